Background: an optimization exercise with open tools, aiming at small area. Do not read the settings as production practice. Where RTL was checked, it was by simulation tests only, not by an equivalence proof against the original. Order is by start time. A run may have started before the one above it ended, and the first run may already hold edits. Not every run is shown, and edits may drop behaviour that the tests do not exercise. Function not checked in runs 1, 3 and 4: the RTL went through the layout flow alone. No activity file was given, so power comes from the tool's default toggle rates. The flow treats the clock pin as an ideal source, which a real chip does not have.

--- constraint.sdc ---
create_clock -name core_clock -period 4.5 [get_ports {clk}]
set_input_delay 0.9000 -clock core_clock [delete_from_list [all_inputs] [get_ports {clk}]]
set_output_delay 0.9000 -clock core_clock [all_outputs]
set_load 0.01 [all_outputs]
--- run.sh ---
#!/bin/bash
# synth_recipe.tcl (not shown) runs the flow's synth.tcl, then flattens the netlist and writes it again
# the make line also repeats each setting of config.mk as NAME=value (left out here)
make -C /OpenROAD-flow-scripts/flow DESIGN_CONFIG=/design/flow/config.mk WORK_HOME=/design/flow/orfs CLKGATE_MAP_FILE= SYNTH_SCRIPT=/design/flow/synth_recipe.tcl finish
--- config.mk ---
export PLATFORM = sky130hd
export DESIGN_NAME = cardinal_ring
export DESIGN_NICKNAME = cardinal_ring
export VERILOG_FILES = /design/flow/design.v
export SDC_FILE = /design/flow/constraint.sdc
export NUM_CORES = 4
export LEC_CHECK = 0
export CAP_MARGIN = 20
export CORE_MARGIN = 2
export CORE_UTILIZATION = 40
export PLACE_DENSITY = 0.6
export SLEW_MARGIN = 20
--- design.v ---
module buffer_1loc 
(
    input clk, reset,  
    input re, we,  
    input [64 - 1:0] data_in,
    output [64 - 1:0] data_out,
    output full, empty
);
    reg [64 - 1:0] mem;  
    reg flag;
    assign full = flag;
    assign empty = ~flag;
    wire re_ql, we_ql;  
    assign re_ql = (re & flag);
    assign we_ql = (we & !flag);
    always @(posedge clk)
    begin
        if(reset)
        begin
            flag <= 0;  
            mem <= 0;
        end
        else
        begin
            if(re_ql) flag <= 0;
            else if(we_ql)
                begin
                    mem <= data_in;
                    flag <= 1;
                end
        end
    end
    assign data_out = mem;
endmodule
module rotating_prioritizer 
#(
	parameter initial_value = 1  
)
(
	input clk, reset,  
	input polarity,  
	input rq_0, rq_1,  
	output reg gt_0, gt_1  
);
	reg last_gt_v0, last_gt_v1; 
	reg rq_0_f, rq_1_f;
	reg gt_0_f, gt_1_f;
	always @(*)
	begin
		if(rq_0_f == 1) 
		begin
			gt_0_f = 1;
			gt_1_f = 0;
		end
		else
		begin
			gt_0_f = 0;
			gt_1_f = rq_1_f;
		end
	end
	always @(*)
	begin
		if(polarity == 1)
			if(last_gt_v1 == 1) 
			begin
				{rq_0_f, rq_1_f} = {rq_0, rq_1};  
				{gt_0, gt_1} = {gt_0_f, gt_1_f};  
			end
			else 
			begin
				{rq_1_f, rq_0_f} = {rq_0, rq_1};  
				{gt_1, gt_0} = {gt_0_f, gt_1_f};  
			end
		else  
			if(last_gt_v0 == 1) 
			begin
				{rq_0_f, rq_1_f} = {rq_0, rq_1};  
				{gt_0, gt_1} = {gt_0_f, gt_1_f};  
			end
			else 
			begin
				{rq_1_f, rq_0_f} = {rq_0, rq_1};  
				{gt_1, gt_0} = {gt_0_f, gt_1_f};  
			end	
	end	
	always @(posedge clk)
	begin
		if(reset) 
		begin
			last_gt_v0 <= initial_value;
			last_gt_v1 <= initial_value;
		end
		else
		begin
			if(polarity == 1)
				if((rq_0 == 0) || (rq_1 == 0))  
					last_gt_v1 <= initial_value;
				else
				begin
					if(gt_0) last_gt_v1 <= 0;
					if(gt_1) last_gt_v1 <= 1;
				end
			else  
				if((rq_0 == 0) || (rq_1 == 0))  
					last_gt_v0 <= initial_value;
				else
				begin
					if(gt_0) last_gt_v0 <= 0;
					if(gt_1) last_gt_v0 <= 1;
				end
		end
	end
endmodule
module cardinal_router 
#(
    parameter PACKET_SIZE = 64  
)
(
    input clk, reset, polarity,  
    input cwsi,  
    output reg cwri,  
    input [PACKET_SIZE - 1:0] cwdi,  
    input ccwsi,  
    output reg ccwri,  
    input [PACKET_SIZE - 1:0] ccwdi,  
    input pesi,  
    output reg peri,  
    input [PACKET_SIZE - 1:0] pedi,  
    output cwso,  
    input cwro,  
    output [PACKET_SIZE - 1:0] cwdo,  
    output ccwso,  
    input ccwro,  
    output [PACKET_SIZE - 1:0] ccwdo,  
    output peso,  
    input pero,  
    output [PACKET_SIZE - 1:0] pedo  
);
    wire full_cwi_v0, full_cwi_v1, full_ccwi_v0, full_ccwi_v1, full_pei_v0, full_pei_v1;
    wire empty_cwi_v0, empty_cwi_v1, empty_ccwi_v0, empty_ccwi_v1, empty_pei_v0, empty_pei_v1;
    reg re_cwi_v0, re_cwi_v1, re_ccwi_v0, re_ccwi_v1, re_pei_v0, re_pei_v1;
    reg we_cwi_v0, we_cwi_v1, we_ccwi_v0, we_ccwi_v1, we_pei_v0, we_pei_v1;
    wire [PACKET_SIZE - 1:0] do_cwi_v0, do_cwi_v1, do_ccwi_v0, do_ccwi_v1, do_pei_v0, do_pei_v1;
    buffer_1loc buf_cwi_v0
    (
        .clk(clk),
        .reset(reset),
        .full(full_cwi_v0),
        .empty(empty_cwi_v0),
        .re(re_cwi_v0),
        .we(we_cwi_v0),
        .data_in(cwdi),
        .data_out(do_cwi_v0)
    );
    buffer_1loc buf_cwi_v1
    (
        .clk(clk),
        .reset(reset),
        .full(full_cwi_v1),
        .empty(empty_cwi_v1),
        .re(re_cwi_v1),
        .we(we_cwi_v1),
        .data_in(cwdi),
        .data_out(do_cwi_v1)
    );
    buffer_1loc buf_ccwi_v0
    (
        .clk(clk),
        .reset(reset),
        .full(full_ccwi_v0),
        .empty(empty_ccwi_v0),
        .re(re_ccwi_v0),
        .we(we_ccwi_v0),
        .data_in(ccwdi),
        .data_out(do_ccwi_v0)
    );
    buffer_1loc buf_ccwi_v1
    (
        .clk(clk),
        .reset(reset),
        .full(full_ccwi_v1),
        .empty(empty_ccwi_v1),
        .re(re_ccwi_v1),
        .we(we_ccwi_v1),
        .data_in(ccwdi),
        .data_out(do_ccwi_v1)
    );
    buffer_1loc buf_pei_v0
    (
        .clk(clk),
        .reset(reset),
        .full(full_pei_v0),
        .empty(empty_pei_v0),
        .re(re_pei_v0),
        .we(we_pei_v0),
        .data_in(pedi),
        .data_out(do_pei_v0)
    );   
    buffer_1loc buf_pei_v1
    (
        .clk(clk),
        .reset(reset),
        .full(full_pei_v1),
        .empty(empty_pei_v1),
        .re(re_pei_v1),
        .we(we_pei_v1),
        .data_in(pedi),
        .data_out(do_pei_v1)
    ); 
    wire vc_cwi, vc_ccwi, vc_pei;
    assign vc_cwi = cwdi[63];
    assign vc_ccwi = ccwdi[63];
    assign vc_pei = pedi[63];
    wire dir_cwi, dir_ccwi, dir_pei;
    assign dir_cwi = cwdi[62];
    assign dir_ccwi = ccwdi[62];
    assign dir_pei = pedi[62];
    wire [7:0] hop_cwi, hop_ccwi, hop_pei;
    assign hop_cwi = cwdi[55-:8];
    assign hop_ccwi = ccwdi[55-:8];
    assign hop_pei = pedi[55-:8];
    wire [15:0] src_cwi, src_ccwi, src_pei;
    assign src_cwi = cwdi[47-:16];
    assign src_ccwi = ccwdi[47-:16];
    assign src_pei = pedi[47-:16];
    always @(*)
    begin
        if(polarity == 0)
        begin
            we_cwi_v0 = 0;
            we_ccwi_v0 = 0;
            we_pei_v0 = 0;
            if(cwsi && cwri) we_cwi_v1 = 1;
            else we_cwi_v1 = 0;
            if(ccwsi && ccwri) we_ccwi_v1 = 1;
            else we_ccwi_v1 = 0; 
            if(pesi && peri) we_pei_v1 = 1;
            else we_pei_v1 = 0;   
        end
        else
        begin
            we_cwi_v1 = 0;
            we_ccwi_v1 = 0;
            we_pei_v1 = 0;
            if(cwsi && cwri) we_cwi_v0 = 1;
            else we_cwi_v0 = 0;
            if(ccwsi && ccwri) we_ccwi_v0 = 1;
            else we_ccwi_v0 = 0; 
            if(pesi && peri) we_pei_v0 = 1;
            else we_pei_v0 = 0; 
        end 
    end
    always @(*)
    begin
        if(polarity == 0)
        begin
            if(empty_cwi_v1) cwri = 1;
            else cwri = 0;
            if(empty_ccwi_v1) ccwri = 1;
            else ccwri = 0;
            if(empty_pei_v1) peri = 1; 
            else peri = 0;
        end
        else  
        begin
            if(empty_cwi_v0) cwri = 1;
            else cwri = 0;
            if(empty_ccwi_v0) ccwri = 1;
            else ccwri = 0;
            if(empty_pei_v0) peri = 1;
            else peri = 0;
        end
    end
    wire full_cwo_v0, full_cwo_v1, full_ccwo_v0, full_ccwo_v1, full_peo_v0, full_peo_v1;
    wire empty_cwo_v0, empty_cwo_v1, empty_ccwo_v0, empty_ccwo_v1, empty_peo_v0, empty_peo_v1;
    wire re_cwo_v0, re_cwo_v1, re_ccwo_v0, re_ccwo_v1, re_peo_v0, re_peo_v1;
    reg we_cwo_v0, we_cwo_v1, we_ccwo_v0, we_ccwo_v1, we_peo_v0, we_peo_v1;
    reg [PACKET_SIZE - 1:0] di_cwo_v0, di_cwo_v1, di_ccwo_v0, di_ccwo_v1, di_peo_v0, di_peo_v1;
    wire [PACKET_SIZE - 1:0] do_cwo_v0, do_cwo_v1, do_ccwo_v0, do_ccwo_v1, do_peo_v0, do_peo_v1;
    buffer_1loc buf_cwo_v0
    (
        .clk(clk),
        .reset(reset),
        .full(full_cwo_v0),
        .empty(empty_cwo_v0),
        .re(re_cwo_v0),
        .we(we_cwo_v0),
        .data_in(di_cwo_v0),
        .data_out(do_cwo_v0)
    );
    buffer_1loc buf_cwo_v1
    (
        .clk(clk),
        .reset(reset),
        .full(full_cwo_v1),
        .empty(empty_cwo_v1),
        .re(re_cwo_v1),
        .we(we_cwo_v1),
        .data_in(di_cwo_v1),
        .data_out(do_cwo_v1)
    );
    buffer_1loc buf_ccwo_v0
    (
        .clk(clk),
        .reset(reset),
        .full(full_ccwo_v0),
        .empty(empty_ccwo_v0),
        .re(re_ccwo_v0),
        .we(we_ccwo_v0),
        .data_in(di_ccwo_v0),
        .data_out(do_ccwo_v0)
    );
    buffer_1loc buf_ccwo_v1
    (
        .clk(clk),
        .reset(reset),
        .full(full_ccwo_v1),
        .empty(empty_ccwo_v1),
        .re(re_ccwo_v1),
        .we(we_ccwo_v1),
        .data_in(di_ccwo_v1),
        .data_out(do_ccwo_v1)
    );
    buffer_1loc buf_peo_v0
    (
        .clk(clk),
        .reset(reset),
        .full(full_peo_v0),
        .empty(empty_peo_v0),
        .re(re_peo_v0),
        .we(we_peo_v0),
        .data_in(di_peo_v0),
        .data_out(do_peo_v0)
    );   
    buffer_1loc buf_peo_v1
    (
        .clk(clk),
        .reset(reset),
        .full(full_peo_v1),
        .empty(empty_peo_v1),
        .re(re_peo_v1),
        .we(we_peo_v1),
        .data_in(di_peo_v1),
        .data_out(do_peo_v1)
    );  
    reg rq_cwi_cwo, rq_cwi_peo; 
    reg rq_ccwi_ccwo, rq_ccwi_peo;
    reg rq_pei_cwo, rq_pei_ccwo;
    always @(*)
    begin
        rq_cwi_cwo = 0;
        rq_cwi_peo = 0;
        rq_ccwi_ccwo = 0;
        rq_ccwi_peo = 0;
        rq_pei_cwo = 0;
        rq_pei_ccwo = 0;
        if(polarity == 0)  
        begin
            if(full_cwi_v0 && (do_cwi_v0[48] == 1) && empty_cwo_v0) rq_cwi_cwo = 1;
            if(full_cwi_v0 && (do_cwi_v0[48] == 0) && empty_peo_v0) rq_cwi_peo = 1;
            if(full_ccwi_v0 && (do_ccwi_v0[48] == 1) && empty_ccwo_v0) rq_ccwi_ccwo = 1;
            if(full_ccwi_v0 && (do_ccwi_v0[48] == 0) && empty_peo_v0) rq_ccwi_peo = 1;
            if(full_pei_v0 && (do_pei_v0[62] == 0) && empty_cwo_v0) rq_pei_cwo = 1;
            if(full_pei_v0 && (do_pei_v0[62] == 1) && empty_ccwo_v0) rq_pei_ccwo = 1;
        end
        else  
        begin
            if(full_cwi_v1 && (do_cwi_v1[48] == 1) && empty_cwo_v1) rq_cwi_cwo = 1;
            if(full_cwi_v1 && (do_cwi_v1[48] == 0) && empty_peo_v1) rq_cwi_peo = 1;
            if(full_ccwi_v1 && (do_ccwi_v1[48] == 1) && empty_ccwo_v1) rq_ccwi_ccwo = 1;
            if(full_ccwi_v1 && (do_ccwi_v1[48] == 0) && empty_peo_v1) rq_ccwi_peo = 1;
            if(full_pei_v1 && (do_pei_v1[62] == 0) && empty_cwo_v1) rq_pei_cwo = 1;
            if(full_pei_v1 && (do_pei_v1[62] == 1) && empty_ccwo_v1) rq_pei_ccwo = 1;
        end
    end
    wire gt_cwi_cwo, gt_cwi_peo; 
    wire gt_ccwi_ccwo, gt_ccwi_peo;
    wire gt_pei_cwo, gt_pei_ccwo;
    rotating_prioritizer #(
        .initial_value(1)  
    )
    arbitor_cwo
    (
        .clk(clk),
        .reset(reset),
        .polarity(polarity),
        .rq_0(rq_cwi_cwo),
        .rq_1(rq_pei_cwo),
        .gt_0(gt_cwi_cwo),
        .gt_1(gt_pei_cwo)
    );
    rotating_prioritizer #(
        .initial_value(1)  
    )
    arbitor_ccwo
    (
        .clk(clk),
        .reset(reset),
        .polarity(polarity),
        .rq_0(rq_ccwi_ccwo),
        .rq_1(rq_pei_ccwo),
        .gt_0(gt_ccwi_ccwo),
        .gt_1(gt_pei_ccwo)
    );
    rotating_prioritizer #(
        .initial_value(1)  
    )
    arbitor_peo
    (
        .clk(clk),
        .reset(reset),
        .polarity(polarity),
        .rq_0(rq_cwi_peo),
        .rq_1(rq_ccwi_peo),
        .gt_0(gt_cwi_peo),
        .gt_1(gt_ccwi_peo)
    );
    always @(*)
    begin
        re_cwi_v0 = 0;
        re_cwi_v1 = 0;
        re_ccwi_v0 = 0;
        re_ccwi_v1 = 0;
        re_pei_v0 = 0;
        re_pei_v1 = 0;
        we_cwo_v0 = 0;
        we_cwo_v1 = 0;
        we_ccwo_v0 = 0;
        we_ccwo_v1 = 0;
        we_peo_v0 = 0;
        we_peo_v1 = 0;
        di_cwo_v0 = 64'bx;
        di_cwo_v1 = 64'bx;
        di_ccwo_v0 = 64'bx;
        di_ccwo_v1 = 64'bx;
        di_peo_v0 = 64'bx;
        di_peo_v1 = 64'bx;
        if(polarity == 0)  
        begin
            if(gt_cwi_cwo)  
            begin
                re_cwi_v0 = 1;
                we_cwo_v0 = 1;
                di_cwo_v0 = do_cwi_v0; 
                di_cwo_v0[55-:8] = do_cwi_v0[55-:8] >> 1;  
            end
            if(gt_cwi_peo)
            begin
                re_cwi_v0 = 1;
                we_peo_v0 = 1;
                di_peo_v0 = do_cwi_v0;
                di_peo_v0[55-:8] = do_cwi_v0[55-:8] >> 1;
            end
            if(gt_ccwi_ccwo)
            begin
                re_ccwi_v0 = 1;
                we_ccwo_v0 = 1;
                di_ccwo_v0 = do_ccwi_v0;
                di_ccwo_v0[55-:8] = do_ccwi_v0[55-:8] >> 1;
            end
            if(gt_ccwi_peo)
            begin
                re_ccwi_v0 = 1;
                we_peo_v0 = 1;
                di_peo_v0 = do_ccwi_v0;
                di_peo_v0[55-:8] = do_ccwi_v0[55-:8] >> 1;
            end
            if(gt_pei_cwo)
            begin
                re_pei_v0 = 1;
                we_cwo_v0 = 1;
                di_cwo_v0 = do_pei_v0;
                di_cwo_v0[55-:8] = do_pei_v0[55-:8] >> 1;
            end
            if(gt_pei_ccwo)
            begin
                re_pei_v0 = 1;
                we_ccwo_v0 = 1;
                di_ccwo_v0 = do_pei_v0;
                di_ccwo_v0[55-:8] = do_pei_v0[55-:8] >> 1;
            end
        end
        else  
        begin
            if(gt_cwi_cwo) 
            begin
                re_cwi_v1 = 1;
                we_cwo_v1 = 1;
                di_cwo_v1 = do_cwi_v1;
                di_cwo_v1[55-:8] = do_cwi_v1[55-:8] >> 1;
            end
            if(gt_cwi_peo)
            begin
                re_cwi_v1 = 1;
                we_peo_v1 = 1;
                di_peo_v1 = do_cwi_v1;
                di_peo_v1[55-:8] = do_cwi_v1[55-:8] >> 1;
            end
            if(gt_ccwi_ccwo)
            begin
                re_ccwi_v1 = 1;
                we_ccwo_v1 = 1;
                di_ccwo_v1 = do_ccwi_v1;
                di_ccwo_v1[55-:8] = do_ccwi_v1[55-:8] >> 1;
            end
            if(gt_ccwi_peo)
            begin
                re_ccwi_v1 = 1;
                we_peo_v1 = 1;
                di_peo_v1 = do_ccwi_v1;
                di_peo_v1[55-:8] = do_ccwi_v1[55-:8] >> 1;
            end
            if(gt_pei_cwo)
            begin
                re_pei_v1 = 1;
                we_cwo_v1 = 1;
                di_cwo_v1 = do_pei_v1;
                di_cwo_v1[55-:8] = do_pei_v1[55-:8] >> 1;
            end
            if(gt_pei_ccwo)
            begin
                re_pei_v1 = 1;
                we_ccwo_v1 = 1;
                di_ccwo_v1 = do_pei_v1;
                di_ccwo_v1[55-:8] = do_pei_v1[55-:8] >> 1;
            end
        end
    end
    assign cwdo = (polarity == 0) ? do_cwo_v1 : do_cwo_v0;
    assign ccwdo = (polarity == 0) ? do_ccwo_v1 : do_ccwo_v0;  
    assign pedo = (polarity == 0) ? do_peo_v1 : do_peo_v0;  
    assign cwso = (polarity == 0) ? (full_cwo_v1 & cwro) : (full_cwo_v0 & cwro);
    assign ccwso = (polarity == 0) ? (full_ccwo_v1 & ccwro) : (full_ccwo_v0 & ccwro);  
    assign peso = (polarity == 0) ? (full_peo_v1 & pero) : (full_peo_v0 & pero); 
    assign re_cwo_v0 = (polarity == 1) ? (cwso & cwro) : 0;
    assign re_cwo_v1 = (polarity == 0) ? (cwso & cwro) : 0;
    assign re_ccwo_v0 = (polarity == 1) ? (ccwso & ccwro) : 0;  
    assign re_ccwo_v1 = (polarity == 0) ? (ccwso & ccwro) : 0;  
    assign re_peo_v0 = (polarity == 1) ? (peso & pero) : 0;
    assign re_peo_v1 = (polarity == 0) ? (peso & pero) : 0;   
endmodule 
module cardinal_ring 
#(
    parameter PAC_SIZE = 64
)
(
    input clk, reset,  
    input node0_pesi, node0_pero,
    output node0_peri, node0_peso,
    input [PAC_SIZE - 1:0] node0_pedi,
    output [PAC_SIZE - 1:0] node0_pedo,
    input node1_pesi, node1_pero,
    output node1_peri, node1_peso,
    input [PAC_SIZE - 1:0] node1_pedi,
    output [PAC_SIZE - 1:0] node1_pedo, 
    input node2_pesi, node2_pero,
    output node2_peri, node2_peso,
    input [PAC_SIZE - 1:0] node2_pedi,
    output [PAC_SIZE - 1:0] node2_pedo,
    input node3_pesi, node3_pero,
    output node3_peri, node3_peso,
    input [PAC_SIZE - 1:0] node3_pedi,
    output [PAC_SIZE - 1:0] node3_pedo,
    output node0_polarity, node1_polarity, node2_polarity, node3_polarity
);
    reg polarity;
    always @(posedge clk)
    begin
        if(reset) polarity <= 1;  
        else polarity <= ~ polarity;
    end
    assign node0_polarity = polarity;
    assign node1_polarity = polarity;
    assign node2_polarity = polarity;
    assign node3_polarity = polarity;
    wire cwr_0, cwr_1, cwr_2, cwr_3;
    wire cws_0, cws_1, cws_2, cws_3;
    wire [PAC_SIZE - 1:0] cwd_0, cwd_1, cwd_2, cwd_3;
    wire ccwr_0, ccwr_1, ccwr_2, ccwr_3;
    wire ccws_0, ccws_1, ccws_2, ccws_3;
    wire [PAC_SIZE - 1:0] ccwd_0, ccwd_1, ccwd_2, ccwd_3;
    cardinal_router #(
        .PACKET_SIZE(PAC_SIZE)
    )
    router_0
    (
        .clk(clk), .reset(reset), .polarity(node0_polarity),
        .cwsi(cws_3), .cwri(cwr_3), .cwdi(cwd_3),
        .ccwsi(ccws_1), .ccwri(ccwr_1), .ccwdi(ccwd_1),
        .pesi(node0_pesi), .peri(node0_peri), .pedi(node0_pedi),
        .cwso(cws_0), .cwro(cwr_0), .cwdo(cwd_0),
        .ccwso(ccws_0), .ccwro(ccwr_0), .ccwdo(ccwd_0),
        .peso(node0_peso), .pero(node0_pero), .pedo(node0_pedo)
    );
    cardinal_router #(
        .PACKET_SIZE(PAC_SIZE)
    )
    router_1
    (
        .clk(clk), .reset(reset), .polarity(node1_polarity),
        .cwsi(cws_0), .cwri(cwr_0), .cwdi(cwd_0),
        .ccwsi(ccws_2), .ccwri(ccwr_2), .ccwdi(ccwd_2),
        .pesi(node1_pesi), .peri(node1_peri), .pedi(node1_pedi),
        .cwso(cws_1), .cwro(cwr_1), .cwdo(cwd_1),
        .ccwso(ccws_1), .ccwro(ccwr_1), .ccwdo(ccwd_1),
        .peso(node1_peso), .pero(node1_pero), .pedo(node1_pedo)
    );
    cardinal_router #(
        .PACKET_SIZE(PAC_SIZE)
    )
    router_2
    (
        .clk(clk), .reset(reset), .polarity(node2_polarity),
        .cwsi(cws_1), .cwri(cwr_1), .cwdi(cwd_1),
        .ccwsi(ccws_3), .ccwri(ccwr_3), .ccwdi(ccwd_3),
        .pesi(node2_pesi), .peri(node2_peri), .pedi(node2_pedi),
        .cwso(cws_2), .cwro(cwr_2), .cwdo(cwd_2),
        .ccwso(ccws_2), .ccwro(ccwr_2), .ccwdo(ccwd_2),
        .peso(node2_peso), .pero(node2_pero), .pedo(node2_pedo)
    );
    cardinal_router #(
        .PACKET_SIZE(PAC_SIZE)
    )
    router_3
    (
        .clk(clk), .reset(reset), .polarity(node3_polarity),
        .cwsi(cws_2), .cwri(cwr_2), .cwdi(cwd_2),
        .ccwsi(ccws_0), .ccwri(ccwr_0), .ccwdi(ccwd_0),
        .pesi(node3_pesi), .peri(node3_peri), .pedi(node3_pedi),
        .cwso(cws_3), .cwro(cwr_3), .cwdo(cwd_3),
        .ccwso(ccws_3), .ccwro(ccwr_3), .ccwdo(ccwd_3),
        .peso(node3_peso), .pero(node3_pero), .pedo(node3_pedo)
    );
endmodule
==> results.txt, run 1 <==
Status: finished clean
Tmin final: 4430 ps
Post-route DRC violation count: 0
Period Utilization, post-route: 0.985
Post-DP HPWL: 370 mm
Final Worst Setup Slack: 68.7 ps
Most common cell after layout, fill and taps aside: nand2_1
Via/cell ratio: 5.80
H-tree depth: 5
Internal: 45.6 mW
Via count: 107600
Vias in the first global route: 94351
Worst slack, placed: 858 ps
Worst path arrival time: 3530 ps
Die Span X: 559 um
Port bufs: 521
Per-cell routed wire length: 28.4 um
Clock latency at the later pin of the worst-skew pair: 890 ps
Max-slew violations: 0
Max-cap violations: 0
Total negative setup slack: 0 ps
Gr usage total: 0.323
Final instance area: 144000 um^2
Switch share: 0.241
Hold Path Stages: 2
Reg power frac: 0.472
Post-CTS Setup Inserts: 0
Hold Startpoint: reset
Post-Syn Area per Cell: 8.70 um^2
Design Power: 60.1 mW
Slew headroom: 0.265
Post-synthesis sequential area ratio: 0.502
GP Congestion: 0.974
Most frequent cells in the layout: nand2_1, dfxtp_1, a21oi_1
CTS tree: built
Asr flop ratio synth: 0
Initial antenna violation count: 75
Post-Place Cell Area: 133000 um^2
Final setup viols: 0
Fmax: 226 MHz
Antenna-violating nets left: 0
Synth Cell Area: 123000 um^2
Worst min path class: primary input to register
Clock power frac: 0.466
Row cnt: 203
I/O pins: 534
Number of synthesis warnings: 4
Pwr dens: 417 nW/um^2
EDFF count, synth: 0
Final Skew: 35.7 ps
Gate power share: 0.062
GR Overflow Total: 0
Reg2Reg Setup Slack: 700 ps
Flops & latches, synth: 3089
Crit end category: primary output
CTS Buffer Depth: 4
Root buf cell: clkbuf_16
Reg2Reg Depth: 7
CTS Buf Count: 318
Total clock sinks: 3089
Initial DRC Count: 14899
Largest net degree at the start of global routing: 206
First-pass GRT wire length: 726 mm
Die ar.: 312000 um^2
RSZ-0062 raised after global routing: no
CP Class: register to primary output
Worst ir drop on vdd: 0.322 mV
Max stage delay cell, worst path: dfxtp_4
Crit path launch: polarity
Final count of hold timing violations: 0
CP startpoint kind: register
Library cells used by synthesis: 77
Nets: 14451
Post-cts resize count: 0
Pre-Repair DR Iteration Count: 8
Slew at the pin closest to its max-slew limit: 1100 ps
Reg2Reg Capture Point: router_0.buf_cwo_v0.mem[49]
P&R area growth vs syn: 17.1%
Core ar.: 306000 um^2
Hold Path Sink: router_1.buf_ccwi_v0.mem[59]
Reg clk slew, reported paths: 60 ps
Switching power total: 14.5 mW
Hold_buf cts: 0
Critical path required time: 3600 ps
Top FF cell, synth: dfxtp_1
FF-to-FF Start: polarity
Crit-path cells: buf_4 -> mux2i_1 -> clkdlybuf4s50_1
Die height: 559 um
Routed WL: 526 mm
Worst-path maximum fanout: 26
Slowest stage delay, CP: 890 ps
Initial core utilization: 0.402
Leak: 50.4 nW
Synth Instances: 14148
Layout cell share with drive strength beyond 1: 0.0878
==> through the flow <==
step                utilization  hold WS (ps)  instances
CTS                       0.471           401      18534
global placement          0.435           429      17965
finish                    0.471           406      18553
global route              0.471           453      18542
detailed placement        0.435           438      17965
floorplan                     -           420      14155
==> layout make-up <==
class                   count  area (um^2)
diodes                     19         47.5
clock buffers             462         9390
clock inverters           107         1500
fillers                 29766       162000
inverters                  15         63.8
multi-input cells        9835        56300
flip-flops and latches   3089        61800
well taps                4100         5130
repair buffers            926         9870
==> worst max-delay path: cells and delay by family (launching register included) <==
kind,cells,cell delay [ps]
DFF,1,890
muxes,1,580
buffers and inverters,2,1110
==> power by group through the flow <==
stage	Sequential [mW]	Combinational [mW]	Clock (mW)
2_1_floorplan	28.7	2.11	0
3_3_place_gp	28.9	3.62	0
3_5_place_dp	28.9	3.65	0
4_1_cts	28.3	3.66	28.1
5_1_grt	28.4	3.88	29.3
6_report	28.4	3.71	28.0
==> worst max path at each step <==
stage,end,slack [ps],cells after the start
2_1_floorplan,node2_pedo[26],1390,9
3_3_place_gp,router_0.buf_cwo_v0.mem[52],890,7
3_5_place_dp,router_0.buf_cwo_v0.mem[49],860,7
4_1_cts,node0_peri,120,3
5_1_grt,node3_pedo[34],140,3
6_report,node0_peri,70,3
==> metal layers <==
layer	wire length (um)	track usage	vias to the layer above
met1	235000	0.481	52505
li1	-	-	48857
met2	194000	0.407	5583
met3	78800	0.133	599
met5	334	0	-
met4	18600	0.108	56
==> Yosys cell counts, drive strengths merged, types with 2 or more instances <==
library cell     n  share of area
a211oi         505          0.031
a21boi           3        0.00021
a21o             9        0.00055
a21oi         2333          0.095
a22oi           61         0.0037
a2bb2oi          2        0.00014
a311oi          63         0.0047
a31o             3        0.00021
a31oi            6        0.00048
a32o             2        0.00016
a32oi            5        0.00042
and2            13        0.00068
and3             3        0.00015
and4b            4        0.00033
buf            426          0.020
clkbuf         790          0.024
dfxtp         3089           0.50
inv             15        0.00046
mux2           253          0.023
mux2i         1437           0.12
nand2         3273           0.10
nand2b          25         0.0013
nand3           18        0.00073
nand3b          10        0.00061
nand4b           6        0.00043
nand4bb          7        0.00064
nor2           569          0.017
nor2b           12        0.00061
nor3            23        0.00098
nor3b           70         0.0043
nor4             3        0.00015
nor4b            3        0.00021
nor4bb           3        0.00024
o21a             6        0.00037
o21ai          985          0.040
o22ai            5        0.00025
o2bb2ai         61         0.0043
o31a             2        0.00014
o32a             3        0.00024
o32ai            2        0.00014
or2             20         0.0010
or3b             2        0.00014
or4b             6        0.00049
==> cell families (layout without fill, tap and decap cells) <==
kind of cell,count (synthesis),after routing,synth area share
AOI/OAI and AO/OA,4061,4061,0.183
buffers and inverters,1231,1510,0.0442
DFF,3089,3089,0.502
muxes,1690,1690,0.140
other,1,27,0.0000305
and+or+nand+nor,4076,4076,0.131
==> inputs of run 2 (changes only) <==
==> design.v (replaced) <==
module buffer_1loc
#(
    parameter WIDTH = 64,
    parameter [WIDTH - 1:0] ZERO = 0
)
(
    input clk, reset,                  
    input we,                          
    input re,                          
    input [WIDTH - 1:0] din,
    output [WIDTH - 1:0] a_data, b_data,
    output reg a_full, b_full
);
    reg [WIDTH - 1:0] a_mem, b_mem;
    genvar i;
    generate
        for (i = 0; i < WIDTH; i = i + 1) begin : bit_g
            if (ZERO[i]) begin : z
                assign a_data[i] = 1'b0;
                assign b_data[i] = 1'b0;
            end else begin : s
                always @(posedge clk) begin
                    a_mem[i] <= b_full ? b_mem[i] : din[i];
                    b_mem[i] <= a_mem[i];
                end
                assign a_data[i] = a_mem[i];
                assign b_data[i] = b_mem[i];
            end
        end
    endgenerate
    always @(posedge clk) begin
        if (reset) begin
            a_full <= 1'b0;
            b_full <= 1'b0;
        end else begin
            a_full <= b_full | we;
            b_full <= a_full & ~re;
        end
    end
endmodule
module rotating_prioritizer
#(
    parameter initial_value = 1  
)
(
    input clk, reset,
    input rq_0, rq_1,
    output gt_0, gt_1
);
    reg cur_last, oth_last;
    assign gt_0 = rq_0 & (cur_last | ~rq_1);
    assign gt_1 = rq_1 & (~cur_last | ~rq_0);
    always @(posedge clk) begin
        if (reset) begin
            cur_last <= initial_value;
            oth_last <= initial_value;
        end else begin
            cur_last <= oth_last;
            oth_last <= (rq_0 & rq_1) ? gt_1 : initial_value;
        end
    end
endmodule
module cardinal_router
#(
    parameter PACKET_SIZE = 64
)
(
    input clk, reset,
    input cwsi, output cwri, input [PACKET_SIZE - 1:0] cwdi,
    input ccwsi, output ccwri, input [PACKET_SIZE - 1:0] ccwdi,
    input pesi, output peri, input [PACKET_SIZE - 1:0] pedi,
    output cwso, input cwro, output [PACKET_SIZE - 1:0] cwdo,
    output ccwso, input ccwro, output [PACKET_SIZE - 1:0] ccwdo,
    output peso, input pero, output [PACKET_SIZE - 1:0] pedo
);
    localparam [PACKET_SIZE - 1:0] Z1 = 64'h0080_0000_0000_0000;
    localparam [PACKET_SIZE - 1:0] Z2 = 64'h00c0_0000_0000_0000;
    function [PACKET_SIZE - 1:0] shift_hop(input [PACKET_SIZE - 1:0] p);
        shift_hop = {p[63:56], 1'b0, p[55:49], p[47:0]};
    endfunction
    wire [PACKET_SIZE - 1:0] cwi_d, ccwi_d, pei_d;
    wire cwi_f, ccwi_f, pei_f;
    wire cwi_bf, ccwi_bf, pei_bf;
    wire re_cwi, re_ccwi, re_pei;
    wire [PACKET_SIZE - 1:0] di_cwo, di_ccwo, di_peo;
    wire cwo_af, ccwo_af, peo_af;
    wire cwo_f, ccwo_f, peo_f;
    wire we_cwo, we_ccwo, we_peo;
    buffer_1loc #(.WIDTH(PACKET_SIZE), .ZERO(Z1)) buf_cwi (
        .clk(clk), .reset(reset), .we(cwsi), .re(re_cwi), .din(cwdi),
        .a_data(cwi_d), .b_data(), .a_full(cwi_f), .b_full(cwi_bf));
    buffer_1loc #(.WIDTH(PACKET_SIZE), .ZERO(Z1)) buf_ccwi (
        .clk(clk), .reset(reset), .we(ccwsi), .re(re_ccwi), .din(ccwdi),
        .a_data(ccwi_d), .b_data(), .a_full(ccwi_f), .b_full(ccwi_bf));
    buffer_1loc #(.WIDTH(PACKET_SIZE), .ZERO(64'd0)) buf_pei (
        .clk(clk), .reset(reset), .we(pesi), .re(re_pei), .din(pedi),
        .a_data(pei_d), .b_data(), .a_full(pei_f), .b_full(pei_bf));
    assign cwri = ~cwi_bf;
    assign ccwri = ~ccwi_bf;
    assign peri = ~pei_bf;
    buffer_1loc #(.WIDTH(PACKET_SIZE), .ZERO(Z1)) buf_cwo (
        .clk(clk), .reset(reset), .we(we_cwo), .re(cwro), .din(di_cwo),
        .a_data(cwdo), .b_data(), .a_full(cwo_af), .b_full(cwo_f));
    buffer_1loc #(.WIDTH(PACKET_SIZE), .ZERO(Z1)) buf_ccwo (
        .clk(clk), .reset(reset), .we(we_ccwo), .re(ccwro), .din(di_ccwo),
        .a_data(ccwdo), .b_data(), .a_full(ccwo_af), .b_full(ccwo_f));
    buffer_1loc #(.WIDTH(PACKET_SIZE), .ZERO(Z2)) buf_peo (
        .clk(clk), .reset(reset), .we(we_peo), .re(pero), .din(di_peo),
        .a_data(pedo), .b_data(), .a_full(peo_af), .b_full(peo_f));
    assign cwso = cwo_af & cwro;
    assign ccwso = ccwo_af & ccwro;
    assign peso = peo_af & pero;
    wire rq_cwi_cwo = cwi_f & cwi_d[48] & ~cwo_f;
    wire rq_cwi_peo = cwi_f & ~cwi_d[48] & ~peo_f;
    wire rq_ccwi_ccwo = ccwi_f & ccwi_d[48] & ~ccwo_f;
    wire rq_ccwi_peo = ccwi_f & ~ccwi_d[48] & ~peo_f;
    wire rq_pei_cwo = pei_f & ~pei_d[62] & ~cwo_f;
    wire rq_pei_ccwo = pei_f & pei_d[62] & ~ccwo_f;
    wire gt_cwi_cwo, gt_pei_cwo, gt_ccwi_ccwo, gt_pei_ccwo, gt_cwi_peo, gt_ccwi_peo;
    rotating_prioritizer #(.initial_value(1)) arbitor_cwo (
        .clk(clk), .reset(reset), .rq_0(rq_cwi_cwo), .rq_1(rq_pei_cwo),
        .gt_0(gt_cwi_cwo), .gt_1(gt_pei_cwo));
    rotating_prioritizer #(.initial_value(1)) arbitor_ccwo (
        .clk(clk), .reset(reset), .rq_0(rq_ccwi_ccwo), .rq_1(rq_pei_ccwo),
        .gt_0(gt_ccwi_ccwo), .gt_1(gt_pei_ccwo));
    rotating_prioritizer #(.initial_value(1)) arbitor_peo (
        .clk(clk), .reset(reset), .rq_0(rq_cwi_peo), .rq_1(rq_ccwi_peo),
        .gt_0(gt_cwi_peo), .gt_1(gt_ccwi_peo));
    assign re_cwi = gt_cwi_cwo | gt_cwi_peo;
    assign re_ccwi = gt_ccwi_ccwo | gt_ccwi_peo;
    assign re_pei = gt_pei_cwo | gt_pei_ccwo;
    assign we_cwo = gt_cwi_cwo | gt_pei_cwo;
    assign we_ccwo = gt_ccwi_ccwo | gt_pei_ccwo;
    assign we_peo = gt_cwi_peo | gt_ccwi_peo;
    assign di_cwo = shift_hop(gt_pei_cwo ? pei_d : cwi_d);
    assign di_ccwo = shift_hop(gt_pei_ccwo ? pei_d : ccwi_d);
    assign di_peo = shift_hop(gt_ccwi_peo ? ccwi_d : cwi_d);
endmodule
module cardinal_ring
#(
    parameter PAC_SIZE = 64
)
(
    input clk, reset,  
    input node0_pesi, node0_pero,
    output node0_peri, node0_peso,
    input [PAC_SIZE - 1:0] node0_pedi,
    output [PAC_SIZE - 1:0] node0_pedo,
    input node1_pesi, node1_pero,
    output node1_peri, node1_peso,
    input [PAC_SIZE - 1:0] node1_pedi,
    output [PAC_SIZE - 1:0] node1_pedo,
    input node2_pesi, node2_pero,
    output node2_peri, node2_peso,
    input [PAC_SIZE - 1:0] node2_pedi,
    output [PAC_SIZE - 1:0] node2_pedo,
    input node3_pesi, node3_pero,
    output node3_peri, node3_peso,
    input [PAC_SIZE - 1:0] node3_pedi,
    output [PAC_SIZE - 1:0] node3_pedo,
    output node0_polarity, node1_polarity, node2_polarity, node3_polarity
);
    reg polarity;
    always @(posedge clk)
    begin
        if (reset) polarity <= 1;
        else polarity <= ~polarity;
    end
    assign node0_polarity = polarity;
    assign node1_polarity = polarity;
    assign node2_polarity = polarity;
    assign node3_polarity = polarity;
    wire cwr_0, cwr_1, cwr_2, cwr_3;
    wire cws_0, cws_1, cws_2, cws_3;
    wire [PAC_SIZE - 1:0] cwd_0, cwd_1, cwd_2, cwd_3;
    wire ccwr_0, ccwr_1, ccwr_2, ccwr_3;
    wire ccws_0, ccws_1, ccws_2, ccws_3;
    wire [PAC_SIZE - 1:0] ccwd_0, ccwd_1, ccwd_2, ccwd_3;
    cardinal_router #(.PACKET_SIZE(PAC_SIZE)) router_0 (
        .clk(clk), .reset(reset),
        .cwsi(cws_3), .cwri(cwr_3), .cwdi(cwd_3),
        .ccwsi(ccws_1), .ccwri(ccwr_1), .ccwdi(ccwd_1),
        .pesi(node0_pesi), .peri(node0_peri), .pedi(node0_pedi),
        .cwso(cws_0), .cwro(cwr_0), .cwdo(cwd_0),
        .ccwso(ccws_0), .ccwro(ccwr_0), .ccwdo(ccwd_0),
        .peso(node0_peso), .pero(node0_pero), .pedo(node0_pedo));
    cardinal_router #(.PACKET_SIZE(PAC_SIZE)) router_1 (
        .clk(clk), .reset(reset),
        .cwsi(cws_0), .cwri(cwr_0), .cwdi(cwd_0),
        .ccwsi(ccws_2), .ccwri(ccwr_2), .ccwdi(ccwd_2),
        .pesi(node1_pesi), .peri(node1_peri), .pedi(node1_pedi),
        .cwso(cws_1), .cwro(cwr_1), .cwdo(cwd_1),
        .ccwso(ccws_1), .ccwro(ccwr_1), .ccwdo(ccwd_1),
        .peso(node1_peso), .pero(node1_pero), .pedo(node1_pedo));
    cardinal_router #(.PACKET_SIZE(PAC_SIZE)) router_2 (
        .clk(clk), .reset(reset),
        .cwsi(cws_1), .cwri(cwr_1), .cwdi(cwd_1),
        .ccwsi(ccws_3), .ccwri(ccwr_3), .ccwdi(ccwd_3),
        .pesi(node2_pesi), .peri(node2_peri), .pedi(node2_pedi),
        .cwso(cws_2), .cwro(cwr_2), .cwdo(cwd_2),
        .ccwso(ccws_2), .ccwro(ccwr_2), .ccwdo(ccwd_2),
        .peso(node2_peso), .pero(node2_pero), .pedo(node2_pedo));
    cardinal_router #(.PACKET_SIZE(PAC_SIZE)) router_3 (
        .clk(clk), .reset(reset),
        .cwsi(cws_2), .cwri(cwr_2), .cwdi(cwd_2),
        .ccwsi(ccws_0), .ccwri(ccwr_0), .ccwdi(ccwd_0),
        .pesi(node3_pesi), .peri(node3_peri), .pedi(node3_pedi),
        .cwso(cws_3), .cwro(cwr_3), .cwdo(cwd_3),
        .ccwso(ccws_3), .ccwro(ccwr_3), .ccwdo(ccwd_3),
        .peso(node3_peso), .pero(node3_pero), .pedo(node3_pedo));
endmodule
==> run 2 against run 1 <==
Effect of this change:
- still clean
- routed wire length decreased by 43%
- first-iteration DRC count decreased by 59%
- setup slack improved by 1200 ps
- total power increased by 13%
- register-to-register slack improved by 1100 ps
- clock power decreased by 4%
- sequential share of layout area increased by 15 points
- critical path depth decreased by 1
- clock skew increased by 20 ps
- utilization increased by 1.8 points
- hold slack got worse by 110 ps
- highest routed layer is now met4
==> results.txt, run 2 <==
Largest area contributor in the netlist: dfxtp_1
Row cnt: 172
Met2 usage: 0.388
Commonest cells post-synth: dfxtp_1, mux2_2, a31oi_1, o21ai_0, a21oi_1
Period Utilization, post-route: 0.720
Slowest stage delay, CP: 810 ps
Die ar.: 226000 um^2
Post-DP HPWL: 184 mm
Internal: 51.7 mW
CTS Buffer Depth: 4
Design Power: 67.9 mW
Root buf cell: clkbuf_16
Antenna-violating nets left: 0
M3 GR Usage: 0.0611
Initial core utilization: 0.403
Clock latency at the later pin of the worst-skew pair: 950 ps
Core ar.: 220000 um^2
Die Span X: 475 um
Crit end category: primary output
CP Class: register to primary output
Crit-path cells: inv_1 -> clkdlybuf4s50_1
Most common cell after layout, fill and taps aside: dfxtp_1
Routed WL: 300 mm
Hold_buf cts: 0
Post-synthesis sequential area ratio: 0.697
Per-cell routed wire length: 28.3 um
First-pass GRT wire length: 421 mm
CP delay by family, top: flip-flops
Post-route DRC violation count: 0
Max stage delay cell, worst path: dfxtp_4
Pre-Repair DR Iteration Count: 6
CP startpoint kind: register
Asr flop ratio synth: 0
Synth top area cells: dfxtp_1, mux2_2, a31oi_1
I/O pins: 534
Reg power frac: 0.529
Via count: 57891
Via/cell ratio: 5.45
GP Congestion: 0.829
Vias in the first global route: 57450
Grt met1 use: 0.347
Total negative setup slack: 0 ps
Slew at the pin closest to its max-slew limit: 1240 ps
Number of synthesis warnings: 6
Buffers & Inverters on Critical Path: 2
H-tree depth: 5
Nets: 7680
EDFF count, synth: 0
Total clock sinks: 3089
Status: finished clean
CTS Buf Count: 322
Final Worst Setup Slack: 1260 ps
Final setup viols: 0
Final Skew: 55.6 ps
Slew headroom: 0.172
Gate power share: 0.075
Max-slew violations: 0
Max-cap violations: 0
Tmin final: 3240 ps
Port bufs: 521
Switching power total: 16.2 mW
Most frequent cells in the layout: dfxtp_1, mux2_2, clkdlybuf4s50_1
Worst path arrival time: 2340 ps
Worst-path maximum fanout: 26
Layout cell share with drive strength beyond 1: 0.185
Synth Instances: 6980
Post-CTS Setup Inserts: 0
Worst ir drop on vdd: 0.329 mV
Switch share: 0.238
Initial antenna violation count: 24
Pwr dens: 631 nW/um^2
Gr usage total: 0.259
Synth Cell Area: 88700 um^2
P&R area growth vs syn: 21.3%
Library cells used by synthesis: 44
CTS tree: built
Die height: 475 um
Reg clk slew, reported paths: 60 ps
Worst min path class: register to register
Worst slack, placed: 1510 ps
Fmax: 309 MHz
Final count of hold timing violations: 0
Most frequent cell after synthesis: dfxtp_1
Clock power frac: 0.397
Post-Syn Area per Cell: 12.7 um^2
Initial DRC Count: 6068
Largest net degree at the start of global routing: 90
RSZ-0062 raised after global routing: no
Leak: 41.9 nW
GR Overflow Total: 0
Post-cts resize count: 0
Area fraction of the dominant cell type after synthesis: 0.697
Critical path required time: 3600 ps
Flops & latches, synth: 3089
Top FF cell, synth: dfxtp_1
Global routing's busiest layer: met2
run 2: changes by cell type after synthesis, sizes merged, moves of 422 or more:
cell	before	now
nand2	3273	19
a21oi	2333	454
mux2i	1437	0
nor2	569	30
a211oi	505	2
mux2	253	756
a31oi	6	492
o21ai	985	515
nor2b	12	446
clkbuf	790	368
run 2: cell families (layout without fill, tap and decap cells):
logic type,after synthesis,after routing,share of synthesized area
AND/OR/NAND/NOR,836,836,0.0580
multiplexers,756,756,0.0960
AO/OA/AOI/OAI,1779,1779,0.124
other,1,26,0.0000423
buffers and inverters,519,1186,0.0246
flip-flops,3089,3089,0.697
run 2: metal layers:
| layer | up-vias | part of all wire |
|---|---|---|
| li1 | 25511 | - |
| met1 | 28888 | 0.43 |
| met2 | 2898 | 0.43 |
| met3 | 594 | 0.087 |
| met4 | 0 | 0.051 |
| met5 | - | 0 |
run 2: stage by stage:
step	area, um^2	instances	hold WS (ps)	utilization
after global placement	96500	10034	330	0.439
after detailed placement	96700	10042	333	0.439
final	108000	10630	299	0.489
after floorplan	88700	6987	327	-
after CTS	107000	10606	307	0.488
after global routing	108000	10615	310	0.489
run 2: final cells by class:
type                       instances  area [um^2]
clock buffer                     467         9450
multi-input combinational       3379        25000
antenna                           18         45.0
inverter                          11         42.5
tap                             2958         3700
clock inverter                    97         1240
sequential                      3089        61900
timing repair buffer             611         6180
fill                           19182       113000
run 2: final timing paths:
path | end | slack (ps) | cells after the start | startpoint
max | node3_peri | 1260 | 2 | router_3.buf_pei.b_full
min | router_2.buf_ccwo.b_mem[21] | 300 | 0 | router_2.buf_ccwo.a_mem[21]
max reg2reg | router_1.buf_ccwi.b_full | 1780 | 4 | router_1.buf_ccwo.b_full
min reg2reg | router_2.buf_ccwo.b_mem[21] | 300 | 0 | router_2.buf_ccwo.a_mem[21]
run 2: power by group through the flow:
stage | clock network (mW) | registers (mW) | logic [mW]
3_5_place_dp | 0 | 36.3 | 5.00
3_3_place_gp | 0 | 36.3 | 4.92
4_1_cts | 27.2 | 35.9 | 5.08
2_1_floorplan | 0 | 34.9 | 2.63
6_report | 26.9 | 35.9 | 5.07
5_1_grt | 28.4 | 36.4 | 5.44
==> inputs of run 3 (changes only) <==
--- a/design.v
+++ b/design.v
@@ -2,5 +2,6 @@
 #(
     parameter WIDTH = 64,
-    parameter [WIDTH - 1:0] ZERO = 0
+    parameter [WIDTH - 1:0] ZERO = 0,
+    parameter NSRC = 1
 )
 (
@@ -8,5 +9,6 @@
     input we,                          
     input re,                          
-    input [WIDTH - 1:0] din,
+    input s0, s1,                      
+    input [WIDTH - 1:0] din0, din1,    
     output [WIDTH - 1:0] a_data, b_data,
     output reg a_full, b_full
@@ -20,6 +22,13 @@
                 assign b_data[i] = 1'b0;
             end else begin : s
+                wire nxt;
+                if (NSRC == 1) begin : m1
+                    and_or2 sel (.s0(b_full), .d0(b_mem[i]), .s1(~b_full), .d1(din0[i]), .y(nxt));
+                end else begin : m2
+                    and_or3 sel (.s0(b_full), .d0(b_mem[i]), .s1(s0), .d1(din0[i]),
+                                 .s2(s1), .d2(din1[i]), .y(nxt));
+                end
                 always @(posedge clk) begin
-                    a_mem[i] <= b_full ? b_mem[i] : din[i];
+                    a_mem[i] <= nxt;
                     b_mem[i] <= a_mem[i];
                 end
@@ -39,4 +48,10 @@
     end
 endmodule
+module and_or2 (input s0, d0, s1, d1, output y);
+    assign y = (s0 & d0) | (s1 & d1);
+endmodule
+module and_or3 (input s0, d0, s1, d1, s2, d2, output y);
+    assign y = (s0 & d0) | (s1 & d1) | (s2 & d2);
+endmodule
 module rotating_prioritizer
 #(
@@ -83,28 +98,27 @@
     wire cwi_bf, ccwi_bf, pei_bf;
     wire re_cwi, re_ccwi, re_pei;
-    wire [PACKET_SIZE - 1:0] di_cwo, di_ccwo, di_peo;
     wire cwo_af, ccwo_af, peo_af;
     wire cwo_f, ccwo_f, peo_f;
     wire we_cwo, we_ccwo, we_peo;
     buffer_1loc #(.WIDTH(PACKET_SIZE), .ZERO(Z1)) buf_cwi (
-        .clk(clk), .reset(reset), .we(cwsi), .re(re_cwi), .din(cwdi),
+        .clk(clk), .reset(reset), .we(cwsi), .re(re_cwi), .s0(1'b0), .s1(1'b0), .din1(64'd0), .din0(cwdi),
         .a_data(cwi_d), .b_data(), .a_full(cwi_f), .b_full(cwi_bf));
     buffer_1loc #(.WIDTH(PACKET_SIZE), .ZERO(Z1)) buf_ccwi (
-        .clk(clk), .reset(reset), .we(ccwsi), .re(re_ccwi), .din(ccwdi),
+        .clk(clk), .reset(reset), .we(ccwsi), .re(re_ccwi), .s0(1'b0), .s1(1'b0), .din1(64'd0), .din0(ccwdi),
         .a_data(ccwi_d), .b_data(), .a_full(ccwi_f), .b_full(ccwi_bf));
     buffer_1loc #(.WIDTH(PACKET_SIZE), .ZERO(64'd0)) buf_pei (
-        .clk(clk), .reset(reset), .we(pesi), .re(re_pei), .din(pedi),
+        .clk(clk), .reset(reset), .we(pesi), .re(re_pei), .s0(1'b0), .s1(1'b0), .din1(64'd0), .din0(pedi),
         .a_data(pei_d), .b_data(), .a_full(pei_f), .b_full(pei_bf));
     assign cwri = ~cwi_bf;
     assign ccwri = ~ccwi_bf;
     assign peri = ~pei_bf;
-    buffer_1loc #(.WIDTH(PACKET_SIZE), .ZERO(Z1)) buf_cwo (
-        .clk(clk), .reset(reset), .we(we_cwo), .re(cwro), .din(di_cwo),
+    buffer_1loc #(.WIDTH(PACKET_SIZE), .ZERO(Z1), .NSRC(2)) buf_cwo (
+        .clk(clk), .reset(reset), .we(we_cwo), .re(cwro), .s0(gt_cwi_cwo), .din0(shift_hop(cwi_d)), .s1(gt_pei_cwo), .din1(shift_hop(pei_d)),
         .a_data(cwdo), .b_data(), .a_full(cwo_af), .b_full(cwo_f));
-    buffer_1loc #(.WIDTH(PACKET_SIZE), .ZERO(Z1)) buf_ccwo (
-        .clk(clk), .reset(reset), .we(we_ccwo), .re(ccwro), .din(di_ccwo),
+    buffer_1loc #(.WIDTH(PACKET_SIZE), .ZERO(Z1), .NSRC(2)) buf_ccwo (
+        .clk(clk), .reset(reset), .we(we_ccwo), .re(ccwro), .s0(gt_ccwi_ccwo), .din0(shift_hop(ccwi_d)), .s1(gt_pei_ccwo), .din1(shift_hop(pei_d)),
         .a_data(ccwdo), .b_data(), .a_full(ccwo_af), .b_full(ccwo_f));
-    buffer_1loc #(.WIDTH(PACKET_SIZE), .ZERO(Z2)) buf_peo (
-        .clk(clk), .reset(reset), .we(we_peo), .re(pero), .din(di_peo),
+    buffer_1loc #(.WIDTH(PACKET_SIZE), .ZERO(Z2), .NSRC(2)) buf_peo (
+        .clk(clk), .reset(reset), .we(we_peo), .re(pero), .s0(gt_cwi_peo), .din0(shift_hop(cwi_d)), .s1(gt_ccwi_peo), .din1(shift_hop(ccwi_d)),
         .a_data(pedo), .b_data(), .a_full(peo_af), .b_full(peo_f));
     assign cwso = cwo_af & cwro;
@@ -133,7 +147,4 @@
     assign we_ccwo = gt_ccwi_ccwo | gt_pei_ccwo;
     assign we_peo = gt_cwi_peo | gt_ccwi_peo;
-    assign di_cwo = shift_hop(gt_pei_cwo ? pei_d : cwi_d);
-    assign di_ccwo = shift_hop(gt_pei_ccwo ? pei_d : ccwi_d);
-    assign di_peo = shift_hop(gt_ccwi_peo ? ccwi_d : cwi_d);
 endmodule
 module cardinal_ring
--- a/config.mk
+++ b/config.mk
@@ -11,2 +11,4 @@
 export PLACE_DENSITY = 0.6
 export SLEW_MARGIN = 20
+export SYNTH_HIERARCHICAL = 1
+export SYNTH_MINIMUM_KEEP_SIZE = 0
==> run 3 against run 2 <==
Effect of this change:
- still clean
- sequential cell count stayed put
- hold slack worse by 11 ps
- critical path depth did not move
- count of clock-buffer cells in the layout shrank 31
- setup slack better by 45 ps
- clock skew grew 14 ps
- global-route usage rose by 1.1 points
- sequential share of layout area up 4.2 points
==> results.txt, run 3 <==
Status: finished clean
Nets: 6749
Via count: 52857
Final setup viols: 0
Die ar.: 205000 um^2
Worst ir drop on vdd: 0.382 mV
Leak: 44.8 nW
Most frequent cells in the layout: dfxtp_1, inv_1, a22o_1
Initial antenna violation count: 17
Global routing's busiest layer: met2
Port bufs: 521
P&R area growth vs syn: 24.7%
Hold Startpoint: router_2.buf_cwo.a_mem[10]
Post-Place Cell Area: 90100 um^2
Worst path arrival time: 2300 ps
Crit-path cells: inv_1 -> clkdlybuf4s50_1
Reg clk slew, reported paths: 60 ps
Critical path required time: 3600 ps
GP Congestion: 0.798
Final Worst Setup Slack: 1300 ps
Fin cells: 9363
CTS Buf Count: 313
H-tree depth: 5
Layout cell share with drive strength beyond 1: 0.0963
Synth Instances: 5573
Slew at the pin closest to its max-slew limit: 1280 ps
Crit path launch: router_3.buf_pei.b_full
CTS Buffer Depth: 4
Worst slack, placed: 1500 ps
Max-slew violations: 0
Crit end category: primary output
Synth Cell Area: 80400 um^2
Most common cell after layout, fill and taps aside: dfxtp_1
Fmax: 313 MHz
Period Utilization, post-route: 0.710
Initial core utilization: 0.403
Tmin final: 3200 ps
Total clock sinks: 3089
Pre-Repair DR Iteration Count: 9
Die Span X: 452 um
Antenna-violating nets left: 0
GR Overflow Total: 0
Via/cell ratio: 5.65
Root buf cell: clkbuf_16
Gr usage total: 0.270
Final count of hold timing violations: 0
Final instance area: 100000 um^2
Max stage delay cell, worst path: dfxtp_4
Slew headroom: 0.150
Initial DRC Count: 8929
Core ar.: 200000 um^2
Routed WL: 287 mm
Per-cell routed wire length: 30.6 um
Post-route DRC violation count: 0
CTS tree: built
Die height: 452 um
Worst min path class: register to register
Slowest stage delay, CP: 760 ps
Post-DP HPWL: 166 mm
Hold_buf cts: 0
FF-to-FF Start: router_0.buf_peo.b_full
Vias in the first global route: 52670
Final Skew: 69.2 ps
Largest net degree at the start of global routing: 54
Dpl cells: 8824
Row cnt: 164
I/O pins: 534
Post-CTS Setup Inserts: 0
RSZ-0062 raised after global routing: no
Max-cap violations: 0
Clock latency at the later pin of the worst-skew pair: 950 ps
Worst-path maximum fanout: 29
Final core utilization: 0.502
Post-cts resize count: 0
First-pass GRT wire length: 394 mm
CP Class: register to primary output
Grt met1 use: 0.354
CP startpoint kind: register
Pwr dens: 564 nW/um^2
M3 GR Usage: 0.0461
Total negative setup slack: 0 ps
Number of synthesis warnings: 13
Post-Syn Area per Cell: 14.4 um^2
Met2 usage: 0.433
## run 3: path summary, 6_finish.rpt
path | endpoint | slack, ps | cells past startpoint
hold reg to reg | router_2.buf_cwo.b_mem[10] | 290 | 0
setup reg to reg | router_0.buf_peo.a_mem[42] | 1400 | 6
hold / removal | router_2.buf_cwo.b_mem[10] | 290 | 0
setup / recovery | node3_peri | 1300 | 2
## run 3: area by class of cell
class	count	area (um^2)
Antenna cell	8	20.0
Clock buffer	436	9140
Clock inverter	95	1030
Fill cell	16894	99400
Inverter	788	2990
Multi-Input combinational cell	1681	15800
Sequential cell	3089	61900
Tap cell	2656	3320
Timing Repair Buffer	610	6090
## run 3: stage by stage
step	hold WS [ps]	total power, mW
after global placement	335	31.3
final	288	56.5
after floorplan	332	30.2
after global routing	310	58.0
after detailed placement	335	31.3
after CTS	297	56.7
## run 3: where the power goes
group          total, mW  leakage (nW)  switching, mW  internal [mW]
clock network       25.7          5.04           10.5           15.2
logic               1.54          14.5          0.832          0.704
registers           29.2          25.3          0.740           28.5
## run 3: critical path: cells and delay by family, from the launching register on
family	cells	cell delay [ps]
buffers and inverters	2	580
flip-flops	1	760
## run 3: per-layer routing
metal	up-vias	wire length, um
met3	574	24100
met5	-	13
met2	2817	131000
met1	26669	117000
met4	2	14100
li1	22795	-
==> inputs of run 4 (changes only) <==
==> flow/run.sh (new file) <==
#!/bin/bash
# Standard ORFS layout, with smaller port buffers and a clock tree without
# dummy loads and with larger sink clusters.
set -euo pipefail
export BUFFER_PORTS_ARGS="-buffer_cell sky130_fd_sc_hd__buf_1"
export CTS_ARGS="-sink_clustering_enable -repair_clock_nets -dont_use_dummy_load -sink_clustering_size 30 -sink_clustering_max_diameter 100"
bash standard.sh > standard.log 2>&1
==> standard.sh (new file) <==
#!/bin/bash
# synth_recipe.tcl (not shown) runs the flow's synth.tcl, then flattens the netlist and writes it again
# the make line also repeats each setting of config.mk as NAME=value (left out here)
make -C /OpenROAD-flow-scripts/flow DESIGN_CONFIG=/design/flow/config.mk WORK_HOME=/design/flow/orfs CLKGATE_MAP_FILE= SYNTH_SCRIPT=/design/flow/synth_recipe.tcl "${@:-finish}"
removed: run.sh
==> run 4 against run 3 <==
Effect of this change:
- count of clock-buffer cells in the layout is 322 lower
- final cell count is 4.5% lower
- setup slack better by 150 ps
- total power is 24% lower
- clock skew is 12 ps lower
- utilization is 5.3 points lower
- still clean
- hold slack better by 1.1 ps
- synthesized cell count stayed put
- area after synthesis stayed put
==> results.txt, run 4 <==
Worst path arrival time: 2150 ps
CP Class: register to primary output
Status: finished clean
Crit path launch: router_1.buf_pei.b_full
GP Congestion: 0.796
Vias in the first global route: 50237
Most frequent cells in the layout: dfxtp_1, inv_1, a22o_1
Tmin final: 3050 ps
Worst-path maximum fanout: 34
Nets: 6554
Initial DRC Count: 8122
Slew headroom: 0.200
Post-cts resize count: 0
Root buf cell: clkbuf_16
CTS Buf Count: 114
CP startpoint kind: register
Period Utilization, post-route: 0.678
Row cnt: 164
Critical path required time: 3600 ps
Via/cell ratio: 5.67
Hold Startpoint: node2_pedi[32]
Crit end category: primary output
CTS Buffer Depth: 3
M3 GR Usage: 0.0356
Total clock sinks: 3089
H-tree depth: 3
Die ar.: 205000 um^2
Initial antenna violation count: 16
First-pass GRT wire length: 378 mm
Post-Syn Area per Cell: 14.4 um^2
Largest net degree at the start of global routing: 66
Global routing's busiest layer: met2
Number of synthesis warnings: 13
Max-slew violations: 0
Met2 usage: 0.421
Gr usage total: 0.259
Min Hold Slack: 290 ps
FF-to-FF Start: router_2.buf_ccwo.b_full
Pwr dens: 480 nW/um^2
Layout cell share with drive strength beyond 1: 0.0445
Final instance area: 89700 um^2
Final Skew: 56.8 ps
RSZ-0062 raised after global routing: no
Die height: 452 um
Synth Cell Area: 80400 um^2
Grt met1 use: 0.343
Leak: 39.9 nW
Reg2Reg Setup Slack: 1650 ps
Reg2Reg Capture Point: router_2.buf_ccwo.a_mem[9]
Hold Path Stages: 2
Worst min path class: primary input to register
Worst slack, placed: 1750 ps
I/O pins: 534
Total negative setup slack: 0 ps
Post-DP HPWL: 163 mm
Final setup viols: 0
Clock latency at the later pin of the worst-skew pair: 810 ps
Fmax: 328 MHz
Core ar.: 200000 um^2
Most common cell after layout, fill and taps aside: dfxtp_1
Per-cell routed wire length: 30.8 um
Worst ir drop on vdd: 0.333 mV
Max-cap violations: 0
Initial core utilization: 0.403
Routed WL: 275 mm
Antenna-violating nets left: 0
Reg2Reg Depth: 5
Final count of hold timing violations: 0
GR Overflow Total: 0
Die Span X: 452 um
Pre-Repair DR Iteration Count: 10
Synth Instances: 5573
Via count: 50738
Hold_buf cts: 0
Worst setup path end: node1_peri
Port bufs: 521
Reg clk slew, reported paths: 110 ps
P&R area growth vs syn: 11.6%
Final Worst Setup Slack: 1450 ps
Slew at the pin closest to its max-slew limit: 1200 ps
CTS tree: built
Design Power: 43.0 mW
Post-route DRC violation count: 0
Post-Place Cell Area: 86800 um^2
Post-CTS Setup Inserts: 0
==> run 4: stage by stage <==
| step | utilization | cells |
|---|---|---|
| 3_5_place_dp | 0.435 | 8828 |
| 5_1_grt | 0.449 | 8944 |
| 3_3_place_gp | 0.435 | 8827 |
| 4_1_cts | 0.449 | 8942 |
| 2_1_floorplan | - | 5577 |
| 6_report | 0.449 | 8946 |
==> run 4: how the worst min path moves through the flow <==
stage,to
2_1_floorplan,router_0.buf_ccwo.b_mem[0]
6_report,router_2.buf_pei.a_mem[32]
3_3_place_gp,router_1.buf_cwo.b_mem[11]
4_1_cts,router_1.buf_pei.a_mem[38]
3_5_place_dp,router_0.buf_peo.b_mem[51]
5_1_grt,router_2.buf_pei.a_mem[38]
==> run 4: per-layer routing <==
metal / vias up / part of all wire
li1: 22129 / -
met1: 25791 / 0.42
met2: 2395 / 0.46
met3: 423 / 0.075
met4: 0 / 0.047
met5: - / 0
==> run 4: critical path: stages, from the launching register on <==
cell and delay [ps]:
dfxtp_4 860, inv_1 250, buf_1 190
==> run 4: final cells by class <==
class / instances / area (um^2)
Clock buffer: 114 / 2850
Timing Repair Buffer: 614 / 2840
Multi-Input combinational cell: 1681 / 15700
Inverter: 788 / 2990
Tap cell: 2656 / 3320
Fill cell: 17881 / 110000
Sequential cell: 3089 / 61900
Antenna cell: 4 / 10.0
==> run 4: report_power, final <==
group,internal [mW],leakage [nW],switching [mW]
logic,0.530,13.2,0.821
clock network,4.56,1.40,7.91
registers,28.5,25.3,0.729
total,33.6,39.9,9.46
==> inputs of run 5 (changes only) <==
--- a/design.v
+++ b/design.v
@@ -2,6 +2,5 @@
 #(
     parameter WIDTH = 64,
-    parameter [WIDTH - 1:0] ZERO = 0,
-    parameter NSRC = 1
+    parameter [WIDTH - 1:0] ZERO = 0
 )
 (
@@ -9,10 +8,10 @@
     input we,                          
     input re,                          
-    input s0, s1,                      
-    input [WIDTH - 1:0] din0, din1,    
-    output [WIDTH - 1:0] a_data, b_data,
+    input [WIDTH - 1:0] din,
+    output [WIDTH - 1:0] a_data,
     output reg a_full, b_full
 );
     reg [WIDTH - 1:0] a_mem, b_mem;
+    wire b_empty = ~b_full;
     genvar i;
     generate
@@ -20,13 +19,7 @@
             if (ZERO[i]) begin : z
                 assign a_data[i] = 1'b0;
-                assign b_data[i] = 1'b0;
             end else begin : s
                 wire nxt;
-                if (NSRC == 1) begin : m1
-                    and_or2 sel (.s0(b_full), .d0(b_mem[i]), .s1(~b_full), .d1(din0[i]), .y(nxt));
-                end else begin : m2
-                    and_or3 sel (.s0(b_full), .d0(b_mem[i]), .s1(s0), .d1(din0[i]),
-                                 .s2(s1), .d2(din1[i]), .y(nxt));
-                end
+                and_or2 sel (.s0(b_full), .d0(b_mem[i]), .s1(b_empty), .d1(din[i]), .y(nxt));
                 always @(posedge clk) begin
                     a_mem[i] <= nxt;
@@ -34,5 +27,4 @@
                 end
                 assign a_data[i] = a_mem[i];
-                assign b_data[i] = b_mem[i];
             end
         end
@@ -44,4 +36,45 @@
         end else begin
             a_full <= b_full | we;
+            b_full <= a_full & ~re;
+        end
+    end
+endmodule
+module buffer_1loc_2src
+#(
+    parameter WIDTH = 64,
+    parameter [WIDTH - 1:0] ZERO = 0
+)
+(
+    input clk, reset,                  
+    input s0, s1,                      
+    input re,                          
+    input [WIDTH - 1:0] din0, din1,
+    output [WIDTH - 1:0] a_data,
+    output reg a_full, b_full
+);
+    reg [WIDTH - 1:0] a_mem, b_mem;
+    genvar i;
+    generate
+        for (i = 0; i < WIDTH; i = i + 1) begin : bit_g
+            if (ZERO[i]) begin : z
+                assign a_data[i] = 1'b0;
+            end else begin : s
+                wire nxt;
+                and_or3 sel (.s0(b_full), .d0(b_mem[i]), .s1(s0), .d1(din0[i]),
+                             .s2(s1), .d2(din1[i]), .y(nxt));
+                always @(posedge clk) begin
+                    a_mem[i] <= nxt;
+                    b_mem[i] <= a_mem[i];
+                end
+                assign a_data[i] = a_mem[i];
+            end
+        end
+    endgenerate
+    always @(posedge clk) begin
+        if (reset) begin
+            a_full <= 1'b0;
+            b_full <= 1'b0;
+        end else begin
+            a_full <= b_full | s0 | s1;
             b_full <= a_full & ~re;
         end
@@ -100,26 +133,25 @@
     wire cwo_af, ccwo_af, peo_af;
     wire cwo_f, ccwo_f, peo_f;
-    wire we_cwo, we_ccwo, we_peo;
     buffer_1loc #(.WIDTH(PACKET_SIZE), .ZERO(Z1)) buf_cwi (
-        .clk(clk), .reset(reset), .we(cwsi), .re(re_cwi), .s0(1'b0), .s1(1'b0), .din1(64'd0), .din0(cwdi),
-        .a_data(cwi_d), .b_data(), .a_full(cwi_f), .b_full(cwi_bf));
+        .clk(clk), .reset(reset), .we(cwsi), .re(re_cwi), .din(cwdi),
+        .a_data(cwi_d), .a_full(cwi_f), .b_full(cwi_bf));
     buffer_1loc #(.WIDTH(PACKET_SIZE), .ZERO(Z1)) buf_ccwi (
-        .clk(clk), .reset(reset), .we(ccwsi), .re(re_ccwi), .s0(1'b0), .s1(1'b0), .din1(64'd0), .din0(ccwdi),
-        .a_data(ccwi_d), .b_data(), .a_full(ccwi_f), .b_full(ccwi_bf));
+        .clk(clk), .reset(reset), .we(ccwsi), .re(re_ccwi), .din(ccwdi),
+        .a_data(ccwi_d), .a_full(ccwi_f), .b_full(ccwi_bf));
     buffer_1loc #(.WIDTH(PACKET_SIZE), .ZERO(64'd0)) buf_pei (
-        .clk(clk), .reset(reset), .we(pesi), .re(re_pei), .s0(1'b0), .s1(1'b0), .din1(64'd0), .din0(pedi),
-        .a_data(pei_d), .b_data(), .a_full(pei_f), .b_full(pei_bf));
+        .clk(clk), .reset(reset), .we(pesi), .re(re_pei), .din(pedi),
+        .a_data(pei_d), .a_full(pei_f), .b_full(pei_bf));
     assign cwri = ~cwi_bf;
     assign ccwri = ~ccwi_bf;
     assign peri = ~pei_bf;
-    buffer_1loc #(.WIDTH(PACKET_SIZE), .ZERO(Z1), .NSRC(2)) buf_cwo (
-        .clk(clk), .reset(reset), .we(we_cwo), .re(cwro), .s0(gt_cwi_cwo), .din0(shift_hop(cwi_d)), .s1(gt_pei_cwo), .din1(shift_hop(pei_d)),
-        .a_data(cwdo), .b_data(), .a_full(cwo_af), .b_full(cwo_f));
-    buffer_1loc #(.WIDTH(PACKET_SIZE), .ZERO(Z1), .NSRC(2)) buf_ccwo (
-        .clk(clk), .reset(reset), .we(we_ccwo), .re(ccwro), .s0(gt_ccwi_ccwo), .din0(shift_hop(ccwi_d)), .s1(gt_pei_ccwo), .din1(shift_hop(pei_d)),
-        .a_data(ccwdo), .b_data(), .a_full(ccwo_af), .b_full(ccwo_f));
-    buffer_1loc #(.WIDTH(PACKET_SIZE), .ZERO(Z2), .NSRC(2)) buf_peo (
-        .clk(clk), .reset(reset), .we(we_peo), .re(pero), .s0(gt_cwi_peo), .din0(shift_hop(cwi_d)), .s1(gt_ccwi_peo), .din1(shift_hop(ccwi_d)),
-        .a_data(pedo), .b_data(), .a_full(peo_af), .b_full(peo_f));
+    buffer_1loc_2src #(.WIDTH(PACKET_SIZE), .ZERO(Z1)) buf_cwo (
+        .clk(clk), .reset(reset), .re(cwro), .s0(gt_cwi_cwo), .din0(shift_hop(cwi_d)), .s1(gt_pei_cwo), .din1(shift_hop(pei_d)),
+        .a_data(cwdo), .a_full(cwo_af), .b_full(cwo_f));
+    buffer_1loc_2src #(.WIDTH(PACKET_SIZE), .ZERO(Z1)) buf_ccwo (
+        .clk(clk), .reset(reset), .re(ccwro), .s0(gt_ccwi_ccwo), .din0(shift_hop(ccwi_d)), .s1(gt_pei_ccwo), .din1(shift_hop(pei_d)),
+        .a_data(ccwdo), .a_full(ccwo_af), .b_full(ccwo_f));
+    buffer_1loc_2src #(.WIDTH(PACKET_SIZE), .ZERO(Z2)) buf_peo (
+        .clk(clk), .reset(reset), .re(pero), .s0(gt_cwi_peo), .din0(shift_hop(cwi_d)), .s1(gt_ccwi_peo), .din1(shift_hop(ccwi_d)),
+        .a_data(pedo), .a_full(peo_af), .b_full(peo_f));
     assign cwso = cwo_af & cwro;
     assign ccwso = ccwo_af & ccwro;
@@ -144,7 +176,4 @@
     assign re_ccwi = gt_ccwi_ccwo | gt_ccwi_peo;
     assign re_pei = gt_pei_cwo | gt_pei_ccwo;
-    assign we_cwo = gt_cwi_cwo | gt_pei_cwo;
-    assign we_ccwo = gt_ccwi_ccwo | gt_pei_ccwo;
-    assign we_peo = gt_cwi_peo | gt_ccwi_peo;
 endmodule
 module cardinal_ring
==> flow/run.sh (replaced) <==
#!/bin/bash
# Standard ORFS layout, with the smallest buffer on the ports and a clock tree
# without dummy loads and with larger sink clusters.
set -euo pipefail
export BUFFER_PORTS_ARGS="-buffer_cell sky130_fd_sc_hd__buf_1"
export CTS_ARGS="-sink_clustering_enable -repair_clock_nets -dont_use_dummy_load -sink_clustering_size 25 -sink_clustering_max_diameter 80"
bash standard.sh > standard.log 2>&1
==> run 5 against run 4 <==
Effect of this change:
- still clean on timing, DRC and antenna
- utilization is 0.39 points higher
- design area increased by 0.87%
- count of clock-buffer cells in the layout increased by 32
- highest routed layer is now met5
==> results.txt, run 5 <==
Max-cap violations: 0
GR Overflow Total: 0
Internal: 34.8 mW
I/O pins: 534
CTS Buffer Depth: 3
P&R area growth vs syn: 12.6%
Initial antenna violation count: 16
Most common cell after layout, fill and taps aside: dfxtp_1
Slew at the pin closest to its max-slew limit: 1150 ps
CTS tree: built
Switch share: 0.220
Layout cell share with drive strength beyond 1: 0.0500
Post-Place Cell Area: 86800 um^2
RSZ-0062 raised after global routing: no
H-tree depth: 4
Port bufs: 521
Final core utilization: 0.453
Hold Path Stages: 2
Crit end category: primary output
Reg power frac: 0.654
CP startpoint kind: register
Final Skew: 89.1 ps
GP Congestion: 0.801
Die height: 452 um
Post-Syn Area per Cell: 14.4 um^2
Synth Cell Area: 80300 um^2
Design Power: 44.7 mW
Total clock sinks: 3089
Pwr dens: 494 nW/um^2
Reg2Reg Depth: 5
Die Span X: 452 um
Core ar.: 200000 um^2
First-pass GRT wire length: 386 mm
Post-route DRC violation count: 0
Max-slew violations: 0
Critical path required time: 3600 ps
Final setup viols: 0
Via count: 51576
Post-DP HPWL: 166 mm
Per-cell routed wire length: 31.5 um
Root buf cell: clkbuf_16
Gr usage total: 0.266
Fmax: 321 MHz
CTS Buf Count: 146
Leak: 40.2 nW
Via/cell ratio: 5.74
Post-CTS Setup Inserts: 0
Largest net degree at the start of global routing: 73
Initial core utilization: 0.402
Worst min path class: primary input to register
Pre-Repair DR Iteration Count: 9
Worst ir drop on vdd: 0.301 mV
Die ar.: 204000 um^2
Clock latency at the later pin of the worst-skew pair: 830 ps
Initial DRC Count: 9438
Switching power total: 9.83 mW
Reg clk slew, reported paths: 100 ps
Vias in the first global route: 49978
Worst-path maximum fanout: 30
Routed WL: 283 mm
Gate power share: 0.031
Tmin final: 3110 ps
CP Class: register to primary output
Worst path arrival time: 2210 ps
Hold_buf cts: 0
Status: finished clean
Final instance area: 90500 um^2
Clock power frac: 0.315
Period Utilization, post-route: 0.692
Total negative setup slack: 0 ps
Final count of hold timing violations: 0
Antenna-violating nets left: 0
Number of synthesis warnings: 13
Slew headroom: 0.231
Row cnt: 164
Nets: 6590
Post-cts resize count: 0
Most frequent cells in the layout: dfxtp_1, inv_1, a22o_1
Synth Instances: 5573
==> run 5: cell count changes in the layout (fill, tap and decap cells not counted), moves of 3 or more <==
| cell | delta |
|---|---|
| o21ba_1 | -12 |
| nor3_1 | +12 |
| clkbuf_16 | +32 |
| buf_12 | +3 |
| or2_1 | -12 |
| nor2_1 | +12 |
==> run 5: path summary, 6_finish.rpt <==
| path | start | to | slack (ps) |
|---|---|---|---|
| setup / recovery | router_3.buf_pei.b_full | node3_peri | 1390 |
| hold / removal | node3_pedi[54] | router_3.buf_pei.a_mem[54] | 250 |
| setup reg to reg | router_1.buf_cwo.b_full | router_1.buf_pei.b_full | 1500 |
| hold reg to reg | router_0.buf_cwo.a_mem[34] | router_0.buf_cwo.b_mem[34] | 300 |
==> run 5: critical path, cell delays in order (launching register included) <==
cell     delay (ps)
dfxtp_4         820
inv_1           350
buf_1           210
==> run 5: stage by stage <==
| stage | setup WS [ps] | hold slack [ps] | cells |
|---|---|---|---|
| 2_1_floorplan | 166 | 332 | 5577 |
| 3_3_place_gp | 1650 | 335 | 8830 |
| 3_5_place_dp | 1680 | 335 | 8830 |
| 4_1_cts | 1300 | 201 | 8976 |
| 5_1_grt | 1310 | 235 | 8981 |
| 6_report | 1390 | 249 | 8982 |
==> run 5: cell type report <==
type,instances,area (um^2)
sequential,3089,61900
inverter,788,2990
multi-input combinational,1681,15700
fill,17916,109000
antenna,4,10.0
timing repair buffer,618,2910
clock buffer,146,3650
tap,2656,3320
==> run 5: routing by layer <==
layer / global-route usage / wire length [um]
met3: 0.0441 / 24300
met2: 0.422 / 129000
met5: 0 / 7
met4: 0.117 / 13300
met1: 0.357 / 117000
==> run 5: power groups by stage <==
stage / registers (mW) / logic (mW) / clock network [mW]
6_report: 29.2 / 1.38 / 14.0
5_1_grt: 29.3 / 1.45 / 15.1
4_1_cts: 29.2 / 1.37 / 14.2
3_5_place_dp: 29.8 / 1.36 / 0
3_3_place_gp: 29.8 / 1.33 / 0
2_1_floorplan: 29.5 / 0.686 / 0
==> inputs of run 6 (changes only) <==
==> flow/run.sh (replaced) <==
#!/bin/bash
# Standard ORFS layout, with the smallest buffer on the ports and a clock tree
# without dummy loads and with larger sink clusters.
set -euo pipefail
export BUFFER_PORTS_ARGS="-buffer_cell sky130_fd_sc_hd__buf_1"
export CTS_ARGS="-sink_clustering_enable -repair_clock_nets -dont_use_dummy_load -sink_clustering_size 30 -sink_clustering_max_diameter 100"
bash standard.sh > standard.log 2>&1
--- a/config.mk
+++ b/config.mk
@@ -6,9 +6,9 @@
 export NUM_CORES = 4
 export LEC_CHECK = 0
-export CAP_MARGIN = 20
+export CAP_MARGIN = 0
 export CORE_MARGIN = 2
-export CORE_UTILIZATION = 40
-export PLACE_DENSITY = 0.6
-export SLEW_MARGIN = 20
+export CORE_UTILIZATION = 60
+export PLACE_DENSITY = 0.75
+export SLEW_MARGIN = 0
 export SYNTH_HIERARCHICAL = 1
 export SYNTH_MINIMUM_KEEP_SIZE = 0
==> run 6 against run 5 <==
Effect of this change:
- utilization is 21 points higher
- setup slack got worse by 200 ps
- register-to-register slack lost 320 ps
- critical path depth increased by 3
- total power decreased by 3.9%
- routed wire length is 9.5% lower
- final cell count fell by 10%
- clock skew up 2.6 ps
==> results.txt, run 6 <==
Status: finished clean
Met2 Wirelength: 115 mm
Final count of hold timing violations: 0
Die height: 370 um
Initial core utilization: 0.603
Worst ir drop on vdd: 0.363 mV
Tmin final: 3320 ps
Max layer used: met4
Core ar.: 133000 um^2
CTS tree: built
Slew headroom: 0.129
Crit path launch: router_1.buf_cwo.b_full
Hold Startpoint: router_2.buf_ccwo.a_mem[31]
FF-to-FF Start: router_1.buf_cwo.b_full
Max-slew violations: 0
Vias in the first global route: 50852
Worst-path maximum fanout: 49
Wl on met1: 97.8 mm
Number of synthesis warnings: 13
I/O pins: 534
Hold Path Sink: router_2.buf_ccwo.b_mem[31]
Post-Syn Area per Cell: 14.4 um^2
Pwr dens: 486 nW/um^2
Via count: 52160
Met3 wire length: 29.5 mm
GP Congestion: 0.831
Slew at the pin closest to its max-slew limit: 1300 ps
Clock latency at the later pin of the worst-skew pair: 800 ps
CTS Buffer Depth: 3
Total clock sinks: 3089
Fin cells: 8044
H-tree depth: 3
Pre-Repair DR Iteration Count: 10
Root buf cell: clkbuf_16
Total negative setup slack: 0 ps
Die ar.: 137000 um^2
First-pass GRT wire length: 356 mm
GR Overflow Total: 0
Crit end category: register
Via/cell ratio: 6.48
Hold_buf cts: 0
Min Hold Slack: 259 ps
Worst min path class: register to register
Worst slack, placed: 1360 ps
Nets: 6543
Reg clk slew, reported paths: 120 ps
Synth Cell Area: 80300 um^2
Port bufs: 521
Post-CTS Setup Inserts: 0
Leak: 39.7 nW
Reg2Reg Depth: 5
Most frequent cells in the layout: dfxtp_1, inv_1, a22o_1
Design Power: 42.9 mW
Post-DP HPWL: 145 mm
Initial DRC Count: 10102
Die Span X: 370 um
Largest net degree at the start of global routing: 73
Post-cts resize count: 0
Post-route DRC violation count: 0
Row cnt: 134
Dpl cells: 7929
Most common cell after layout, fill and taps aside: dfxtp_1
Worst path arrival time: 3960 ps
Initial antenna violation count: 3
Gr usage total: 0.361
Period Utilization, post-route: 0.737
Final instance area: 88400 um^2
Fmax: 302 MHz
CTS Buf Count: 114
Max-cap violations: 0
Final Skew: 91.7 ps
Reg2Reg Capture Point: router_1.buf_cwo.a_mem[19]
Reg2Reg Setup Slack: 1180 ps
CP startpoint kind: register
Final Worst Setup Slack: 1180 ps
CP Class: register to register
Antenna-violating nets left: 0
Per-cell routed wire length: 31.8 um
Final setup viols: 0
Hold Path Stages: 0
Final core utilization: 0.664
Layout cell share with drive strength beyond 1: 0.0429
Routed WL: 256 mm
Synth Instances: 5573
Critical path required time: 5150 ps
RSZ-0062 raised after global routing: no
P&R area growth vs syn: 10.1%
Post-Place Cell Area: 85500 um^2
-- run 6: cell types whose count changed in the layout (fill, tap and decap cells not counted), sizes merged --
cell / change
clkbuf: -32
buf: -15
diode: -3
-- run 6: worst max-delay path: stages, from the launching register on --
cell,delay (ps)
dfxtp_4,580
and3b_1,460
a21boi_4,790
buf_4,970
a222oi_1,150
inv_1,110
-- run 6: where the power goes --
group	internal, mW	leakage (nW)	switching, mW
logic	0.526	13.0	0.813
registers	28.5	25.3	0.749
clock network	4.56	1.40	7.79
-- run 6: final cells by class --
type,count,area [um^2]
inverters,788,2990
flip-flops and latches,3089,61900
clock buffers,114,2850
diodes,1,2.50
repair buffers,603,2750
multi-input cells,1681,15700
fillers,9687,44700
well taps,1768,2210
-- run 6: worst max-delay path by stage --
| stage | cells after the start | slack, ps | end |
|---|---|---|---|
| floorplan | 4 | 170 | router_0.buf_cwo.a_mem[0] |
| global placement | 5 | 1430 | router_1.buf_cwi.b_full |
| detailed placement | 5 | 1360 | router_1.buf_cwi.b_full |
| CTS | 5 | 1290 | router_1.buf_cwo.a_mem[19] |
| global route | 5 | 1230 | router_1.buf_cwo.a_mem[19] |
| finish | 5 | 1180 | router_1.buf_cwo.a_mem[19] |
-- run 6: layer usage --
metal / vias up / track usage
met4: 0 / 0.183
met3: 663 / 0.0783
li1: 22116 / -
met5: - / 0
met2: 3502 / 0.561
met1: 25879 / 0.478
==> inputs of run 7 (changes only) <==
==> flow/run.sh (replaced) <==
#!/bin/bash
# Standard ORFS layout, with the smallest buffer on the ports and a clock tree
# without dummy loads and with larger sink clusters.
set -euo pipefail
export BUFFER_PORTS_ARGS="-buffer_cell sky130_fd_sc_hd__buf_1"
export CTS_ARGS="-sink_clustering_enable -repair_clock_nets -dont_use_dummy_load -sink_clustering_size 30 -sink_clustering_max_diameter 50"
bash standard.sh > standard.log 2>&1
==> run 7 against run 6 <==
Effect of this change:
- hold slack worse by 25 ps
- setup slack better by 53 ps
- sequential cell count unchanged
- via count increased by 1.5%
- global-route usage increased by 0.39 points
- synthesized cell count unchanged
- design area grew 1.6%
- combinational power about the same
- area after synthesis unchanged
- critical path type unchanged
==> results.txt, run 7 <==
Status: finished clean
Root buf cell: clkbuf_16
I/O pins: 534
Initial antenna violation count: 4
Die ar.: 137000 um^2
Tmin final: 3260 ps
Reg clk slew, reported paths: 100 ps
Via/cell ratio: 6.54
CP Class: register to register
Gr usage total: 0.365
Final count of hold timing violations: 0
P&R area growth vs syn: 11.8%
Post-DP HPWL: 145 mm
Vias in the first global route: 51488
Critical path required time: 5180 ps
Synth Cell Area: 80300 um^2
Slowest stage delay, CP: 970 ps
Max-slew violations: 0
Crit path launch: router_1.buf_cwo.b_full
Fmax: 306 MHz
GP Congestion: 0.831
Post-cts resize count: 0
Via count: 52956
FF-to-FF Start: router_1.buf_cwo.b_full
CTS Buffer Depth: 3
Final setup viols: 0
Largest net degree at the start of global routing: 73
Clock latency at the later pin of the worst-skew pair: 850 ps
Post-CTS Setup Inserts: 0
CP startpoint kind: register
Worst ir drop on vdd: 0.386 mV
Pre-Repair DR Iteration Count: 13
Worst-path maximum fanout: 49
Worst setup path end: router_1.buf_cwo.a_mem[19]
Most frequent cells in the layout: dfxtp_1, inv_1, a22o_1
Synth Instances: 5573
Final Skew: 92.0 ps
Reg2Reg Setup Slack: 1240 ps
Most common cell after layout, fill and taps aside: dfxtp_1
Post-route DRC violation count: 0
First-pass GRT wire length: 359 mm
Post-Syn Area per Cell: 14.4 um^2
Per-cell routed wire length: 31.9 um
Slew headroom: 0.115
Layout cell share with drive strength beyond 1: 0.0512
Row cnt: 134
Total clock sinks: 3089
Reg2Reg Depth: 5
Post-Place Cell Area: 85500 um^2
Worst path arrival time: 3940 ps
Reg2Reg Capture Point: router_1.buf_cwo.a_mem[19]
Hold_buf cts: 0
Min Hold Slack: 234 ps
Total negative setup slack: 0 ps
Final instance area: 89800 um^2
Number of synthesis warnings: 13
Period Utilization, post-route: 0.725
GR Overflow Total: 0
Initial core utilization: 0.603
CTS tree: built
Nets: 6598
Crit-path cells: and3b_1 -> a21boi_4 -> buf_4 -> a222oi_1 -> inv_1
Routed WL: 258 mm
Max stage delay cell, worst path: buf_4
Slew at the pin closest to its max-slew limit: 1320 ps
Initial DRC Count: 10301
Die Span X: 370 um
Core ar.: 133000 um^2
Crit end category: register
CTS Buf Count: 169
Die height: 370 um
Port bufs: 521
Worst min path class: primary input to register
Leak: 40.4 nW
RSZ-0062 raised after global routing: no
H-tree depth: 4
Antenna-violating nets left: 0
Max-cap violations: 0
Pwr dens: 506 nW/um^2
-- run 7: cell count changes in the layout (fill, tap and decap cells not counted) --
cell       delta
clkbuf_16    +55
diode_2       +1
-- run 7: per-layer routing --
metal | wire (um) | global-route usage
met4 | 14500 | 0.198
met2 | 115000 | 0.562
met5 | 0 | 0
met3 | 30700 | 0.0784
met1 | 97400 | 0.482
-- run 7: layout make-up --
class / count / area, um^2
timing repair buffer: 603 / 2750
antenna: 2 / 5.00
sequential: 3089 / 61900
multi-input combinational: 1681 / 15700
fill: 9528 / 43400
tap: 1768 / 2210
clock buffer: 169 / 4230
inverter: 788 / 2990
-- run 7: power breakdown --
group	internal, mW	switching [mW]
clock network	6.67	8.19
logic	0.526	0.818
registers	28.5	0.752
-- run 7: worst min-delay path by stage --
stage,start,endpoint,slack [ps],cells past startpoint
floorplan,router_0.buf_ccwo.a_mem[0],router_0.buf_ccwo.b_mem[0],330,0
global placement,router_3.buf_ccwo.a_mem[15],router_3.buf_ccwo.b_mem[15],330,0
detailed placement,router_0.buf_peo.a_mem[0],router_0.buf_peo.b_mem[0],330,0
CTS,node3_pedi[27],router_3.buf_pei.a_mem[27],190,2
global route,node3_pedi[27],router_3.buf_pei.a_mem[27],220,2
finish,node3_pedi[27],router_3.buf_pei.a_mem[27],230,2
-- run 7: worst max-delay path, delay by kind of cell, from the launching register on --
| kind | cells | cell delay (ps) |
|---|---|---|
| flip-flops | 1 | 570 |
| buffers and inverters | 2 | 1080 |
| AO/OA/AOI/OAI | 2 | 950 |
| AND/OR/NAND/NOR | 1 | 450 |
-- run 7: stage by stage --
stage          utilization  power (mW)  setup WS, ps  std cells
2_1_floorplan            -        30.2           166       5577
3_3_place_gp         0.643        31.0          1430       7929
3_5_place_dp         0.643        31.1          1360       7929
4_1_cts              0.674        45.4          1360       8098
5_1_grt              0.674        46.6          1310       8098
6_report             0.674        45.4          1240       8100
==> inputs of run 8 (changes only) <==
==> flow/run.sh (replaced) <==
#!/bin/bash
# Standard ORFS layout, with the smallest buffer on the ports and a clock tree
# without dummy loads and with larger sink clusters.
set -euo pipefail
export BUFFER_PORTS_ARGS="-buffer_cell sky130_fd_sc_hd__buf_1"
export CTS_ARGS="-sink_clustering_enable -repair_clock_nets -dont_use_dummy_load -sink_clustering_size 30 -sink_clustering_max_diameter 100"
bash standard.sh > standard.log 2>&1
--- a/config.mk
+++ b/config.mk
@@ -9,4 +9,6 @@
 export CORE_MARGIN = 2
 export CORE_UTILIZATION = 60
+export GPL_ROUTABILITY_DRIVEN = 0
+export GPL_TIMING_DRIVEN = 0
 export PLACE_DENSITY = 0.75
 export SLEW_MARGIN = 0
==> run 8 against run 7 <==
Effect of this change:
- utilization up 0.90 points
- area after synthesis unchanged
- via count about the same
- largest power group unchanged
- design area up 1.3%
- sequential share of layout area down 0.91 points
- setup slack worse by 120 ps
- still clean
==> results.txt, run 8 <==
Status: finished clean
Number of synthesis warnings: 13
Worst min path class: primary input to register
Final core utilization: 0.683
GR Overflow Total: 0
Worst-path maximum fanout: 40
Nets: 6609
Gr usage total: 0.367
Dpl cells: 7997
Core ar.: 133000 um^2
Switching power total: 9.38 mW
Worst slack, placed: 1330 ps
Pre-Repair DR Iteration Count: 10
Total negative setup slack: 0 ps
Post-CTS Setup Inserts: 0
Die Span X: 370 um
Initial DRC Count: 10512
Post-DP HPWL: 160 mm
Initial core utilization: 0.603
Post-Syn Area per Cell: 14.4 um^2
RSZ-0062 raised after global routing: no
Gate power share: 0.035
P&R area growth vs syn: 13.3%
Slew at the pin closest to its max-slew limit: 1120 ps
Die ar.: 137000 um^2
CTS tree: built
Per-cell routed wire length: 32.0 um
Internal: 33.6 mW
Final setup viols: 0
Final instance area: 91000 um^2
Total clock sinks: 3089
Crit end category: register
First-pass GRT wire length: 362 mm
Die height: 370 um
Fin cells: 8110
Hold_buf cts: 0
Max-slew violations: 0
Register area: 61900 um^2
Root buf cell: clkbuf_16
Min Hold Slack: 300 ps
Critical path required time: 5200 ps
Fmax: 296 MHz
Multi-input logic area: 15700 um^2
CTS Buf Count: 112
Worst ir drop on vdd: 0.359 mV
CP startpoint kind: register
Design Power: 43.0 mW
Worst path arrival time: 4080 ps
Max-cap violations: 0
Tmin final: 3380 ps
Initial antenna violation count: 2
Switch share: 0.218
Final Skew: 49.6 ps
Row cnt: 134
Post-Place Cell Area: 88200 um^2
Synth Cell Area: 80300 um^2
CTS Buffer Depth: 3
Most common cell after layout, fill and taps aside: dfxtp_1
Synth Instances: 5573
Leak: 40.7 nW
CP Class: register to register
H-tree depth: 3
Final Worst Setup Slack: 1120 ps
Largest net degree at the start of global routing: 55
Routed WL: 260 mm
Via count: 52929
Slew headroom: 0.252
Clock latency at the later pin of the worst-skew pair: 800 ps
Reg clk slew, reported paths: 110 ps
Final count of hold timing violations: 0
Via/cell ratio: 6.53
Pwr dens: 473 nW/um^2
Filler instances: 9350
Reg power frac: 0.680
Post-route DRC violation count: 0
Vias in the first global route: 51412
Antenna-violating nets left: 0
Clock power frac: 0.285
I/O pins: 534
Layout cell share with drive strength beyond 1: 0.0528
Most frequent cells in the layout: dfxtp_1, inv_1, a22o_1
Period Utilization, post-route: 0.751
Post-cts resize count: 0
Port bufs: 521
==> run 8: path summary, 6_finish.rpt <==
kind	from	cells past startpoint	endpoint	slack, ps
max	router_0.buf_cwo.b_full	9	router_0.buf_cwo.a_mem[29]	1120
min	node1_pero	2	router_1.buf_peo.b_full	300
max reg2reg	router_0.buf_cwo.b_full	9	router_0.buf_cwo.a_mem[29]	1120
min reg2reg	router_1.buf_peo.a_mem[60]	0	router_1.buf_peo.b_mem[60]	320
==> run 8: power groups by stage <==
stage	sequential, mW	combinational, mW	clock, mW
final	29.2	1.52	12.3
after global routing	29.3	1.56	13.2
after CTS	29.2	1.47	12.3
after detailed placement	29.8	1.45	0
after global placement	29.8	1.19	0
after floorplan	29.5	0.686	0
==> run 8: routing by layer <==
layer	GRT usage	part of all wire	up-vias
met1	0.489	0.38	26214
met2	0.564	0.44	3791
met4	0.167	0.050	0
met5	0	0	-
met3	0.0946	0.13	693
li1	-	-	22231
==> run 8: critical path, stage by stage (launching register included) <==
cell	delay [ps]
dfxtp_4	820
buf_16	380
and3b_1	310
a21boi_4	740
buf_16	260
buf_16	210
buf_16	190
buf_16	190
a222oi_1	110
inv_1	70
==> run 8: cell type report <==
type                       instances  share of cell area
tap                             1768              0.0243
antenna                            1           0.0000275
timing repair buffer             652              0.0575
multi-input combinational       1681               0.172
buffer                            19             0.00157
sequential                      3089               0.681
inverter                         788              0.0328
clock buffer                     112              0.0308
==> inputs of run 9 (changes only) <==
--- a/design.v
+++ b/design.v
@@ -2,5 +2,6 @@
 #(
     parameter WIDTH = 64,
-    parameter [WIDTH - 1:0] ZERO = 0
+    parameter [WIDTH - 1:0] ZERO = 0,
+    parameter [WIDTH - 1:0] ONE = 0
 )
 (
@@ -19,4 +20,6 @@
             if (ZERO[i]) begin : z
                 assign a_data[i] = 1'b0;
+            end else if (ONE[i]) begin : o
+                assign a_data[i] = 1'b1;
             end else begin : s
                 wire nxt;
@@ -43,5 +46,6 @@
 #(
     parameter WIDTH = 64,
-    parameter [WIDTH - 1:0] ZERO = 0
+    parameter [WIDTH - 1:0] ZERO = 0,
+    parameter [WIDTH - 1:0] ONE = 0
 )
 (
@@ -59,4 +63,6 @@
             if (ZERO[i]) begin : z
                 assign a_data[i] = 1'b0;
+            end else if (ONE[i]) begin : o
+                assign a_data[i] = 1'b1;
             end else begin : s
                 wire nxt;
@@ -124,4 +130,5 @@
     localparam [PACKET_SIZE - 1:0] Z1 = 64'h0080_0000_0000_0000;
     localparam [PACKET_SIZE - 1:0] Z2 = 64'h00c0_0000_0000_0000;
+    localparam [PACKET_SIZE - 1:0] DIR = 64'h4000_0000_0000_0000;
     function [PACKET_SIZE - 1:0] shift_hop(input [PACKET_SIZE - 1:0] p);
         shift_hop = {p[63:56], 1'b0, p[55:49], p[47:0]};
@@ -133,8 +140,8 @@
     wire cwo_af, ccwo_af, peo_af;
     wire cwo_f, ccwo_f, peo_f;
-    buffer_1loc #(.WIDTH(PACKET_SIZE), .ZERO(Z1)) buf_cwi (
+    buffer_1loc #(.WIDTH(PACKET_SIZE), .ZERO(Z1 | DIR)) buf_cwi (
         .clk(clk), .reset(reset), .we(cwsi), .re(re_cwi), .din(cwdi),
         .a_data(cwi_d), .a_full(cwi_f), .b_full(cwi_bf));
-    buffer_1loc #(.WIDTH(PACKET_SIZE), .ZERO(Z1)) buf_ccwi (
+    buffer_1loc #(.WIDTH(PACKET_SIZE), .ZERO(Z1), .ONE(DIR)) buf_ccwi (
         .clk(clk), .reset(reset), .we(ccwsi), .re(re_ccwi), .din(ccwdi),
         .a_data(ccwi_d), .a_full(ccwi_f), .b_full(ccwi_bf));
@@ -145,8 +152,8 @@
     assign ccwri = ~ccwi_bf;
     assign peri = ~pei_bf;
-    buffer_1loc_2src #(.WIDTH(PACKET_SIZE), .ZERO(Z1)) buf_cwo (
+    buffer_1loc_2src #(.WIDTH(PACKET_SIZE), .ZERO(Z1 | DIR)) buf_cwo (
         .clk(clk), .reset(reset), .re(cwro), .s0(gt_cwi_cwo), .din0(shift_hop(cwi_d)), .s1(gt_pei_cwo), .din1(shift_hop(pei_d)),
         .a_data(cwdo), .a_full(cwo_af), .b_full(cwo_f));
-    buffer_1loc_2src #(.WIDTH(PACKET_SIZE), .ZERO(Z1)) buf_ccwo (
+    buffer_1loc_2src #(.WIDTH(PACKET_SIZE), .ZERO(Z1), .ONE(DIR)) buf_ccwo (
         .clk(clk), .reset(reset), .re(ccwro), .s0(gt_ccwi_ccwo), .din0(shift_hop(ccwi_d)), .s1(gt_pei_ccwo), .din1(shift_hop(pei_d)),
         .a_data(ccwdo), .a_full(ccwo_af), .b_full(ccwo_f));
--- a/config.mk
+++ b/config.mk
@@ -9,6 +9,4 @@
 export CORE_MARGIN = 2
 export CORE_UTILIZATION = 60
-export GPL_ROUTABILITY_DRIVEN = 0
-export GPL_TIMING_DRIVEN = 0
 export PLACE_DENSITY = 0.75
 export SLEW_MARGIN = 0
==> run 9 against run 8 <==
Effect of this change:
- global-route usage down 1.6 points
- clock skew up 40 ps
- fmax up 16%
- register-to-register slack better by 460 ps
- area after synthesis down 0.93%
- critical path depth down 6
- hold slack better by 1.8 ps
==> results.txt, run 9 <==
FF-to-FF Start: router_1.buf_cwi.b_full
Slew at the pin closest to its max-slew limit: 1290 ps
Reg2Reg Capture Point: router_1.buf_cwi.a_mem[2]
Die ar.: 136000 um^2
Gr usage total: 0.351
Antenna-violating nets left: 0
Post-cts resize count: 0
RSZ-0062 raised after global routing: no
Post-DP HPWL: 143 mm
Slew headroom: 0.142
CTS Buffer Depth: 3
Met2 usage: 0.541
Initial antenna violation count: 10
Worst path arrival time: 3560 ps
Layout cell share with drive strength beyond 1: 0.0438
Tmin final: 2920 ps
Worst ir drop on vdd: 0.375 mV
Hold Startpoint: node2_pedi[11]
Per-cell routed wire length: 31.0 um
Final setup viols: 0
Global routing's busiest layer: met2
Total negative setup slack: 0 ps
Initial core utilization: 0.605
Reg clk slew, reported paths: 110 ps
Vias in the first global route: 49934
Synth Instances: 5529
Die height: 368 um
Final Skew: 89.6 ps
Via count: 51483
GP Congestion: 0.841
Period Utilization, post-route: 0.649
Grt met1 use: 0.480
I/O pins: 534
First-pass GRT wire length: 346 mm
P&R area growth vs syn: 9.98%
Total clock sinks: 3057
Most frequent cells in the layout: dfxtp_1, inv_1, a22o_1
Core ar.: 131000 um^2
M3 GR Usage: 0.0757
Reg2Reg Setup Slack: 1580 ps
Reg2Reg Depth: 3
Hold Path Stages: 2
GR Overflow Total: 0
Crit end category: register
H-tree depth: 3
Max-cap violations: 0
Worst-path maximum fanout: 34
CTS Buf Count: 112
Critical path required time: 5140 ps
Port bufs: 521
CP Class: register to register
Status: finished clean
Root buf cell: clkbuf_16
Largest net degree at the start of global routing: 65
Hold_buf cts: 0
Post-Syn Area per Cell: 14.4 um^2
Post-CTS Setup Inserts: 0
CP startpoint kind: register
Synth Cell Area: 79600 um^2
Post-route DRC violation count: 0
Fin cells: 7989
Die Span X: 368 um
Final count of hold timing violations: 0
Clock latency at the later pin of the worst-skew pair: 800 ps
Routed WL: 248 mm
Hold Path Sink: router_2.buf_pei.a_mem[11]
Via/cell ratio: 6.44
Initial DRC Count: 9886
Worst min path class: primary input to register
Most common cell after layout, fill and taps aside: dfxtp_1
Row cnt: 133
Dpl cells: 7874
Crit path launch: router_1.buf_cwi.b_full
Filler instances: 9521
Fmax: 343 MHz
Leak: 39.3 nW
Number of synthesis warnings: 15
Max-slew violations: 0
Pre-Repair DR Iteration Count: 13
CTS tree: built
Nets: 6499
Pwr dens: 485 nW/um^2
run 9: worst max-delay path by stage:
stage | endpoint | slack, ps | cells after the start
floorplan | router_0.buf_cwo.a_mem[0] | 220 | 4
global placement | router_1.buf_cwi.a_mem[29] | 1670 | 3
detailed placement | router_1.buf_cwi.a_mem[28] | 1690 | 3
CTS | router_1.buf_cwi.a_mem[2] | 1640 | 3
global route | router_1.buf_cwi.a_mem[2] | 1600 | 3
finish | router_1.buf_cwi.a_mem[2] | 1580 | 3
run 9: per-stage QoR:
| step | setup WS (ps) | hold slack [ps] | util | total power, mW | instance area, um^2 |
|---|---|---|---|---|---|
| final | 1580 | 302 | 0.666 | 42.4 | 87500 |
| after global routing | 1600 | 284 | 0.666 | 43.5 | 87500 |
| after CTS | 1640 | 260 | 0.666 | 42.3 | 87500 |
| after detailed placement | 1690 | 337 | 0.644 | 30.7 | 84700 |
| after global placement | 1670 | 334 | 0.644 | 30.7 | 84700 |
| after floorplan | 219 | 332 | - | 29.9 | 79600 |
run 9: power breakdown:
group	internal [mW]	switching (mW)
clock network	4.48	7.70
registers	28.2	0.721
logic	0.519	0.794
total	33.2	9.21
run 9: cell type report:
type / instances / area [um^2] / share of cell area
Tap cell: 1755 / 2200 / 0.0251
Sequential cell: 3057 / 61300 / 0.700
Inverter: 780 / 2940 / 0.0336
Multi-Input combinational cell: 1673 / 15500 / 0.178
Timing Repair Buffer: 609 / 2730 / 0.0312
Antenna cell: 3 / 7.51 / 0.0000858
Clock buffer: 112 / 2800 / 0.0320
run 9: worst max-delay path, cell delays in order (launching register included):
cell	delay (ps)
dfxtp_4	830
clkinv_2	900
buf_4	680
a22o_1	310
run 9: layer usage:
metal | part of all wire | wire length [um]
met3 | 0.12 | 28600
met2 | 0.45 | 110000
met5 | 0.000040 | 10
met4 | 0.047 | 11600
met1 | 0.39 | 97100
==> inputs of run 10 (changes only) <==
--- a/config.mk
+++ b/config.mk
@@ -9,5 +9,5 @@
 export CORE_MARGIN = 2
 export CORE_UTILIZATION = 60
-export PLACE_DENSITY = 0.75
+export PLACE_DENSITY = 0.85
 export SLEW_MARGIN = 0
 export SYNTH_HIERARCHICAL = 1
==> run 10 against run 9 <==
Effect of this change:
- routed wire length up 3.7%
- critical path type is now register to primary output
- count of clock-buffer cells in the layout is 1 higher
- setup slack got worse by 49 ps
- die area did not move
- still clean
- largest cell class unchanged
- highest routed layer unchanged
- final cell count down 0.18%
- register-to-register slack got worse by 40 ps
==> results.txt, run 10 <==
Die Span X: 368 um
Number of synthesis warnings: 15
Worst path arrival time: 2070 ps
Largest net degree at the start of global routing: 65
Crit end category: primary output
Status: finished clean
Via count: 53231
Post-CTS Setup Inserts: 0
Row cnt: 133
Dpl cells: 7856
Final core utilization: 0.665
Hold_buf cts: 0
Final Skew: 126 ps
M3 GR Usage: 0.0941
Filler instances: 8815
Critical path required time: 3600 ps
Clock latency at the later pin of the worst-skew pair: 820 ps
I/O pins: 534
Most frequent cells in the layout: dfxtp_1, inv_1, a22o_1
Fmax: 337 MHz
Initial DRC Count: 11079
Global routing's busiest layer: met2
Slowest stage delay, CP: 990 ps
CTS tree: built
Final setup viols: 0
Worst min path class: primary input to register
Port bufs: 521
Synth Cell Area: 79600 um^2
Slew at the pin closest to its max-slew limit: 1310 ps
Tmin final: 2970 ps
GP Congestion: 0.853
Layout cell share with drive strength beyond 1: 0.0412
Core ar.: 131000 um^2
Via/cell ratio: 6.67
Final count of hold timing violations: 0
First-pass GRT wire length: 360 mm
P&R area growth vs syn: 9.88%
H-tree depth: 3
Fin cells: 7975
GR Overflow Total: 0
Total negative setup slack: 0 ps
Die height: 368 um
Post-route DRC violation count: 0
Worst ir drop on vdd: 0.354 mV
Max stage delay cell, worst path: dfxtp_4
Gr usage total: 0.363
Reg clk slew, reported paths: 110 ps
Grt met1 use: 0.472
CTS Buf Count: 113
Initial antenna violation count: 8
Nets: 6482
Pwr dens: 487 nW/um^2
Met2 usage: 0.547
Crit-path cells: inv_1 -> buf_1
Reg2Reg Depth: 5
Worst-path maximum fanout: 36
Initial core utilization: 0.605
Max-slew violations: 0
Synth Instances: 5529
Multi-input logic area: 15500 um^2
Pre-Repair DR Iteration Count: 10
Antenna-violating nets left: 0
Post-Syn Area per Cell: 14.4 um^2
Vias in the first global route: 52894
Total clock sinks: 3057
CP startpoint kind: register
Post-DP HPWL: 145 mm
Most common cell after layout, fill and taps aside: dfxtp_1
Die ar.: 136000 um^2
Routed WL: 257 mm
Slew headroom: 0.126
CP Class: register to primary output
Leak: 39.3 nW
RSZ-0062 raised after global routing: no
Hold Path Stages: 2
Root buf cell: clkbuf_16
Period Utilization, post-route: 0.660
CTS Buffer Depth: 3
Per-cell routed wire length: 32.2 um
Register area: 61300 um^2
Max-cap violations: 0
Post-cts resize count: 0
run 10: critical path, delay by kind of cell, from the launching register on:
| family | cells | cell delay (ps) |
|---|---|---|
| flops | 1 | 990 |
| buf+inv | 2 | 250 |
run 10: final timing paths:
kind	slack, ps	start	to
max	1530	router_0.buf_pei.b_full	node0_peri
min	280	node3_pedi[40]	router_3.buf_pei.a_mem[40]
max reg2reg	1540	router_2.buf_cwo.b_full	router_2.buf_cwo.a_mem[56]
min reg2reg	300	router_0.buf_pei.a_mem[46]	router_0.buf_pei.b_mem[46]
run 10: layer usage:
metal / vias to the layer above / share of wire
met3: 885 / 0.14
met1: 26158 / 0.36
li1: 21849 / -
met4: 6 / 0.066
met5: - / 0.00016
met2: 4333 / 0.43
run 10: stage by stage:
stage | power [mW] | area [um^2] | setup WS (ps) | hold slack [ps]
6_report | 42.6 | 87400 | 1530 | 280
5_1_grt | 43.5 | 87400 | 1450 | 281
4_1_cts | 42.4 | 87400 | 1520 | 245
3_5_place_dp | 30.8 | 84600 | 1850 | 335
3_3_place_gp | 30.7 | 84600 | 1890 | 334
2_1_floorplan | 29.9 | 79600 | 219 | 332
run 10: report_power, final:
part | internal, mW | switching [mW]
sequential | 28.2 | 0.776
combinational | 0.519 | 0.813
clock | 4.52 | 7.75
run 10: layout make-up:
cell class,instances,area share
tap,1755,0.0251
antenna,6,0.000172
clock buffer,113,0.0323
sequential,3057,0.701
inverter,780,0.0338
timing repair buffer,591,0.0298
multi-input combinational,1673,0.178

## re-timing with driven ports
No port has a modelled driver above. Below, the same layouts with a new extraction and two added sets of constraints.
Step 1 assumes that a clkbuf_16 drives the clock port and a buf_2 every other input.
Step 2 also shifts input and output timing later by t, the mid clock arrival at the registers, as if the neighbouring blocks saw the same clock.
a / b / c = ideal ports / drivers / drivers and shift; a / b = the first two.
run | t, ns | setup slack, ns | cell pins on the clock port's net
run 1 | 0.978 | 0.069 / -0.032 / 0.701 | 1
run 2 | 1.008 | 1.259 / 1.167 / 1.495 | 1
run 3 | 1.000 | 1.304 / 1.218 / 1.395 | 1
run 4 | 0.867 | 1.449 / 1.362 / 1.654 | 1
run 5 | 0.880 | 1.387 / 1.302 / 1.503 | 1
run 6 | 0.842 | 1.184 / 1.184 / 1.184 | 1
run 7 | 0.889 | 1.237 / 1.237 / 1.237 | 1
run 8 | 0.850 | 1.119 / 1.119 / 1.119 | 1
run 9 | 0.842 | 1.581 / 1.581 / 1.581 | 1
run 10 | 0.837 | 1.532 / 1.454 / 1.538 | 1
After both steps setup and hold are still met in every run listed.
